From an optimization exercise on the open Yosys and OpenROAD flow, aimed at small area, a short achievable clock period and few clock cycles per item; shortcuts taken in it are not production practice.
RTL that was checked went through simulation tests only; none was proved equivalent to the original.
The runs stand in the order in which they began. Some may have run side by side, so a run need not build on the results above it, and the first need not be the original design.
Not every run is shown, and edits may drop behaviour that the tests do not exercise.
Only the layout flow was run in run 2; the RTL was not checked for function there.
No activity file was given, so power comes from the tool's default toggle rates.

[flow/config.mk]
export PLATFORM = sky130hd
export DESIGN_NAME = net_16_8_8_4_16_1_5
export DESIGN_NICKNAME = net_16_8_8_4_16_1_5
export VERILOG_FILES = /design/flow/design.v
export SDC_FILE = /design/flow/constraint.sdc
export NUM_CORES = 4
export LEC_CHECK = 0
export CAP_MARGIN = 20
export CORE_MARGIN = 2
export CORE_UTILIZATION = 40
export SLEW_MARGIN = 20
[flow/constraint.sdc]
create_clock -name core_clock -period 11.0 [get_ports {clk}]
set_input_delay 2.2000 -clock core_clock [delete_from_list [all_inputs] [get_ports {clk}]]
set_output_delay 2.2000 -clock core_clock [all_outputs]
set_load 0.01 [all_outputs]
[flow/design.v]
module memory(clk, data_in, data_out, addr, wr_en);
    parameter                   T=16, SIZE=64;
    localparam                  LOGSIZE=$clog2(SIZE);
    input [T-1:0]               data_in;
    output logic [T-1:0]        data_out;
    input [LOGSIZE-1:0]         addr;
    input                       clk, wr_en;
    logic [SIZE-1:0][T-1:0]     mem;
    always_ff @(posedge clk) begin
        data_out <= mem[addr];
        if (wr_en)
            mem[addr] <= data_in;
    end
endmodule
module f_ff(clk, reset, clear, enable_f, acc, f);
    parameter                           T = 14;                          
    input                               clk, reset, clear, enable_f;     
    input signed [T-1:0]                acc;                             
    output logic signed [T-1:0]         f;                               
    always_ff @ (posedge clk) begin                                      
        if (reset == 1 || clear == 1)                                    
            f <= 0;                                                      
        else if (enable_f == 1)                                          
            f <= acc;                                                    
    end
endmodule
module control(clk, reset, input_valid, output_ready,
               addr_x, wr_en_x, addr_w, clear_acc, en_acc,
               input_ready, output_valid, state);
    parameter                   T = 14, M = 8, N = 8, P = 1;                                     
    localparam                  SIZE_x=$clog2(N), SIZE_w=$clog2(M*N);                            
    parameter [1:0]             STATE_INIT = 0,                                                  
                                STATE_STORE_X = 1, 
                                STATE_COMPUTE = 2, 
                                STATE_STALL = 3;
    output logic [1:0]          state; 
    logic [1:0]                 next_state;                                                      
    logic [SIZE_x:0]            iterations_x;                                                    
    logic [SIZE_w:0]            iterations_w;                                                    
    logic                       en_acc_delay, clear_acc_delay;                                   
    input                       clk, reset, input_valid, output_ready;                           
    output logic [SIZE_x-1:0]   addr_x;                                                          
    output logic [SIZE_w-1:0]   addr_w;                                                          
    output logic                wr_en_x, clear_acc, en_acc, input_ready, output_valid;           
    always_ff @ (posedge clk) begin
        if (reset)                                   
            state <= STATE_INIT;                     
        else begin                                   
            state <= next_state;                     
        end
    end
    always_ff @ (posedge clk) begin
        if (reset) begin                             
            iterations_x <= 0;                       
            iterations_w <= 0;                       
        end 
        else if (state == STATE_COMPUTE) begin       
            if (iterations_x == N-1) begin           
                iterations_x <= 0;                   
                iterations_w <= iterations_w + 1;  
            end
            else begin                               
                iterations_x <= iterations_x + 1;    
                iterations_w <= iterations_w + 1;    
            end
        end
        else if (state == STATE_STALL) begin         
            iterations_x <= iterations_x;            
            iterations_w <= iterations_w;            
        end
        else if (state != next_state) begin          
            iterations_x <= 0;                       
            iterations_w <= 0;                       
        end
        else if (state == STATE_STORE_X && input_valid && input_ready)    
            iterations_x <= iterations_x + 1;        
    end
    always_ff @ (posedge clk) begin
        if (reset) begin                             
            en_acc <= 0;                             
            clear_acc <= 1;                          
        end
        else begin                                   
            en_acc <= en_acc_delay;                  
            clear_acc <= clear_acc_delay;            
        end
    end
    always_ff @ (posedge clk) begin
        if (reset)                                   
            output_valid <= 0;                       
        if (state == STATE_STALL && next_state == STATE_STALL)   
            output_valid <= 1;                       
        else                                         
            output_valid <= 0;                       
    end
    always_comb begin
        case(state)
            STATE_INIT: begin
                addr_x = 0;                          
                wr_en_x = 0;                         
                addr_w = 0;                          
                clear_acc_delay = 1;                 
                en_acc_delay = 0;                    
                input_ready = 0;                     
                if (input_valid)                     
                    next_state = STATE_STORE_X;      
                else
                    next_state = STATE_INIT;         
            end
            STATE_STORE_X: begin                    
                addr_x = iterations_x;               
                wr_en_x = 1;                         
                addr_w = 0;                          
                clear_acc_delay = 0;                 
                en_acc_delay = 0;                    
                input_ready = 1;                     
                if (input_valid && iterations_x == N-1)          
                    next_state = STATE_COMPUTE;                  
                else                                             
                    next_state = STATE_STORE_X;                  
            end
            STATE_COMPUTE: begin
                addr_x = iterations_x;               
                wr_en_x = 0;                         
                addr_w = iterations_w;               
                clear_acc_delay = 0;                 
                en_acc_delay = 1;                    
                input_ready = 0;                     
                if ((iterations_w + 1) % N == 0)     
                    next_state = STATE_STALL;        
                else                                 
                    next_state = STATE_COMPUTE;      
            end
            STATE_STALL: begin
                addr_x = iterations_x;               
                wr_en_x = 0;                         
                addr_w = iterations_w;               
                en_acc_delay = 0;                    
                if (output_valid && output_ready)    
                    clear_acc_delay = 1;             
                else                                 
                    clear_acc_delay = 0;             
                input_ready = 0;                     
                if (output_valid && output_ready) begin              
                    if (iterations_w == M*N/P)                         
                        next_state = STATE_INIT;                     
                    else                                             
                        next_state = STATE_COMPUTE;                  
                end
                else                                                 
                    next_state = STATE_STALL;                        
            end
            default: begin
                addr_x = 0;                          
                wr_en_x = 0;                         
                addr_w = 0;                          
                clear_acc_delay = 1;                 
                en_acc_delay = 0;                    
                input_ready = 0;                     
                next_state = STATE_INIT;             
            end
        endcase
    end
endmodule
module l1_fc_8_16_16_1_2_W_rom_l1_fc_8_16_16_1_20(clk, addr, z);
   input clk;
   input [6:0] addr;
   output logic signed [15:0] z;
   always_ff @(posedge clk) begin
      case(addr)
        0: z <= 16'd7;
        1: z <= -16'd4;
        2: z <= 16'd7;
        3: z <= -16'd1;
        4: z <= 16'd6;
        5: z <= 16'd3;
        6: z <= -16'd5;
        7: z <= 16'd3;
        8: z <= -16'd2;
        9: z <= -16'd5;
        10: z <= 16'd6;
        11: z <= -16'd3;
        12: z <= -16'd8;
        13: z <= -16'd4;
        14: z <= -16'd2;
        15: z <= 16'd5;
        16: z <= -16'd2;
        17: z <= -16'd8;
        18: z <= 16'd0;
        19: z <= -16'd8;
        20: z <= 16'd1;
        21: z <= -16'd4;
        22: z <= 16'd4;
        23: z <= 16'd4;
        24: z <= -16'd4;
        25: z <= -16'd6;
        26: z <= 16'd3;
        27: z <= -16'd7;
        28: z <= 16'd7;
        29: z <= -16'd5;
        30: z <= -16'd7;
        31: z <= -16'd8;
        32: z <= 16'd5;
        33: z <= 16'd0;
        34: z <= -16'd8;
        35: z <= 16'd7;
        36: z <= 16'd0;
        37: z <= 16'd6;
        38: z <= -16'd6;
        39: z <= 16'd2;
        40: z <= 16'd5;
        41: z <= -16'd6;
        42: z <= -16'd3;
        43: z <= -16'd4;
        44: z <= 16'd3;
        45: z <= 16'd3;
        46: z <= 16'd7;
        47: z <= 16'd1;
        48: z <= 16'd0;
        49: z <= -16'd2;
        50: z <= -16'd8;
        51: z <= -16'd6;
        52: z <= -16'd8;
        53: z <= 16'd4;
        54: z <= -16'd4;
        55: z <= 16'd0;
        56: z <= -16'd2;
        57: z <= 16'd4;
        58: z <= -16'd7;
        59: z <= 16'd2;
        60: z <= 16'd1;
        61: z <= -16'd6;
        62: z <= 16'd5;
        63: z <= -16'd5;
        default: z <= '0;
      endcase
   end
endmodule
module l1_fc_8_16_16_1_2_W_rom_l1_fc_8_16_16_1_21(clk, addr, z);
   input clk;
   input [6:0] addr;
   output logic signed [15:0] z;
   always_ff @(posedge clk) begin
      case(addr)
        0: z <= 16'd1;
        1: z <= 16'd4;
        2: z <= 16'd7;
        3: z <= 16'd2;
        4: z <= 16'd3;
        5: z <= 16'd4;
        6: z <= -16'd2;
        7: z <= 16'd1;
        8: z <= 16'd3;
        9: z <= -16'd4;
        10: z <= -16'd7;
        11: z <= -16'd3;
        12: z <= -16'd8;
        13: z <= 16'd6;
        14: z <= -16'd8;
        15: z <= 16'd7;
        16: z <= -16'd3;
        17: z <= 16'd0;
        18: z <= 16'd6;
        19: z <= -16'd8;
        20: z <= -16'd1;
        21: z <= -16'd4;
        22: z <= -16'd3;
        23: z <= -16'd7;
        24: z <= -16'd3;
        25: z <= 16'd5;
        26: z <= 16'd1;
        27: z <= -16'd3;
        28: z <= 16'd6;
        29: z <= 16'd2;
        30: z <= 16'd5;
        31: z <= 16'd4;
        32: z <= -16'd7;
        33: z <= 16'd3;
        34: z <= -16'd4;
        35: z <= -16'd4;
        36: z <= 16'd3;
        37: z <= -16'd3;
        38: z <= 16'd3;
        39: z <= 16'd4;
        40: z <= -16'd3;
        41: z <= 16'd2;
        42: z <= -16'd7;
        43: z <= -16'd4;
        44: z <= -16'd3;
        45: z <= -16'd8;
        46: z <= -16'd1;
        47: z <= 16'd1;
        48: z <= -16'd1;
        49: z <= 16'd3;
        50: z <= -16'd7;
        51: z <= 16'd4;
        52: z <= -16'd7;
        53: z <= 16'd5;
        54: z <= -16'd8;
        55: z <= 16'd1;
        56: z <= -16'd6;
        57: z <= -16'd8;
        58: z <= 16'd3;
        59: z <= 16'd2;
        60: z <= 16'd2;
        61: z <= -16'd5;
        62: z <= 16'd5;
        63: z <= 16'd4;
        default: z <= '0;
      endcase
   end
endmodule
module multiplier(a, b, ab);
    parameter                                 T=16;
    input logic signed [T-1:0]                a, b;
    logic signed [2*T-1:0]                    intermediate;
    output logic signed [T-1:0]               ab;
    always_comb begin
        intermediate = a * b;
        if (intermediate > 17'sd32767)
            ab = 16'sd32767;
        else if (intermediate < -17'sd32768)
            ab = -16'sd32768;
        else
            ab = intermediate[15:0];
    end
endmodule
module adder(ab, f, acc);
    parameter                                 T=16;
    input signed [T-1:0]                      ab, f;
    logic signed [T:0]                        intermediate;
    output logic signed [T-1:0]               acc;
    always_comb begin
        intermediate = f + ab;
        if (intermediate > 17'sd32767)
            acc = 16'sd32767;
        else if (intermediate < -17'sd32768)
            acc = -16'sd32768;
        else
            acc = intermediate[15:0];
    end
endmodule
module OutputMUX_l1_fc_8_16_16_1_2(clk, reset, output_data_inside, output_valid_inside, output_data, output_valid, output_ready, output_ready_inside);
    parameter                                 T=16, P=2;
    localparam                                SIZE_turn=$clog2(P);
    input                                     clk, reset;
    input [P-1:0]                             output_valid_inside;
    input signed [P-1:0][T-1:0]               output_data_inside;
    output logic signed [T-1:0]               output_data;
    output logic                              output_valid;
    input                                     output_ready;
    output logic [P-1:0]                      output_ready_inside;
    logic [SIZE_turn-1:0]                     turn;
    always_comb begin
        if (turn == 0) begin
            output_data = output_data_inside[0];
            output_valid = output_valid_inside[0]; 
            output_ready_inside = (output_ready << 0);
        end
        else if (turn == 1) begin
            output_data = output_data_inside[1];
            output_valid = output_valid_inside[1];
            output_ready_inside = (output_ready << 1);
        end
        else begin
            output_data = '0;
            output_valid = 0;
            output_ready_inside = '0;
        end
    end
    always_ff @ (posedge clk) begin
        if (reset)
            turn <= 0;
        else if (output_ready && output_valid) begin
            if (turn == P-1)
                turn <= 0;
            else
                turn <= turn + 1;
        end
    end
endmodule
module DataPath_l1_fc_8_16_16_1_20(clk, reset, input_data, addr_x, wr_en_x, addr_w, clear_acc, en_acc, output_data);
    parameter                      T=16, M=8, N=16;
    localparam                     SIZE_x=$clog2(N), SIZE_w=$clog2(M*N);
    input                          clk, reset;
    input[T-1:0]                   input_data;
    input                          wr_en_x, clear_acc, en_acc;
    input logic [SIZE_x-1:0]       addr_x;
    input logic [SIZE_w-1:0]       addr_w;
    output logic [T-1:0]           output_data;
    logic [T-1:0]                  mem_x_out, mem_w_out;
    logic [T-1:0]                  multiplier_out, acc;
    memory #(T,N) mem_x(.clk(clk), .data_in(input_data), .data_out(mem_x_out), .addr(addr_x), .wr_en(wr_en_x));
    l1_fc_8_16_16_1_2_W_rom_l1_fc_8_16_16_1_20 mem_w(.clk(clk), .addr(addr_w), .z(mem_w_out));
    multiplier multiplier0(.a(mem_x_out), .b(mem_w_out), .ab(multiplier_out));
    adder adder0(.ab(multiplier_out), .f(output_data), .acc(acc));
    f_ff #(T) f_ff0(.clk(clk), .reset(reset), .clear(clear_acc), .enable_f(en_acc), .acc(acc), .f(output_data));
endmodule
module DataPath_l1_fc_8_16_16_1_21(clk, reset, input_data, addr_x, wr_en_x, addr_w, clear_acc, en_acc, output_data);
    parameter                      T=16, M=8, N=16;
    localparam                     SIZE_x=$clog2(N), SIZE_w=$clog2(M*N);
    input                          clk, reset;
    input[T-1:0]                   input_data;
    input                          wr_en_x, clear_acc, en_acc;
    input logic [SIZE_x-1:0]       addr_x;
    input logic [SIZE_w-1:0]       addr_w;
    output logic [T-1:0]           output_data;
    logic [T-1:0]                  mem_x_out, mem_w_out;
    logic [T-1:0]                  multiplier_out, acc;
    memory #(T,N) mem_x(.clk(clk), .data_in(input_data), .data_out(mem_x_out), .addr(addr_x), .wr_en(wr_en_x));
    l1_fc_8_16_16_1_2_W_rom_l1_fc_8_16_16_1_21 mem_w(.clk(clk), .addr(addr_w), .z(mem_w_out));
    multiplier multiplier0(.a(mem_x_out), .b(mem_w_out), .ab(multiplier_out));
    adder adder0(.ab(multiplier_out), .f(output_data), .acc(acc));
    f_ff #(T) f_ff0(.clk(clk), .reset(reset), .clear(clear_acc), .enable_f(en_acc), .acc(acc), .f(output_data));
endmodule
module ReLU(incoming, outgoing);
    parameter                                 T=16;
    input signed [T-1:0]                      incoming;
    output logic signed [T-1:0]               outgoing;
    always_comb begin
        if (incoming < 0)
            outgoing = 0;
        else
            outgoing = incoming;
    end
endmodule
module l1_fc_8_16_16_1_2(clk, reset, input_valid, input_ready, input_data, output_valid, output_ready, output_data);
   parameter                     T=16, M=8, N=16, P=2;
   localparam                    SIZE_x=$clog2(N), SIZE_w=$clog2(M*N);
   input                         clk, reset, input_valid, output_ready;
   input signed [T-1:0]          input_data;
   output logic signed [T-1:0]   output_data;
   output logic                  output_valid, input_ready;
   logic                         wr_en_x0, clear_acc0, en_acc0;
   logic[SIZE_x-1:0]             addr_x0;
   logic[SIZE_w-1:0]             addr_w0;
   logic                         wr_en_x1, clear_acc1, en_acc1;
   logic[SIZE_x-1:0]             addr_x1;
   logic[SIZE_w-1:0]             addr_w1;
   parameter[1:0]                STATE_INIT=0, STATE_STORE_X=1, STATE_COMPUTE=2, STATE_STALL=3;
   logic[1:0]                    state;
   logic [P-1:0]                 input_ready_inside, output_valid_inside, output_ready_inside;
   logic [P-1:0][T-1:0]          output_data_inside;
   assign input_ready = input_ready_inside[0] & input_ready_inside[1];
   control #(T,M,N,P) control0(.clk(clk), .reset(reset), .input_valid(input_valid && (state != STATE_COMPUTE && state != STATE_STALL)), .output_ready(output_ready_inside[0]), .addr_x(addr_x0), .wr_en_x(wr_en_x0), .addr_w(addr_w0), .clear_acc(clear_acc0), .en_acc(en_acc0), .input_ready(input_ready_inside[0]), .output_valid(output_valid_inside[0]));
   control #(T,M,N,P) control1(.clk(clk), .reset(reset), .input_valid(input_valid && (state != STATE_COMPUTE && state != STATE_STALL)), .output_ready(output_ready_inside[1]), .addr_x(addr_x1), .wr_en_x(wr_en_x1), .addr_w(addr_w1), .clear_acc(clear_acc1), .en_acc(en_acc1), .input_ready(input_ready_inside[1]), .output_valid(output_valid_inside[1]), .state(state));
   logic signed [T-1:0] datapathout0;
   DataPath_l1_fc_8_16_16_1_20 datapathinstance0(.clk(clk), .reset(reset), .input_data(input_data), .addr_x(addr_x0), .wr_en_x(wr_en_x0), .addr_w(addr_w0), .clear_acc(clear_acc0), .en_acc(en_acc0), .output_data(datapathout0));
   ReLU ReLU0(.incoming(datapathout0), .outgoing(output_data_inside[0]));
   logic signed [T-1:0] datapathout1;
   DataPath_l1_fc_8_16_16_1_21 datapathinstance1(.clk(clk), .reset(reset), .input_data(input_data), .addr_x(addr_x1), .wr_en_x(wr_en_x1), .addr_w(addr_w1), .clear_acc(clear_acc1), .en_acc(en_acc1), .output_data(datapathout1));
   ReLU ReLU1(.incoming(datapathout1), .outgoing(output_data_inside[1]));
   OutputMUX_l1_fc_8_16_16_1_2 outputmux(.clk(clk), .reset(reset), .output_data_inside(output_data_inside), .output_valid_inside(output_valid_inside), .output_data(output_data), .output_valid(output_valid), .output_ready(output_ready), .output_ready_inside(output_ready_inside));
endmodule
module l2_fc_8_8_16_1_2_W_rom_l2_fc_8_8_16_1_20(clk, addr, z);
   input clk;
   input [5:0] addr;
   output logic signed [15:0] z;
   always_ff @(posedge clk) begin
      case(addr)
        0: z <= 16'd0;
        1: z <= 16'd5;
        2: z <= 16'd1;
        3: z <= -16'd6;
        4: z <= -16'd7;
        5: z <= 16'd7;
        6: z <= 16'd4;
        7: z <= 16'd4;
        8: z <= -16'd6;
        9: z <= 16'd4;
        10: z <= -16'd6;
        11: z <= -16'd1;
        12: z <= 16'd5;
        13: z <= -16'd6;
        14: z <= -16'd7;
        15: z <= 16'd4;
        16: z <= -16'd4;
        17: z <= 16'd0;
        18: z <= 16'd4;
        19: z <= -16'd2;
        20: z <= -16'd8;
        21: z <= -16'd2;
        22: z <= 16'd3;
        23: z <= 16'd3;
        24: z <= 16'd1;
        25: z <= 16'd0;
        26: z <= -16'd5;
        27: z <= -16'd2;
        28: z <= 16'd6;
        29: z <= -16'd3;
        30: z <= -16'd7;
        31: z <= 16'd7;
        default: z <= '0;
      endcase
   end
endmodule
module l2_fc_8_8_16_1_2_W_rom_l2_fc_8_8_16_1_21(clk, addr, z);
   input clk;
   input [5:0] addr;
   output logic signed [15:0] z;
   always_ff @(posedge clk) begin
      case(addr)
        0: z <= -16'd8;
        1: z <= 16'd7;
        2: z <= 16'd1;
        3: z <= 16'd6;
        4: z <= 16'd5;
        5: z <= 16'd2;
        6: z <= 16'd5;
        7: z <= -16'd2;
        8: z <= 16'd3;
        9: z <= 16'd2;
        10: z <= 16'd6;
        11: z <= 16'd1;
        12: z <= 16'd3;
        13: z <= -16'd8;
        14: z <= -16'd6;
        15: z <= -16'd4;
        16: z <= -16'd7;
        17: z <= -16'd1;
        18: z <= 16'd6;
        19: z <= -16'd6;
        20: z <= -16'd3;
        21: z <= 16'd4;
        22: z <= 16'd2;
        23: z <= -16'd8;
        24: z <= 16'd2;
        25: z <= 16'd4;
        26: z <= 16'd5;
        27: z <= 16'd3;
        28: z <= 16'd5;
        29: z <= 16'd6;
        30: z <= -16'd5;
        31: z <= 16'd6;
        default: z <= '0;
      endcase
   end
endmodule
module OutputMUX_l2_fc_8_8_16_1_2(clk, reset, output_data_inside, output_valid_inside, output_data, output_valid, output_ready, output_ready_inside);
    parameter                                 T=16, P=2;
    localparam                                SIZE_turn=$clog2(P);
    input                                     clk, reset;
    input [P-1:0]                             output_valid_inside;
    input signed [P-1:0][T-1:0]               output_data_inside;
    output logic signed [T-1:0]               output_data;
    output logic                              output_valid;
    input                                     output_ready;
    output logic [P-1:0]                      output_ready_inside;
    logic [SIZE_turn-1:0]                     turn;
    always_comb begin
        if (turn == 0) begin
            output_data = output_data_inside[0];
            output_valid = output_valid_inside[0]; 
            output_ready_inside = (output_ready << 0);
        end
        else if (turn == 1) begin
            output_data = output_data_inside[1];
            output_valid = output_valid_inside[1];
            output_ready_inside = (output_ready << 1);
        end
        else begin
            output_data = '0;
            output_valid = 0;
            output_ready_inside = '0;
        end
    end
    always_ff @ (posedge clk) begin
        if (reset)
            turn <= 0;
        else if (output_ready && output_valid) begin
            if (turn == P-1)
                turn <= 0;
            else
                turn <= turn + 1;
        end
    end
endmodule
module DataPath_l2_fc_8_8_16_1_20(clk, reset, input_data, addr_x, wr_en_x, addr_w, clear_acc, en_acc, output_data);
    parameter                      T=16, M=8, N=8;
    localparam                     SIZE_x=$clog2(N), SIZE_w=$clog2(M*N);
    input                          clk, reset;
    input[T-1:0]                   input_data;
    input                          wr_en_x, clear_acc, en_acc;
    input logic [SIZE_x-1:0]       addr_x;
    input logic [SIZE_w-1:0]       addr_w;
    output logic [T-1:0]           output_data;
    logic [T-1:0]                  mem_x_out, mem_w_out;
    logic [T-1:0]                  multiplier_out, acc;
    memory #(T,N) mem_x(.clk(clk), .data_in(input_data), .data_out(mem_x_out), .addr(addr_x), .wr_en(wr_en_x));
    l2_fc_8_8_16_1_2_W_rom_l2_fc_8_8_16_1_20 mem_w(.clk(clk), .addr(addr_w), .z(mem_w_out));
    multiplier multiplier0(.a(mem_x_out), .b(mem_w_out), .ab(multiplier_out));
    adder adder0(.ab(multiplier_out), .f(output_data), .acc(acc));
    f_ff #(T) f_ff0(.clk(clk), .reset(reset), .clear(clear_acc), .enable_f(en_acc), .acc(acc), .f(output_data));
endmodule
module DataPath_l2_fc_8_8_16_1_21(clk, reset, input_data, addr_x, wr_en_x, addr_w, clear_acc, en_acc, output_data);
    parameter                      T=16, M=8, N=8;
    localparam                     SIZE_x=$clog2(N), SIZE_w=$clog2(M*N);
    input                          clk, reset;
    input[T-1:0]                   input_data;
    input                          wr_en_x, clear_acc, en_acc;
    input logic [SIZE_x-1:0]       addr_x;
    input logic [SIZE_w-1:0]       addr_w;
    output logic [T-1:0]           output_data;
    logic [T-1:0]                  mem_x_out, mem_w_out;
    logic [T-1:0]                  multiplier_out, acc;
    memory #(T,N) mem_x(.clk(clk), .data_in(input_data), .data_out(mem_x_out), .addr(addr_x), .wr_en(wr_en_x));
    l2_fc_8_8_16_1_2_W_rom_l2_fc_8_8_16_1_21 mem_w(.clk(clk), .addr(addr_w), .z(mem_w_out));
    multiplier multiplier0(.a(mem_x_out), .b(mem_w_out), .ab(multiplier_out));
    adder adder0(.ab(multiplier_out), .f(output_data), .acc(acc));
    f_ff #(T) f_ff0(.clk(clk), .reset(reset), .clear(clear_acc), .enable_f(en_acc), .acc(acc), .f(output_data));
endmodule
module l2_fc_8_8_16_1_2(clk, reset, input_valid, input_ready, input_data, output_valid, output_ready, output_data);
   parameter                     T=16, M=8, N=8, P=2;
   localparam                    SIZE_x=$clog2(N), SIZE_w=$clog2(M*N);
   input                         clk, reset, input_valid, output_ready;
   input signed [T-1:0]          input_data;
   output logic signed [T-1:0]   output_data;
   output logic                  output_valid, input_ready;
   logic                         wr_en_x0, clear_acc0, en_acc0;
   logic[SIZE_x-1:0]             addr_x0;
   logic[SIZE_w-1:0]             addr_w0;
   logic                         wr_en_x1, clear_acc1, en_acc1;
   logic[SIZE_x-1:0]             addr_x1;
   logic[SIZE_w-1:0]             addr_w1;
   parameter[1:0]                STATE_INIT=0, STATE_STORE_X=1, STATE_COMPUTE=2, STATE_STALL=3;
   logic[1:0]                    state;
   logic [P-1:0]                 input_ready_inside, output_valid_inside, output_ready_inside;
   logic [P-1:0][T-1:0]          output_data_inside;
   assign input_ready = input_ready_inside[0] & input_ready_inside[1];
   control #(T,M,N,P) control0(.clk(clk), .reset(reset), .input_valid(input_valid && (state != STATE_COMPUTE && state != STATE_STALL)), .output_ready(output_ready_inside[0]), .addr_x(addr_x0), .wr_en_x(wr_en_x0), .addr_w(addr_w0), .clear_acc(clear_acc0), .en_acc(en_acc0), .input_ready(input_ready_inside[0]), .output_valid(output_valid_inside[0]));
   control #(T,M,N,P) control1(.clk(clk), .reset(reset), .input_valid(input_valid && (state != STATE_COMPUTE && state != STATE_STALL)), .output_ready(output_ready_inside[1]), .addr_x(addr_x1), .wr_en_x(wr_en_x1), .addr_w(addr_w1), .clear_acc(clear_acc1), .en_acc(en_acc1), .input_ready(input_ready_inside[1]), .output_valid(output_valid_inside[1]), .state(state));
   logic signed [T-1:0] datapathout0;
   DataPath_l2_fc_8_8_16_1_20 datapathinstance0(.clk(clk), .reset(reset), .input_data(input_data), .addr_x(addr_x0), .wr_en_x(wr_en_x0), .addr_w(addr_w0), .clear_acc(clear_acc0), .en_acc(en_acc0), .output_data(datapathout0));
   ReLU ReLU0(.incoming(datapathout0), .outgoing(output_data_inside[0]));
   logic signed [T-1:0] datapathout1;
   DataPath_l2_fc_8_8_16_1_21 datapathinstance1(.clk(clk), .reset(reset), .input_data(input_data), .addr_x(addr_x1), .wr_en_x(wr_en_x1), .addr_w(addr_w1), .clear_acc(clear_acc1), .en_acc(en_acc1), .output_data(datapathout1));
   ReLU ReLU1(.incoming(datapathout1), .outgoing(output_data_inside[1]));
   OutputMUX_l2_fc_8_8_16_1_2 outputmux(.clk(clk), .reset(reset), .output_data_inside(output_data_inside), .output_valid_inside(output_valid_inside), .output_data(output_data), .output_valid(output_valid), .output_ready(output_ready), .output_ready_inside(output_ready_inside));
endmodule
module l3_fc_4_8_16_1_1_W_rom_l3_fc_4_8_16_1_10(clk, addr, z);
   input clk;
   input [4:0] addr;
   output logic signed [15:0] z;
   always_ff @(posedge clk) begin
      case(addr)
        0: z <= -16'd7;
        1: z <= 16'd5;
        2: z <= 16'd4;
        3: z <= -16'd1;
        4: z <= -16'd2;
        5: z <= 16'd4;
        6: z <= -16'd4;
        7: z <= -16'd1;
        8: z <= 16'd6;
        9: z <= 16'd1;
        10: z <= 16'd3;
        11: z <= -16'd8;
        12: z <= 16'd7;
        13: z <= -16'd4;
        14: z <= -16'd8;
        15: z <= -16'd5;
        16: z <= 16'd5;
        17: z <= 16'd4;
        18: z <= 16'd5;
        19: z <= -16'd3;
        20: z <= 16'd0;
        21: z <= 16'd2;
        22: z <= 16'd2;
        23: z <= 16'd2;
        24: z <= 16'd7;
        25: z <= 16'd3;
        26: z <= 16'd2;
        27: z <= 16'd4;
        28: z <= 16'd4;
        29: z <= 16'd5;
        30: z <= -16'd1;
        31: z <= -16'd1;
        default: z <= '0;
      endcase
   end
endmodule
module DataPath_l3_fc_4_8_16_1_10(clk, reset, input_data, addr_x, wr_en_x, addr_w, clear_acc, en_acc, output_data);
    parameter                      T=16, M=4, N=8;
    localparam                     SIZE_x=$clog2(N), SIZE_w=$clog2(M*N);
    input                          clk, reset;
    input[T-1:0]                   input_data;
    input                          wr_en_x, clear_acc, en_acc;
    input logic [SIZE_x-1:0]       addr_x;
    input logic [SIZE_w-1:0]       addr_w;
    output logic [T-1:0]           output_data;
    logic [T-1:0]                  mem_x_out, mem_w_out;
    logic [T-1:0]                  multiplier_out, acc;
    memory #(T,N) mem_x(.clk(clk), .data_in(input_data), .data_out(mem_x_out), .addr(addr_x), .wr_en(wr_en_x));
    l3_fc_4_8_16_1_1_W_rom_l3_fc_4_8_16_1_10 mem_w(.clk(clk), .addr(addr_w), .z(mem_w_out));
    multiplier multiplier0(.a(mem_x_out), .b(mem_w_out), .ab(multiplier_out));
    adder adder0(.ab(multiplier_out), .f(output_data), .acc(acc));
    f_ff #(T) f_ff0(.clk(clk), .reset(reset), .clear(clear_acc), .enable_f(en_acc), .acc(acc), .f(output_data));
endmodule
module l3_fc_4_8_16_1_1(clk, reset, input_valid, input_ready, input_data, output_valid, output_ready, output_data);
   parameter                     T=16, M=4, N=8, P=1;
   localparam                    SIZE_x=$clog2(N), SIZE_w=$clog2(M*N);
   input                         clk, reset, input_valid, output_ready;
   input signed [T-1:0]          input_data;
   output logic signed [T-1:0]   output_data;
   output logic                  output_valid, input_ready;
   logic                         wr_en_x0, clear_acc0, en_acc0;
   logic[SIZE_x-1:0]             addr_x0;
   logic[SIZE_w-1:0]             addr_w0;
   control #(T,M,N,P) control0(.clk(clk), .reset(reset), .input_valid(input_valid), .output_ready(output_ready), .addr_x(addr_x0), .wr_en_x(wr_en_x0), .addr_w(addr_w0), .clear_acc(clear_acc0), .en_acc(en_acc0), .input_ready(input_ready), .output_valid(output_valid));
   logic signed [T-1:0] datapathout0;
   DataPath_l3_fc_4_8_16_1_10 datapathinstance0(.clk(clk), .reset(reset), .input_data(input_data), .addr_x(addr_x0), .wr_en_x(wr_en_x0), .addr_w(addr_w0), .clear_acc(clear_acc0), .en_acc(en_acc0), .output_data(datapathout0));
   ReLU ReLU0(.incoming(datapathout0), .outgoing(output_data));
endmodule
module net_16_8_8_4_16_1_5(clk, reset, input_valid, input_ready, input_data, output_valid, output_ready, output_data);
   parameter                     T=16, N=16, M1=8, M2=8, M3=4;
   input                         clk, reset, input_valid, output_ready;
   input signed [T-1:0]          input_data;
   output logic signed [T-1:0]   output_data;
   output logic                  output_valid, input_ready;
   logic[T-1:0]                  dataL12, dataL23;
   logic                         validL12, validL23, readyL12, readyL23;
   l1_fc_8_16_16_1_2 l1_fc_8_16_16_1_20(.clk(clk), .reset(reset), .input_valid(input_valid), .input_ready(input_ready), .input_data(input_data), .output_valid(validL12), .output_ready(readyL12), .output_data(dataL12));
   l2_fc_8_8_16_1_2 l2_fc_8_8_16_1_20(.clk(clk), .reset(reset), .input_valid(validL12), .input_ready(readyL12), .input_data(dataL12), .output_valid(validL23), .output_ready(readyL23), .output_data(dataL23));
   l3_fc_4_8_16_1_1 l3_fc_4_8_16_1_10(.clk(clk), .reset(reset), .input_valid(validL23), .input_ready(readyL23), .input_data(dataL23), .output_valid(output_valid), .output_ready(output_ready), .output_data(output_data));
endmodule
[flow/run.sh]
#!/bin/bash
# synth_recipe.tcl (not shown) runs the flow's synth.tcl, then flattens the netlist and writes it again
# the make line also repeats each setting of config.mk as NAME=value (left out here)
make -C /OpenROAD-flow-scripts/flow DESIGN_CONFIG=/design/flow/config.mk WORK_HOME=/design/flow/orfs CLKGATE_MAP_FILE= SYNTH_SCRIPT=/design/flow/synth_recipe.tcl finish
==> results of run 1 <==
## worst max-delay path, delay by kind of cell (launching register included)
| family | cells | cell delay, ns |
|---|---|---|
| fa+ha+maj | 9 | 4.20 |
| flops | 1 | 0.41 |
| compound gates | 13 | 3.51 |
| buf+inv | 7 | 0.84 |
| xor+xnor | 2 | 0.28 |
| simple gates | 4 | 1.07 |
## report_power, final
part           internal, mW  switching (mW)  leakage [nW]  total, mW
combinational          1.86            2.65          34.8       4.51
clock                  2.63            1.85          2.12       4.48
sequential             4.84           0.106          10.1       4.95
total                  9.33            4.61          47.0       13.9
## timing repair
item	CTS	global route
gates resized for setup	0	39
setup buffers	0	12
endpoints found under the setup margin	0	78
## worst paths after layout
check	from	end	slack [ns]	cells past startpoint
setup / recovery	l1_fc_8_16_16_1_20.datapathinstance1.mem_w.z[14]	l1_fc_8_16_16_1_20.datapathinstance1.f_ff0.f[0]	0.53	35
hold / removal	l2_fc_8_8_16_1_20.control0.iterations_x[3]	l2_fc_8_8_16_1_20.control0.iterations_x[3]	0.49	1
setup reg to reg	l1_fc_8_16_16_1_20.datapathinstance1.mem_w.z[14]	l1_fc_8_16_16_1_20.datapathinstance1.f_ff0.f[0]	0.53	35
hold reg to reg	l2_fc_8_8_16_1_20.control0.iterations_x[3]	l2_fc_8_8_16_1_20.control0.iterations_x[3]	0.49	1
## flip-flops by register name (all words and copies together), names as in the netlist, 5 cells and up
signal,count
l1_fc_8_16_16_1_20.control0.iterations_x,5
l1_fc_8_16_16_1_20.datapathinstance0.mem_x.data_out,16
l1_fc_8_16_16_1_20.control1.iterations_w,8
l2_fc_8_8_16_1_20.datapathinstance1.mem_x.data_out,16
l3_fc_4_8_16_1_10.datapathinstance0.f_ff0.f,16
l2_fc_8_8_16_1_20.datapathinstance0.f_ff0.f,16
l1_fc_8_16_16_1_20.datapathinstance0.mem_x.mem,256
l3_fc_4_8_16_1_10.datapathinstance0.mem_x.mem,128
l2_fc_8_8_16_1_20.control0.iterations_w,7
l1_fc_8_16_16_1_20.datapathinstance1.mem_x.data_out,16
l1_fc_8_16_16_1_20.datapathinstance1.f_ff0.f,16
l2_fc_8_8_16_1_20.datapathinstance1.mem_x.mem,128
l3_fc_4_8_16_1_10.control0.iterations_w,6
l2_fc_8_8_16_1_20.datapathinstance1.f_ff0.f,16
l1_fc_8_16_16_1_20.control0.iterations_w,8
l2_fc_8_8_16_1_20.datapathinstance0.mem_x.data_out,16
l2_fc_8_8_16_1_20.control1.iterations_w,7
l3_fc_4_8_16_1_10.datapathinstance0.mem_x.data_out,16
l2_fc_8_8_16_1_20.datapathinstance0.mem_x.mem,128
l1_fc_8_16_16_1_20.datapathinstance0.f_ff0.f,16
l1_fc_8_16_16_1_20.datapathinstance1.mem_x.mem,256
l1_fc_8_16_16_1_20.control1.iterations_x,5
## layer usage
| layer | vias to the layer above | share of wire |
|---|---|---|
| li1 | 34670 | - |
| met1 | 37430 | 0.44 |
| met2 | 2252 | 0.48 |
| met3 | 414 | 0.054 |
| met4 | 2 | 0.030 |
| met5 | - | 0.000048 |
## cell type report
cell class,count,area (um^2),area share
Timing Repair Buffer,205,1624,0.01473
Inverter,1524,5724,0.05193
Multi-Input combinational cell,6908,62130,0.5636
Clock buffer,182,3825,0.03470
Clock inverter,57,485.5,0.004404
Tap cell,3366,4212,0.03821
Sequential cell,1161,32230,0.2924
Antenna cell,2,5.005,0.00004540
## kinds of logic after synthesis
| kind of cell | after synthesis | synth area share |
|---|---|---|
| and+or+nand+nor | 2275 | 0.1050 |
| DFF | 1161 | 0.3165 |
| muxes | 351 | 0.04301 |
| AOI/OAI and AO/OA | 2392 | 0.1659 |
| other | 1 | 0.00003684 |
| xor gates and xnor gates | 282 | 0.02434 |
| adders and majority gates | 1607 | 0.2684 |
| buffers and inverters | 2073 | 0.07685 |
## through the flow
step                instance area (um^2)  hold WS [ns]
floorplan                         101800        0.4002
global placement                  105500        0.4501
detailed placement                105600        0.4496
CTS                               109900        0.4910
global route                      110200        0.5110
finish                            110200        0.4904
## cells in the mapped netlist (27+ instances only)
cell type     n
nand2_1     914
xor2_1       90
a21o_1      141
a31oi_1      51
ha_1        608
mux2i_1     119
o31ai_1      41
clkbuf_1    493
xnor2_1     191
nand3_1     131
a211oi_1    129
nor2b_1      72
nor3_1      130
edfxtp_1    896
and2_1      214
or2_2        27
mux2_2      181
o21ai_0     522
nand2b_1    121
o21a_1       27
inv_1      1518
fa_1        970
a21oi_1     411
a221oi_1     44
a221o_1      28
a22oi_1      64
nor3b_1      31
a22o_1      587
a311oi_1     31
dfxtp_1     265
nand4_1      40
buf_1        42
nor2_1      445
maj3_1       29
and3_1       37
mux4_2       51
o211ai_1     48
==> run notes, run 1 <==
- Mean Syn Cell Area: between 10 and 15 um^2
- CTS Sinks: between 1000 and 1500
- Relative slew margins: 0.1318
- Yosys warns: 16
- Via count: between 70000 and 80000
- Post-route antenna net violation count: 0
- Met2 usage: 0.3481
- Largest area contributor in the netlist: edfxtp_1
- Largest net degree at the start of global routing: around 200
- Tmin final: between 10 and 15 ns
- Ys flop type: edfxtp_1
- Place WS: about 0.11 ns
- Crit-path most repeated cell: fa_1
- Setup CP Type: register to register
- Setup crit end kind: register
- Hpwl dp: 195700 um
- Synth unique cells: 107
- Slew @ Worst Pin: around 1.3 ns
- Post-Syn Nets: between 10000 and 15000
- Final core occ: 0.4349
- Core area: between 200000 and 300000 um^2
- Peak VDD IR: roughly 0.17 mV
- Root buf cell: clkbuf_16
- Status: timing/DRC/antenna clean
- TNS Setup: 0 ns
- Hold-fix buffers, CTS: 0
- H-tree levels: 4
- Die H: a little over 500 um
- Largest fanout on the critical path: 15
- Full die area: roughly 260000 um^2
- Vias in the first global route: approximately 76000
- Num rows: between 150 and 200
- Share of cells above drive strength 1: 0.07652
- Crit path setup slack, layout: about 0.53 ns
- Worst clock skew: between 0.06 and 0.07 ns
- Cts bufs inserted: around 140
- DRC errors left: 0
- Commonest non-fill, non-tap cell in the layout: inv_1
- Cells after Synth: between 10000 and 15000
- Fin crit share: 0.9519
- Post-synth EDFFs: 896
- Final setup viols: 0
- GRT Util Overall: 0.2059
- Clk buf depth: 4
- Leakage Power: 47.02 nW
- Met1 global-route usage: 0.2774
- Most frequent cells in the layout: inv_1, fa_1, nand2_1
- Mapped cell area: just over 100000 um^2
- Power, Total: about 14 mW
- Placed Cells: between 10000 and 15000
- PortBufs: 36
- Starting Density: 0.4016
- Placer's final routability congestion estimate: about 0.9
- Async S/R FF share, synth: 0
- Area growth, synth to finish: 8.297%
- Worst setup SP type: register
- TritonRoute pass-1 iters: 6
- Met3 Track Usage GR: 0.02442
- Wirelength per Cell: between 20 and 25 um
- Vias per cell: 5.578
- PwrDens: around 130 nW/um^2
- CP Data Arrival Time: roughly 11 ns
- Synth top area share: 0.2643
- Die X: approximately 500 um
- Hold crit path type: register to register
- Synth area leaders: edfxtp_1, fa_1, ha_1
- Post-Route WL: approximately 270000 um
- Final slew viol count: 0
- Total congestion overflow: 0
- CP max stage cell: fa_1
- First-pass GRT wire length: between 400000 and 500000 um
- Synth Register Bits: roughly 1200
- Max capacitance violation total: 0
- Clock Latency Late Sink: just under 0.8 ns
- FMAX: roughly 0.096 GHz
- Nets@finish: about 12000
- Crit path required time: ~12 ns
- Initial antenna violation count: 4
- CTS tree: built
- Boundary pin count: 38
- Initial DRC Count: 6281
- Sequential fraction of the synthesis area: 0.3165
- Final hold vios: 0
- Gr busiest metal: met2
- Peak per-stage delay on the critical path: roughly 0.54 ns
- Filler Cell Count: 24000
- Layout Cells excl Fill: between 10000 and 15000
- Clock transition at path regs: 0.06 ns
Testbench counts, summed over its fixed seeds: cycles 51,280, items 512.
==> inputs of run 2 (changes only) <==
==> flow/design.v (replaced) <==
module net_16_8_8_4_16_1_5(clk, reset, input_valid, input_ready, input_data,
                           output_valid, output_ready, output_data);
  input                        clk, reset, input_valid, output_ready;
  input  signed [15:0]         input_data;
  output logic signed [15:0]   output_data;
  output logic                 output_valid, input_ready;
  function automatic logic signed [15:0] mulsat(input logic [7:0] s, input logic signed [16:0] u,
                                                input logic signed [16:0] nu);
    logic signed [17:0] a1, a2, n1, n2, q0, q1;
    logic signed [19:0] pr;
    a1 = u;
    a2 = a1 <<< 1;
    n1 = nu;
    n2 = n1 <<< 1;
    q0 = ({18{s[0]}} & a1) | ({18{s[1]}} & a2) | ({18{s[2]}} & n1) | ({18{s[3]}} & n2);
    q1 = ({18{s[4]}} & a1) | ({18{s[5]}} & a2) | ({18{s[6]}} & n1) | ({18{s[7]}} & n2);
    pr = q1;
    pr = q0 + (pr <<< 2);
    if (pr[19] & ~&pr[18:15])      mulsat = 16'sh8000;
    else if (~pr[19] & |pr[18:15]) mulsat = 16'sh7fff;
    else                           mulsat = pr[15:0];
  endfunction
  function automatic logic signed [15:0] addsat(input logic signed [15:0] a, input logic signed [15:0] b);
    logic signed [16:0] s;
    s = a + b;
    if (s[16] != s[15]) addsat = s[16] ? 16'sh8000 : 16'sh7fff;
    else                addsat = s[15:0];
  endfunction
  function automatic logic [14:0] relu(input logic signed [15:0] a);
    relu = a[15] ? 15'd0 : a[14:0];
  endfunction
  genvar g;
  logic [3:0]          icnt;         
  logic                pend;         
  logic                accept;
  logic signed [16:0]  x_r, nx_r;    
  logic                xv;
  logic                xf, xl;       
  logic                pv, pf, pl;   
  logic [7:0]          dec1 [0:7];   
  logic                l1_full;      
  logic [14:0]         h1 [0:7];
  logic                h1_full;      
  logic                handoff, consume, h1_full_n, ready_n;
  logic [3:0]          icnt_n;
  logic                pend_n;
  logic signed [16:0]  in17;
  logic                busy, v2, v3, adv;
  logic [3:0]          step;
  logic [3:0]          sv;
  logic [14:0]         slot [0:3];
  assign accept    = input_valid & input_ready;
  assign consume   = adv & (step == 4'd15) & v2;
  assign handoff   = l1_full & (~h1_full | consume);
  assign h1_full_n = handoff | (h1_full & ~consume);
  assign icnt_n    = icnt + {3'd0, accept};
  assign pend_n    = (pend & ~handoff) | (accept & (icnt == 4'd15));
  assign ready_n   = (icnt_n != 4'd0) | ~pend_n | ~h1_full_n | (busy & v2 & (step == 4'd12));
  assign in17      = input_data;
  always_ff @(posedge clk) begin
    x_r  <= in17;
    nx_r <= -in17;
    if (reset) begin
      xf <= 1'b0;
      xl <= 1'b0;
      pf <= 1'b0;
      pl <= 1'b0;
      xv <= 1'b0;
      pv <= 1'b0;
      icnt <= 4'd0;
      pend <= 1'b0;
      l1_full <= 1'b0;
      input_ready <= 1'b0;
    end else begin
      xf <= accept & (icnt == 4'd0);
      xl <= accept & (icnt == 4'd15);
      pf <= xf;
      pl <= xl;
      xv <= accept;
      pv <= xv;
      icnt <= icnt_n;
      pend <= pend_n;
      l1_full <= (l1_full & ~handoff) | pl;
      input_ready <= ready_n;
    end
  end
  assign dec1[0][0] = (icnt == 4'd11) | (icnt == 4'd15);
  assign dec1[0][1] = 1'b0;
  assign dec1[0][2] = (icnt == 4'd0) | (icnt == 4'd2) | (icnt == 4'd3) | (icnt == 4'd5) | (icnt == 4'd6) | (icnt == 4'd7) | (icnt == 4'd9);
  assign dec1[0][3] = (icnt == 4'd4) | (icnt == 4'd8) | (icnt == 4'd10) | (icnt == 4'd14);
  assign dec1[0][4] = (icnt == 4'd5) | (icnt == 4'd7) | (icnt == 4'd15);
  assign dec1[0][5] = (icnt == 4'd0) | (icnt == 4'd2) | (icnt == 4'd4) | (icnt == 4'd10);
  assign dec1[0][6] = (icnt == 4'd1) | (icnt == 4'd6) | (icnt == 4'd9) | (icnt == 4'd11) | (icnt == 4'd13);
  assign dec1[0][7] = (icnt == 4'd12);
  assign dec1[1][0] = (icnt == 4'd0) | (icnt == 4'd7) | (icnt == 4'd10) | (icnt == 4'd11);
  assign dec1[1][1] = 1'b0;
  assign dec1[1][2] = (icnt == 4'd2) | (icnt == 4'd4) | (icnt == 4'd8) | (icnt == 4'd15);
  assign dec1[1][3] = (icnt == 4'd3) | (icnt == 4'd6) | (icnt == 4'd13);
  assign dec1[1][4] = (icnt == 4'd1) | (icnt == 4'd3) | (icnt == 4'd4) | (icnt == 4'd5) | (icnt == 4'd8);
  assign dec1[1][5] = (icnt == 4'd2) | (icnt == 4'd13) | (icnt == 4'd15);
  assign dec1[1][6] = (icnt == 4'd9) | (icnt == 4'd11);
  assign dec1[1][7] = (icnt == 4'd10) | (icnt == 4'd12) | (icnt == 4'd14);
  assign dec1[2][0] = (icnt == 4'd4) | (icnt == 4'd11) | (icnt == 4'd14);
  assign dec1[2][1] = 1'b0;
  assign dec1[2][2] = (icnt == 4'd10) | (icnt == 4'd12) | (icnt == 4'd13);
  assign dec1[2][3] = (icnt == 4'd0) | (icnt == 4'd9);
  assign dec1[2][4] = (icnt == 4'd6) | (icnt == 4'd7) | (icnt == 4'd10);
  assign dec1[2][5] = (icnt == 4'd12);
  assign dec1[2][6] = (icnt == 4'd5) | (icnt == 4'd8) | (icnt == 4'd9) | (icnt == 4'd13);
  assign dec1[2][7] = (icnt == 4'd1) | (icnt == 4'd3) | (icnt == 4'd11) | (icnt == 4'd14) | (icnt == 4'd15);
  assign dec1[3][0] = (icnt == 4'd0) | (icnt == 4'd6) | (icnt == 4'd7) | (icnt == 4'd8) | (icnt == 4'd9) | (icnt == 4'd10) | (icnt == 4'd11) | (icnt == 4'd14);
  assign dec1[3][1] = 1'b0;
  assign dec1[3][2] = (icnt == 4'd4);
  assign dec1[3][3] = (icnt == 4'd2) | (icnt == 4'd12) | (icnt == 4'd13);
  assign dec1[3][4] = (icnt == 4'd9) | (icnt == 4'd13) | (icnt == 4'd14) | (icnt == 4'd15);
  assign dec1[3][5] = (icnt == 4'd2) | (icnt == 4'd12);
  assign dec1[3][6] = (icnt == 4'd0) | (icnt == 4'd5) | (icnt == 4'd6) | (icnt == 4'd8) | (icnt == 4'd11);
  assign dec1[3][7] = (icnt == 4'd3) | (icnt == 4'd7);
  assign dec1[4][0] = (icnt == 4'd0) | (icnt == 4'd8) | (icnt == 4'd10) | (icnt == 4'd15);
  assign dec1[4][1] = 1'b0;
  assign dec1[4][2] = (icnt == 4'd3) | (icnt == 4'd12) | (icnt == 4'd13) | (icnt == 4'd14);
  assign dec1[4][3] = (icnt == 4'd5) | (icnt == 4'd6) | (icnt == 4'd7) | (icnt == 4'd9);
  assign dec1[4][4] = (icnt == 4'd0) | (icnt == 4'd7) | (icnt == 4'd8) | (icnt == 4'd12) | (icnt == 4'd13);
  assign dec1[4][5] = (icnt == 4'd3) | (icnt == 4'd5) | (icnt == 4'd14);
  assign dec1[4][6] = (icnt == 4'd6) | (icnt == 4'd9) | (icnt == 4'd10) | (icnt == 4'd11);
  assign dec1[4][7] = (icnt == 4'd2);
  assign dec1[5][0] = (icnt == 4'd0) | (icnt == 4'd5) | (icnt == 4'd8) | (icnt == 4'd10) | (icnt == 4'd12) | (icnt == 4'd15);
  assign dec1[5][1] = 1'b0;
  assign dec1[5][2] = (icnt == 4'd1) | (icnt == 4'd4) | (icnt == 4'd6) | (icnt == 4'd14);
  assign dec1[5][3] = (icnt == 4'd9);
  assign dec1[5][4] = (icnt == 4'd1) | (icnt == 4'd4) | (icnt == 4'd6) | (icnt == 4'd7) | (icnt == 4'd9);
  assign dec1[5][5] = 1'b0;
  assign dec1[5][6] = (icnt == 4'd2) | (icnt == 4'd3) | (icnt == 4'd5) | (icnt == 4'd8) | (icnt == 4'd11) | (icnt == 4'd12);
  assign dec1[5][7] = (icnt == 4'd0) | (icnt == 4'd10) | (icnt == 4'd13);
  assign dec1[6][0] = (icnt == 4'd10) | (icnt == 4'd12) | (icnt == 4'd14);
  assign dec1[6][1] = 1'b0;
  assign dec1[6][2] = (icnt == 4'd15);
  assign dec1[6][3] = (icnt == 4'd1) | (icnt == 4'd3) | (icnt == 4'd8) | (icnt == 4'd11) | (icnt == 4'd13);
  assign dec1[6][4] = (icnt == 4'd5) | (icnt == 4'd9) | (icnt == 4'd11) | (icnt == 4'd14);
  assign dec1[6][5] = 1'b0;
  assign dec1[6][6] = (icnt == 4'd3) | (icnt == 4'd6) | (icnt == 4'd13) | (icnt == 4'd15);
  assign dec1[6][7] = (icnt == 4'd2) | (icnt == 4'd4) | (icnt == 4'd10);
  assign dec1[7][0] = (icnt == 4'd2) | (icnt == 4'd4) | (icnt == 4'd5) | (icnt == 4'd7) | (icnt == 4'd14);
  assign dec1[7][1] = 1'b0;
  assign dec1[7][2] = (icnt == 4'd0) | (icnt == 4'd1) | (icnt == 4'd10) | (icnt == 4'd13);
  assign dec1[7][3] = (icnt == 4'd8) | (icnt == 4'd11) | (icnt == 4'd12);
  assign dec1[7][4] = (icnt == 4'd1) | (icnt == 4'd3) | (icnt == 4'd5) | (icnt == 4'd10) | (icnt == 4'd11) | (icnt == 4'd12) | (icnt == 4'd14) | (icnt == 4'd15);
  assign dec1[7][5] = 1'b0;
  assign dec1[7][6] = (icnt == 4'd8) | (icnt == 4'd13);
  assign dec1[7][7] = (icnt == 4'd2) | (icnt == 4'd4) | (icnt == 4'd6) | (icnt == 4'd9);
  generate for (g = 0; g < 8; g++) begin : l1
    logic [7:0]         sel;          
    logic signed [15:0] p, acc;
    always_ff @(posedge clk) begin
      sel <= accept ? dec1[g] : 8'd0;        
      p   <= mulsat(sel, x_r, nx_r);
      acc <= addsat(pf ? 16'sd0 : acc, p);
      if (handoff) h1[g] <= relu(acc);
    end
  end endgenerate
  assign adv = busy & ~((step == 4'd8) & v3 & sv[0]);
  always_ff @(posedge clk) begin
    if (reset) begin
      busy <= 1'b0;
      step <= 4'd0;
      v2 <= 1'b0;
      v3 <= 1'b0;
      h1_full <= 1'b0;
    end else begin
      h1_full <= h1_full_n;
      if (adv) begin
        step <= step + 4'd1;
        if (step == 4'd15) begin
          v2 <= h1_full_n;
          v3 <= v2;
          busy <= h1_full_n | v2;
        end
      end else if (~busy & handoff) begin
        busy <= 1'b1;
        step <= 4'd0;
        v2 <= 1'b1;
        v3 <= 1'b0;
      end
    end
  end
  logic [2:0]          c2;
  logic [7:0]          dec2 [0:3];
  logic [14:0]         u2;
  logic signed [16:0]  u2_r, nu2_r;
  logic                f2_d, f2_dd;
  logic [14:0]         h2 [0:3];
  assign c2 = step[2:0];
  assign u2 = h1[c2];
  always_ff @(posedge clk) begin
    u2_r  <= {2'b0, u2};
    nu2_r <= -{2'b0, u2};
    if (reset) begin
      f2_d <= 1'b0;
      f2_dd <= 1'b0;
    end else begin
      f2_d <= adv & (c2 == 3'd0);
      f2_dd <= f2_d;
    end
  end
  assign dec2[0][0] = (step == 4'd1) | (step == 4'd2) | (step == 4'd4);
  assign dec2[0][1] = 1'b0;
  assign dec2[0][2] = (step == 4'd5) | (step == 4'd14) | (step == 4'd15);
  assign dec2[0][3] = (step == 4'd3) | (step == 4'd11) | (step == 4'd13);
  assign dec2[0][4] = (step == 4'd1) | (step == 4'd6) | (step == 4'd7) | (step == 4'd10) | (step == 4'd14) | (step == 4'd15);
  assign dec2[0][5] = (step == 4'd5);
  assign dec2[0][6] = (step == 4'd3) | (step == 4'd8);
  assign dec2[0][7] = (step == 4'd4) | (step == 4'd12);
  assign dec2[1][0] = (step == 4'd2) | (step == 4'd4) | (step == 4'd6) | (step == 4'd8) | (step == 4'd12);
  assign dec2[1][1] = 1'b0;
  assign dec2[1][2] = (step == 4'd1) | (step == 4'd9);
  assign dec2[1][3] = (step == 4'd3) | (step == 4'd5) | (step == 4'd7) | (step == 4'd10) | (step == 4'd11) | (step == 4'd14);
  assign dec2[1][4] = (step == 4'd4) | (step == 4'd5) | (step == 4'd6) | (step == 4'd13) | (step == 4'd14);
  assign dec2[1][5] = (step == 4'd1) | (step == 4'd3) | (step == 4'd10);
  assign dec2[1][6] = (step == 4'd11) | (step == 4'd12);
  assign dec2[1][7] = (step == 4'd0) | (step == 4'd8) | (step == 4'd15);
  assign dec2[2][0] = (step == 4'd4) | (step == 4'd6) | (step == 4'd8) | (step == 4'd13) | (step == 4'd14);
  assign dec2[2][1] = 1'b0;
  assign dec2[2][2] = (step == 4'd3) | (step == 4'd10) | (step == 4'd15);
  assign dec2[2][3] = (step == 4'd0) | (step == 4'd2) | (step == 4'd5) | (step == 4'd11) | (step == 4'd12);
  assign dec2[2][4] = (step == 4'd1) | (step == 4'd4) | (step == 4'd7);
  assign dec2[2][5] = (step == 4'd12) | (step == 4'd15);
  assign dec2[2][6] = (step == 4'd0) | (step == 4'd2) | (step == 4'd5) | (step == 4'd10) | (step == 4'd13);
  assign dec2[2][7] = (step == 4'd6) | (step == 4'd14);
  assign dec2[3][0] = (step == 4'd3) | (step == 4'd10) | (step == 4'd12);
  assign dec2[3][1] = 1'b0;
  assign dec2[3][2] = (step == 4'd0) | (step == 4'd4) | (step == 4'd11) | (step == 4'd14);
  assign dec2[3][3] = (step == 4'd1) | (step == 4'd2) | (step == 4'd6) | (step == 4'd8) | (step == 4'd13) | (step == 4'd15);
  assign dec2[3][4] = (step == 4'd0) | (step == 4'd1) | (step == 4'd4) | (step == 4'd8) | (step == 4'd9) | (step == 4'd10) | (step == 4'd11) | (step == 4'd12);
  assign dec2[3][5] = (step == 4'd2) | (step == 4'd13) | (step == 4'd15);
  assign dec2[3][6] = (step == 4'd6) | (step == 4'd7) | (step == 4'd14);
  assign dec2[3][7] = (step == 4'd5);
  generate for (g = 0; g < 4; g++) begin : l2
    logic [7:0]         sel;
    logic signed [15:0] p, acc;
    always_ff @(posedge clk) begin
      sel <= (adv & v2) ? dec2[g] : 8'd0;
      p   <= mulsat(sel, u2_r, nu2_r);
      acc <= addsat(f2_dd ? 16'sd0 : acc, p);
      if (adv & ((step == 4'd10) | (step == 4'd2))) h2[g] <= relu(acc);
    end
  end endgenerate
  logic [3:0]          k3;
  logic [2:0]          c3;
  logic                pair, val3, f3_d, f3_dd, a3_d, a3_dd;
  logic [7:0]          dec3 [0:1];
  logic [14:0]         u3;
  logic signed [16:0]  u3_r, nu3_r;
  logic [14:0]         y [0:3];
  assign k3   = step + 4'd5;           
  assign c3   = k3[3:1];
  assign pair = k3[0];
  assign val3 = (step >= 4'd11) ? v2 : v3;
  assign u3   = h2[c3[1:0]];
  always_ff @(posedge clk) begin
    u3_r   <= {2'b0, u3};
    nu3_r  <= -{2'b0, u3};
    if (reset) begin
      f3_d <= 1'b0;
      f3_dd <= 1'b0;
      a3_d <= 1'b0;
      a3_dd <= 1'b0;
    end else begin
      f3_d <= adv & (c3 == 3'd0);
      f3_dd <= f3_d;
      a3_d <= adv;
      a3_dd <= a3_d;
    end
  end
  assign dec3[0][0] = (step == 4'd0) | (step == 4'd2) | (step == 4'd11) | (step == 4'd12) | (step == 4'd13);
  assign dec3[0][1] = 1'b0;
  assign dec3[0][2] = (step == 4'd1) | (step == 4'd9);
  assign dec3[0][3] = (step == 4'd3) | (step == 4'd6) | (step == 4'd8) | (step == 4'd10);
  assign dec3[0][4] = (step == 4'd0) | (step == 4'd5) | (step == 4'd6) | (step == 4'd8) | (step == 4'd10) | (step == 4'd12) | (step == 4'd13) | (step == 4'd14) | (step == 4'd15);
  assign dec3[0][5] = 1'b0;
  assign dec3[0][6] = (step == 4'd2) | (step == 4'd7);
  assign dec3[0][7] = (step == 4'd11);
  assign dec3[1][0] = (step == 4'd6) | (step == 4'd13);
  assign dec3[1][1] = 1'b0;
  assign dec3[1][2] = (step == 4'd3) | (step == 4'd8) | (step == 4'd9) | (step == 4'd10) | (step == 4'd12) | (step == 4'd14) | (step == 4'd15);
  assign dec3[1][3] = (step == 4'd0) | (step == 4'd11);
  assign dec3[1][4] = (step == 4'd0) | (step == 4'd2) | (step == 4'd4) | (step == 4'd6) | (step == 4'd14) | (step == 4'd15);
  assign dec3[1][5] = (step == 4'd3) | (step == 4'd11) | (step == 4'd12);
  assign dec3[1][6] = (step == 4'd5) | (step == 4'd9);
  assign dec3[1][7] = (step == 4'd1) | (step == 4'd7);
  generate for (g = 0; g < 2; g++) begin : l3
    logic [7:0]         sel;
    logic signed [15:0] p, top, oth;
    always_ff @(posedge clk) begin
      sel <= (adv & val3) ? dec3[g] : 8'd0;
      p <= mulsat(sel, u3_r, nu3_r);
      if (a3_dd) begin
        top <= oth;
        oth <= addsat(f3_dd ? 16'sd0 : top, p);
      end
    end
    assign y[g]     = relu(top);
    assign y[g + 2] = relu(oth);
  end endgenerate
  logic load, shift;
  assign load  = adv & (step == 4'd13) & v3;
  assign shift = sv[0] & output_ready;
  always_ff @(posedge clk) begin
    if (reset) sv <= 4'd0;
    else if (load) sv <= 4'b1111;
    else if (shift) sv <= {1'b0, sv[3:1]};
    if (load) begin
      slot[0] <= y[0];
      slot[1] <= y[1];
      slot[2] <= y[2];
      slot[3] <= y[3];
    end else if (shift) begin
      slot[0] <= slot[1];
      slot[1] <= slot[2];
      slot[2] <= slot[3];
    end
  end
  assign output_valid = sv[0];
  assign output_data  = {1'b0, slot[0]};
endmodule
==> flow/flow/run.sh (new file) <==
#!/bin/bash
set -euo pipefail
bash standard.sh synth > synth.log 2>&1
bash standard.sh SETUP_SLACK_MARGIN=7.5 finish > layout.log 2>&1
==> flow/standard.sh (new file) <==
#!/bin/bash
# synth_recipe.tcl (not shown) runs the flow's synth.tcl, then flattens the netlist and writes it again
# the make line also repeats each setting of config.mk as NAME=value (left out here)
make -C /OpenROAD-flow-scripts/flow DESIGN_CONFIG=/design/flow/config.mk WORK_HOME=/design/flow/orfs CLKGATE_MAP_FILE= SYNTH_SCRIPT=/design/flow/synth_recipe.tcl "${@:-finish}"
--- a/flow/config.mk
+++ b/flow/config.mk
@@ -6,4 +6,5 @@
 export NUM_CORES = 4
 export LEC_CHECK = 0
+export ABC_CLOCK_PERIOD_IN_PS = 4000
 export CAP_MARGIN = 20
 export CORE_MARGIN = 2
removed: flow/run.sh
==> run 2 against run 1 <==
Net effect:
- clock-buffer cell count fell by 59
- first-iteration DRC count up 17%
- synthesized cell count shrank 30%
- area after synthesis decreased by 39%
- largest cell class unchanged
- clock power is 19% lower
- power is 6.0% lower
- register-to-register slack improved by 6.8 ns
- combinational power grew 8.4%
- worst hold slack worse by 0.069 ns
==> run notes, run 2 <==
- Status: timing/DRC/antenna clean
- Final slew viol count: 0
- Final hold vios: 0
- Most frequent cells in the layout: nand2_1, a21oi_1, dfxtp_1
- Max capacitance violation total: 0
- Hold Path Origin: l3[1].oth[10]
- Ant. Diodes: 0
- Fin crit share: 0.3334
- Clk buf depth: 3
- Die X: between 300 and 400 um
- Largest regs: l1.acc: 128 flops, l1.p: 128 flops, h1: 120 flops
- H-tree levels: 3
- RSZ-0062 raised after global routing: true
- Switching Share: 0.3558
- Share of cells above drive strength 1: 0.1621
- Relative slew margins: 0.3746
- Slew @ Worst Pin: approximately 0.94 ns
- Mean Syn Cell Area: 8.687 um^2
- PortBufs: 36
- Setup CP Type: register to register
- Post-synth EDFFs: 304
- Internal power: roughly 8.4 mW
- Mapped cell area: 61740 um^2
- Core area: 153700 um^2
- Wirelength per Cell: around 22 um
- Hold-fix buffers, CTS: 0
- Worst hold stages: 0
- Final setup viols: 0
- Hpwl dp: 133200 um
- TritonRoute pass-1 iters: 16
- Post-Syn Nets: roughly 7600
- Largest area contributor in the netlist: dfxtp_1
- Worst clock skew: roughly 0.032 ns
- Logic gate share of total power: 0.373
- Via count: roughly 55000
- Vias in the first global route: 50190
- Hold crit path type: register to register
- Worst setup SP type: register
- Worst Reg-to-Reg Cells: 16
- Worst Hold End: l3[1].top[10]
- Initial DRC Count: between 7000 and 8000
- Synth top area share: 0.2043
- Largest net degree at the start of global routing: roughly 90
- CP Data Arrival Time: between 4 and 5 ns
- Full die area: 157500 um^2
- Psw: 4.661 mW
- Synth Register Bits: about 930
- Crit path setup slack, layout: 7.333 ns
- Commonest non-fill, non-tap cell in the layout: nand2_1
- RR Startpoint: x_r[3]
- Leakage Power: 31.15 nW
- Vias per cell: between 5 and 6
- Starting Density: 0.4017
- Placer's final routability congestion estimate: 0.9310
- CTS Sinks: between 900 and 1000
- Clk pwr share: 0.277
- GRT Util Overall: 0.2345
- CP Cell Sequence: buf_12 > buf_12 > a222oi_1 > buf_4 > inv_2 > ha_4 > a211oi_4 > o21ai_2 > a31oi_2 > o21ai_2 > a311o_1 > xor2_1 > or3_4 > o21ai_4 > clkbuf_16 > o21ai_2
- First-pass GRT wire length: around 290000 um
- Tmin final: 3.667 ns
- CP max stage cell: or3_4
- Place WS: around 6.1 ns
- Die H: about 400 um
- Ys flop type: dfxtp_1
- Peak VDD IR: 0.1338 mV
- Crit path required time: 11.60 ns
- Reg2reg setup slack: ~7.3 ns
- Boundary pin count: 38
- Synth unique cells: a little over 100
- Total congestion overflow: 0
- Synth area leaders: dfxtp_1, edfxtp_1, ha_1
- Root buf cell: clkbuf_16
- Sequential share of power: 0.350
- Area growth, synth to finish: 18.24%
- Cells after Synth: between 7000 and 8000
- Crit-path most repeated cell: o21ai_2
- Peak per-stage delay on the critical path: roughly 0.42 ns
- Most common library cells after synthesis: dfxtp_1, a21oi_1, nand2_1
- Async S/R FF share, synth: 0
- Setup crit end kind: register
- FMAX: between 0.2 and 0.3 GHz
- Nets@finish: between 7000 and 8000
- Largest fanout on the critical path: 7
- Post-Route WL: roughly 200000 um
- CTS tree: built
- Yosys warns: 8
- Most common cell in the netlist: dfxtp_1
- Clock transition at path regs: around 0.060 ns
- PwrDens: 179.5 nW/um^2
- Sequential fraction of the synthesis area: 0.3521
- Num rows: ~140
- Initial antenna violation count: 0
- Cts bufs inserted: roughly 100
- R2r endpoint: l1[5].p[11]
- Post-route antenna net violation count: 0
- TNS Setup: 0 ns
- DRC errors left: 0
- Clock Latency Late Sink: between 0.7 and 0.8 ns
[run 2: cell count changes in the layout (fill, tap and decap cells not counted), sizes merged, moves of 121 or more]
cell	change
inv	-1106
fa	-942
edfxtp	-592
a22o	-564
nor2b	+431
dfxtp	+365
nand2	-322
a222oi	+263
a22oi	+259
and2	-193
a21oi	+191
mux2	-172
ha	-135
buf	+121
[run 2: per-layer routing]
metal / global-route usage / vias up / wire length, um
met3: 0.03120 / 511 / 14150
li1: - / 25970 / -
met5: 0 / - / 0
met4: 0.1163 / 0 / 11750
met1: 0.3190 / 25730 / 84960
met2: 0.3645 / 2323 / 88460
[run 2: metrics by stage]
| stage | power [mW] | cells | hold slack (ns) | utilization | instance area [um^2] |
|---|---|---|---|---|---|
| floorplan | 7.836 | 7107 | 0.4130 | - | 61830 |
| global placement | 8.834 | 8773 | 0.4215 | 0.4119 | 63300 |
| detailed placement | 8.907 | 8773 | 0.4253 | 0.4119 | 63300 |
| CTS | 12.78 | 9076 | 0.4244 | 0.4512 | 69350 |
| global route | 13.85 | 9238 | 0.4363 | 0.4750 | 73000 |
| finish | 13.10 | 9238 | 0.4211 | 0.4750 | 73000 |
[run 2: worst max-delay path by stage]
stage                       startpoint             to  depth (start not counted)
after floorplan                step[1]       h1[0][0]                         10
after global placement              pf  l1[4].acc[11]                         13
after detailed placement            pf  l1[4].acc[11]                         13
after CTS                       x_r[3]     l1[4].p[7]                         15
after global routing      l3[0].sel[6]    l3[0].p[12]                         15
final                           x_r[3]    l1[5].p[11]                         16
[run 2: layout make-up]
type	count	area (um^2)
Sequential cell	934	22030
Multi-Input combinational cell	5319	39870
Timing Repair inverter	1	5.005
Tap cell	2044	2557
Clock inverter	68	754.5
Fill cell	14270	80690
Clock buffer	123	2818
Timing Repair Buffer	339	3412
Inverter	410	1550
[run 2: power groups by stage]
stage | Sequential [mW] | Clock, mW | Combinational (mW)
6_report | 4.59 | 3.63 | 4.89
2_1_floorplan | 4.41 | 0 | 3.43
3_3_place_gp | 4.66 | 0 | 4.17
5_1_grt | 4.63 | 3.81 | 5.41
3_5_place_dp | 4.65 | 0 | 4.25
4_1_cts | 4.58 | 3.68 | 4.52
[run 2: critical path, delay by kind of cell, from the launching register on]
family,cells,cell delay (ns)
and+or+nand+nor,1,0.42
adders and majority gates,1,0.22
xor gates and xnor gates,1,0.19
AOI/OAI and AO/OA,8,1.68
buffers and inverters,5,0.70
DFF,1,0.36
[run 2: repair_timing]
action / CTS / global route
pin swaps: 81 / 222
gates resized for setup: 482 / 521
endpoints found under the setup margin: 611 / 548
gates cloned: 14 / 23
setup buffers: 98 / 139
[run 2: kinds of logic after synthesis]
kind of cell | synth area share
adders and majority gates | 0.1109
and+or+nand+nor | 0.1637
xor gates and xnor gates | 0.05733
other | 0.00006074
buffers and inverters | 0.05393
muxes | 0.009221
AOI/OAI and AO/OA | 0.2527
DFF | 0.3521
==> inputs of run 3 (changes only) <==
--- a/flow/design.v
+++ b/flow/design.v
@@ -46,5 +46,5 @@
   logic                pend_n;
   logic signed [16:0]  in17;
-  logic                busy, v2, v3, adv;
+  logic                busy, v2, v3, adv, stall, pz;
   logic [3:0]          step;
   logic [3:0]          sv;
@@ -71,5 +71,5 @@
       pend <= 1'b0;
       l1_full <= 1'b0;
-      input_ready <= 1'b0;
+      input_ready <= 1'b1;         
     end else begin
       xf <= accept & (icnt == 4'd0);
@@ -159,5 +159,6 @@
     end
   end endgenerate
-  assign adv = busy & ~((step == 4'd8) & v3 & sv[0]);
+  assign stall = (step == 4'd8) & v3 & sv[0];
+  assign adv   = busy & ~stall & ~pz;
   always_ff @(posedge clk) begin
     if (reset) begin
@@ -167,6 +168,8 @@
       v3 <= 1'b0;
       h1_full <= 1'b0;
+      pz <= 1'b0;
     end else begin
       h1_full <= h1_full_n;
+      pz <= pz ^ (busy & ~adv);
       if (adv) begin
         step <= step + 4'd1;
@@ -247,5 +250,5 @@
   logic [3:0]          k3;
   logic [2:0]          c3;
-  logic                pair, val3, f3_d, f3_dd, a3_d, a3_dd;
+  logic                pair, val3, f3_d, f3_dd;
   logic [7:0]          dec3 [0:1];
   logic [14:0]         u3;
@@ -263,11 +266,7 @@
       f3_d <= 1'b0;
       f3_dd <= 1'b0;
-      a3_d <= 1'b0;
-      a3_dd <= 1'b0;
     end else begin
       f3_d <= adv & (c3 == 3'd0);
       f3_dd <= f3_d;
-      a3_d <= adv;
-      a3_dd <= a3_d;
     end
   end
@@ -294,8 +293,6 @@
       sel <= (adv & val3) ? dec3[g] : 8'd0;
       p <= mulsat(sel, u3_r, nu3_r);
-      if (a3_dd) begin
-        top <= oth;
-        oth <= addsat(f3_dd ? 16'sd0 : top, p);
-      end
+      top <= oth;
+      oth <= addsat(f3_dd ? 16'sd0 : top, p);
     end
     assign y[g]     = relu(top);
==> flow/flow/run.sh (replaced) <==
#!/bin/bash
set -euo pipefail
bash standard.sh synth > synth.log 2>&1
bash standard.sh SETUP_SLACK_MARGIN=7.2 finish > layout.log 2>&1
--- a/flow/config.mk
+++ b/flow/config.mk
@@ -9,4 +9,5 @@
 export CAP_MARGIN = 20
 export CORE_MARGIN = 2
-export CORE_UTILIZATION = 40
+export CORE_UTILIZATION = 30
+export PLACE_DENSITY = 0.45
 export SLEW_MARGIN = 20
==> run 3 against run 2 <==
Net effect:
- still clean
- power is 12% higher
- worst setup slack worse by 0.12 ns
- wire length is 1.6% higher
- clock power hardly changed
- flip-flop and latch count is 1 lower
- global-route usage is 4.5 points lower
- final cell count is 3.7% higher
- combinational power is 27% higher
- sequential share of layout area is 0.65 points higher
- die area is 31% higher
- synthesized cell count is 1.7% lower
- critical endpoint is now l1[2].p[14]
- highest routed layer unchanged
==> run notes, run 3 <==
- Status: timing/DRC/antenna clean
- CP Data Arrival Time: between 4 and 5 ns
- Vias in the first global route: slightly below 50000
- Most common library cells after synthesis: dfxtp_1, a21oi_1, nand2_1
- Largest fanout on the critical path: 32
- First-pass GRT wire length: approximately 310000 um
- Post-route antenna net violation count: 0
- Placer's final routability congestion estimate: approximately 0.89
- Async S/R FF share, synth: 0
- Commonest non-fill, non-tap cell in the layout: dfxtp_1
- H-tree levels: 3
- TNS Setup: 0 ns
- Clk pwr share: 0.247
- Setup CP Type: register to register
- GRT Util Overall: 0.1892
- Num rows: about 170
- Nets@finish: ~7300
- Wirelength per Cell: approximately 21 um
- Switching Share: 0.3817
- CTS Sinks: ~930
- Synth top area share: 0.2278
- CTS tree: built
- Initial DRC Count: 5643
- Crit path required time: around 12 ns
- Synth area leaders: dfxtp_1, edfxtp_1, ha_1
- Layout Cells excl Fill: 9579
- Crit path from: nx_r[0]
- Final hold vios: 0
- Synth unique cells: 98
- Worst clock skew: around 0.048 ns
- Buf/Inv on CP: 3
- R2r endpoint: l1[2].p[14]
- Boundary pin count: 38
- PortBufs: 36
- Largest area contributor in the netlist: dfxtp_1
- Tmin final: 3.791 ns
- Post-Syn Nets: about 7500
- Hold Path Origin: l3[1].oth[13]
- Full die area: around 210000 um^2
- Internal power: approximately 9.1 mW
- Fin crit share: 0.3446
- Die X: around 450 um
- Ys flop type: dfxtp_1
- Hold crit path type: register to register
- Max capacitance violation total: 0
- RSZ-0062 raised after global routing: true
- Vias per cell: roughly 5.4
- Final slew viol count: 0
- Share of cells above drive strength 1: 0.09736
- Cells after Synth: 6988
- Root buf cell: clkbuf_16
- Worst setup SP type: register
- Peak VDD IR: 0.1152 mV
- Hold-fix buffers, CTS: 0
- Initial antenna violation count: 5
- Starting Density: 0.3017
- Most common cell in the netlist: dfxtp_1
- Psw: 5.610 mW
- Mean Syn Cell Area: around 8.7 um^2
- Yosys warns: 8
- Peak per-stage delay on the critical path: between 0.4 and 0.5 ns
- FMAX: ~0.26 GHz
- DRC errors left: 0
- Largest net degree at the start of global routing: 97
- PwrDens: 213.0 nW/um^2
- Die H: 454.6 um
- Clock transition at path regs: roughly 0.060 ns
- Worst Reg-to-Reg Cells: 14
- Crit-path most repeated cell: o31ai_2
- Leakage Power: 29.87 nW
- Relative slew margins: 0.2894
- Most frequent cells in the layout: dfxtp_1, a21oi_1, nand2_1
- Placed Cells: approximately 9300
- Final setup viols: 0
- Setup crit end kind: register
- Worst hold stages: 0
- Synth Register Bits: 933
- Setup crit end: l1[2].p[14]
- RR Startpoint: nx_r[0]
- Clk buf depth: 3
- Slew @ Worst Pin: between 1 and 1.5 ns
- Sequential share of power: 0.331
- Area growth, synth to finish: 13.31%
- Filler Cell Count: about 21000
- Cts bufs inserted: approximately 100
- CP Cell Sequence: buf_6 > o21a_1 > ha_1 > inv_1 > fa_1 > nor2b_1 > o2111ai_1 > nand4b_1 > o31ai_2 > o31ai_2 > o211ai_1 > o31a_2 > buf_12 > o31a_1
- Logic gate share of total power: 0.422
- Largest regs: l1.acc: 128 flops, l1.p: 128 flops, h1: 120 flops
- Hpwl dp: 144500 um
- Mapped cell area: roughly 60000 um^2
- Post-synth EDFFs: between 200 and 250
- TritonRoute pass-1 iters: 13
- Stages on the worst setup path: 14
- Reg2reg setup slack: slightly above 7 ns
- CP max stage cell: fa_1
- Clock Latency Late Sink: roughly 0.76 ns
- Top Family by Delay on Critical Path: compound AO/OA/AOI/OAI gates
- Total congestion overflow: 0
- Sequential fraction of the synthesis area: 0.3461
- Via count: just over 50000
- Core area: around 200000 um^2
- Post-Route WL: just over 200000 um
run 3: cell count changes after synthesis, moves of 22 or more:
cell | previous run | this run
nand2b_1 | 159 | 91
nand2_1 | 588 | 525
inv_1 | 407 | 433
o21ai_0 | 443 | 316
a22oi_1 | 323 | 301
nand4_1 | 28 | 53
a21oi_1 | 600 | 578
a21o_1 | 139 | 203
o31ai_1 | 45 | 18
xor2_1 | 176 | 203
dfxtp_1 | 630 | 693
nor3_1 | 101 | 123
edfxtp_1 | 304 | 240
run 3: cell families (layout without fill, tap and decap cells):
| kind of cell | Yosys count | in the layout | share of synthesized area |
|---|---|---|---|
| compound gates | 2241 | 2245 | 0.2560 |
| simple gates | 1900 | 1901 | 0.1556 |
| flops | 933 | 933 | 0.3461 |
| buf+inv | 897 | 806 | 0.05626 |
| fa+ha+maj | 523 | 523 | 0.1100 |
| xor+xnor | 447 | 447 | 0.06489 |
| mux | 46 | 46 | 0.01119 |
| other cells | 1 | 6 | 0.00006156 |
run 3: final cells by class:
class | count | area, um^2 | share of cell area
sequential | 933 | 21280 | 0.3083
antenna | 5 | 12.51 | 0.0001813
clock inverter | 57 | 663.1 | 0.009608
clock buffer | 138 | 2913 | 0.04220
timing repair inverter | 2 | 12.51 | 0.0001813
inverter | 437 | 1658 | 0.02402
timing repair buffer | 172 | 1712 | 0.02480
tap | 2672 | 3343 | 0.04844
multi-input combinational | 5163 | 37430 | 0.5423
run 3: per-stage QoR:
stage	utilization	power [mW]	setup WS [ns]	cell area, um^2	hold WS [ns]
after floorplan	-	9.350	7.226	60920	0.3235
after global placement	0.3134	10.88	6.095	63280	0.3251
after detailed placement	0.3134	10.88	6.024	63280	0.3314
after CTS	0.3353	14.68	7.101	67700	0.3176
after global routing	0.3418	15.75	7.020	69010	0.3228
final	0.3418	14.70	7.209	69020	0.3128
run 3: worst min-delay path by stage:
| stage | to | slack [ns] |
|---|---|---|
| 2_1_floorplan | l3[1].top[0] | 0.32 |
| 3_5_place_dp | l3[1].top[14] | 0.33 |
| 5_1_grt | l3[1].top[13] | 0.32 |
| 6_report | l3[1].top[13] | 0.31 |
| 4_1_cts | l3[1].top[13] | 0.32 |
| 3_3_place_gp | l3[1].top[3] | 0.33 |
run 3: repair_timing:
action	4_1_cts	5_1_grt
buffers inserted	33	46
gates resized for setup	159	208
pin swaps	21	47
cloned	5	3
endpoints found under the setup margin	488	417
run 3: worst register-to-register path, delay by kind of cell (launching register included):
kind	cells	cell delay [ns]
AO/OA/AOI/OAI	7	1.76
adder cells (fa/ha/maj)	2	0.67
buffers and inverters	3	0.56
flip-flops	1	0.32
AND/OR/NAND/NOR	2	0.37
run 3: power groups by stage:
stage,clock network [mW],logic [mW],registers [mW]
4_1_cts,3.73,6.08,4.87
2_1_floorplan,0,4.75,4.60
6_report,3.63,6.21,4.87
3_3_place_gp,0,5.94,4.94
3_5_place_dp,0,5.94,4.93
5_1_grt,3.87,6.94,4.94
run 3: routing by layer:
metal	GRT usage	share of wire	up-vias
met4	0.06364	0.035	0
met1	0.2626	0.47	24590
li1	-	-	25230
met5	0	0	-
met2	0.3030	0.45	1573
met3	0.02170	0.049	303
Testbench counts for the RTL of run 3, summed over its fixed seeds: cycles 8,488, items 512.
==> inputs of run 4 (changes only) <==
==> flow/run.sh (new file) <==
#!/bin/bash
# synth_recipe.tcl (not shown) runs the flow's synth.tcl, then flattens the netlist and writes it again
# the make line also repeats each setting of config.mk as NAME=value (left out here)
make -C /OpenROAD-flow-scripts/flow DESIGN_CONFIG=/design/flow/config.mk WORK_HOME=/design/flow/orfs CLKGATE_MAP_FILE= SYNTH_SCRIPT=/design/flow/synth_recipe.tcl finish
--- a/flow/config.mk
+++ b/flow/config.mk
@@ -11,3 +11,4 @@
 export CORE_UTILIZATION = 30
 export PLACE_DENSITY = 0.45
+export SETUP_SLACK_MARGIN = 5
 export SLEW_MARGIN = 20
removed: flow/flow/run.sh
removed: flow/standard.sh
==> run 4 against run 3 <==
Net effect:
- cell area fell by 3.0%
- core utilization fell by 1.0 points
- fmax fell by 22%
- clock skew rose by 0.015 ns
- synthesized cell count did not move
- global-route usage fell by 0.15 points
- power fell by 0.71%
- worst setup slack got worse by 1.1 ns
- critical path type unchanged
==> run notes, run 4 <==
- First-pass GRT wire length: approximately 300000 um
- Clk buf depth: 3
- TritonRoute pass-1 iters: 15
- Num rows: about 170
- Setup repair bufs after CTS: 0
- Initial antenna violation count: 4
- Post-route antenna net violation count: 0
- Post-Synth Adder-Cell Area: 0.1100
- Max capacitance violation total: 0
- Relative slew margins: 0.2582
- Final hold vios: 0
- Mapped cell area: approximately 60000 um^2
- Final slew viol count: 0
- RR Startpoint: step[2]
- CP Data Arrival Time: roughly 5.2 ns
- Post-synthesis compound-gate area fraction: 0.2560
- Post_cts resized: 0
- Top Family by Delay on Critical Path: buffers and inverters
- FMAX: around 0.2 GHz
- Worst setup SP type: register
- Metal1 wirelength: 93300 um
- Vias in the first global route: approximately 50000
- Synth Register Bits: roughly 930
- Clock Latency Late Sink: 0.75 ns
- Buf/Inv on CP: 3
- CP Cell Sequence: buf_4 > nor2b_1 > nand4_1 > nor2b_1 > nand2_1 > o21ai_1 > nand2_1 > inv_4 > buf_4
- Starting Density: 0.3017
- Fin crit share: 0.4414
- Ys flop type: dfxtp_1
- Slew @ Worst Pin: between 1 and 1.5 ns
- WL met2: 89490 um
- RSZ-0062 raised after global routing: false
- Async S/R FF share, synth: 0
- Main combinational cell family by area after synthesis: compound AO/OA/AOI/OAI gates
- Simple-gate share of the synthesized area: 0.1556
- Post-Route WL: between 200000 and 250000 um
- Area growth, synth to finish: 9.950%
- Clock transition at path regs: ~0.060 ns
- CTS tree: built
- Via count: between 50000 and 60000
- Sequential fraction of the synthesis area: 0.3461
- Hold crit path type: register to register
- Hold Path Origin: l3[1].oth[14]
- TNS Setup: 0 ns
- Cells after Synth: roughly 7000
- Yosys warns: 8
- Hpwl dp: 144800 um
- Leakage Power: between 20 and 30 nW
- Share of cells above drive strength 1: 0.05150
- H-tree levels: 3
- Post-synth EDFFs: 240
- Top sig layer: met4
- PwrDens: ~220 nW/um^2
- Crit path from: step[2]
- Die X: roughly 450 um
- Tmin final: 4.856 ns
- Core area: around 200000 um^2
- Setup CP Type: register to register
- Initial DRC Count: 5993
- Placer's final routability congestion estimate: around 0.9
- Wirelength per Cell: between 20 and 25 um
- Mux contribution to synthesized area: 0.01119
- PortBufs: 36
- Largest regs: l1.acc: 128 flops, l1.p: 128 flops, h1: 120 flops
- Synth area leaders: dfxtp_1, edfxtp_1, ha_1
- Peak per-stage delay on the critical path: around 0.81 ns
- Vias per cell: 5.400
- Most common cell in the netlist: dfxtp_1
- Crit path setup slack, layout: 6.144 ns
- Peak VDD IR: ~0.13 mV
- Mean Syn Cell Area: between 8 and 9 um^2
- DR WL met3: ~11000 um
- Final setup viols: 0
- Hold slack: ~0.34 ns
- Largest net degree at the start of global routing: just under 100
- GRT Util Overall: 0.1876
- Root buf cell: clkbuf_16
- Most frequent cells in the layout: dfxtp_1, a21oi_1, nand2_1
- Status: timing/DRC/antenna clean
- Largest area contributor in the netlist: dfxtp_1
- Setup crit end kind: register
- Cts bufs inserted: between 100 and 150
- Commonest non-fill, non-tap cell in the layout: dfxtp_1
- Boundary pin count: 38
- Crit path required time: between 10 and 15 ns
- Total congestion overflow: 0
- Full die area: 206700 um^2
- CP max stage cell: buf_4
- Worst clock skew: roughly 0.063 ns
- CTS Sinks: about 930
- Post-Syn Nets: between 7000 and 8000
- DRC errors left: 0
- Die H: 454.6 um
- Synth unique cells: 98
- Place WS: between 6 and 7 ns
- Largest fanout on the critical path: 75
- Hold-fix buffers, CTS: 0
- Nets@finish: about 7200
- Synth top area share: 0.2278
- Most common library cells after synthesis: dfxtp_1, a21oi_1, nand2_1
- Post-Synth XOR/XNOR Area: 0.06489
==> run 4: cell types whose count changed in the layout (fill, tap and decap cells not counted), moves of 9 or more <==
| cell | previous run | this run |
|---|---|---|
| dfxtp_1 | 578 | 685 |
| dfxtp_2 | 93 | 7 |
| buf_4 | 98 | 53 |
| dfxtp_4 | 22 | 1 |
| buf_12 | 20 | 0 |
| clkdlybuf4s50_1 | 18 | 35 |
| dlygate4sd2_1 | 16 | 0 |
| xnor2_1 | 224 | 239 |
| buf_6 | 14 | 0 |
| nor2_1 | 359 | 373 |
| xnor2_2 | 19 | 5 |
| nor2_2 | 14 | 2 |
| a21oi_1 | 568 | 578 |
| a21oi_2 | 19 | 10 |
==> run 4: path summary, 6_finish.rpt <==
path	slack [ns]	cells after the start	endpoint
worst min register to register	0.34	0	l3[1].top[14]
worst max-delay path	6.14	9	h1[7][11]
worst max register to register	6.14	9	h1[7][11]
worst min-delay path	0.34	0	l3[1].top[14]
==> run 4: through the flow <==
step / total power, mW / instances / utilization / cell area [um^2]
floorplan: 9.350 / 6988 / - / 60910
global placement: 10.92 / 9288 / 0.3132 / 63240
detailed placement: 10.89 / 9288 / 0.3133 / 63250
CTS: 14.71 / 9487 / 0.3316 / 66950
global route: 15.62 / 9489 / 0.3317 / 66970
finish: 14.59 / 9492 / 0.3317 / 66970
==> run 4: area by class of cell <==
class                      instances  area [um^2]
tap                             2672         3343
multi-input combinational       5158        36430
antenna                            4        10.01
fill                           20950       134900
clock buffer                     142         3044
clock inverter                    57        653.1
inverter                         437         1643
timing repair buffer              89        753.2
sequential                       933        21090
==> run 4: report_power, final <==
part | switching [mW] | leakage [nW] | internal, mW
clock network | 1.56 | 1.82 | 2.15
logic | 3.48 | 19.4 | 2.54
registers | 0.507 | 7.92 | 4.35
total | 5.54 | 29.1 | 9.05
==> run 4: cell families after synthesis <==
kind of cell	count (synthesis)
compound gates	2241
simple gates	1900
flops	933
buf+inv	897
fa+ha+maj	523
xor+xnor	447
mux	46
other cells	1
==> run 4: per-layer routing <==
layer	up-vias	global-route usage
met3	310	0.02599
met2	1505	0.2985
met1	24420	0.2590
met4	0	0.06431
li1	25030	-
met5	-	0
==> inputs of run 5 (changes only) <==
==> flow/flow/run.sh (new file) <==
#!/bin/bash
set -euo pipefail
bash standard.sh synth > synth.log 2>&1
bash standard.sh SETUP_SLACK_MARGIN=7.5 finish > layout.log 2>&1
==> flow/standard.sh (new file) <==
#!/bin/bash
# synth_recipe.tcl (not shown) runs the flow's synth.tcl, then flattens the netlist and writes it again
# the make line also repeats each setting of config.mk as NAME=value (left out here)
make -C /OpenROAD-flow-scripts/flow DESIGN_CONFIG=/design/flow/config.mk WORK_HOME=/design/flow/orfs CLKGATE_MAP_FILE= SYNTH_SCRIPT=/design/flow/synth_recipe.tcl "${@:-finish}"
--- a/flow/config.mk
+++ b/flow/config.mk
@@ -11,4 +11,3 @@
 export CORE_UTILIZATION = 30
 export PLACE_DENSITY = 0.45
-export SETUP_SLACK_MARGIN = 5
 export SLEW_MARGIN = 20
removed: flow/run.sh
==> run 5 against run 4 <==
Net effect:
- clock-buffer cell count fell by 14
- sequential power barely moved
- combinational power rose by 9.0%
- register-to-register slack improved by 1.2 ns
- flip-flop and latch count did not move
- worst setup slack improved by 1.2 ns
- critical endpoint is now l1[7].p[14]
- highest routed layer is now met5
- clock power fell by 2%
- core utilization rose by 2.9 points
- worst hold slack improved by 0.0057 ns
- cell area rose by 8.8%
==> run notes, run 5 <==
- Status: timing/DRC/antenna clean
- Via count: between 50000 and 60000
- TNS Setup: 0 ns
- RSZ-0062 raised after global routing: true
- Post-synth EDFFs: 240
- CTS Sinks: approximately 930
- Tmin final: roughly 3.7 ns
- Filler Cell Count: 20630
- Most common cell in the netlist: dfxtp_1
- Largest regs: l1.acc: 128 flops, l1.p: 128 flops, h1: 120 flops
- Hold-fix buffers, CTS: 0
- Cells after Synth: roughly 7000
- Die H: between 400 and 500 um
- Most frequent cells in the layout: dfxtp_1, nand2_1, nor2b_1
- Ys flop type: dfxtp_1
- GRT Util Overall: 0.1933
- Hold Path Origin: l3[1].oth[10]
- Initial antenna violation count: 9
- Post-route antenna net violation count: 0
- CP Data Arrival Time: 4.27 ns
- Core area: between 200000 and 250000 um^2
- Nets@finish: approximately 7500
- Placer's final routability congestion estimate: just under 0.9
- Post-Route WL: about 210000 um
- First-pass GRT wire length: 311200 um
- H-tree levels: 3
- Largest area contributor in the netlist: dfxtp_1
- Mapped cell area: 60910 um^2
- Synth unique cells: 98
- Crit path required time: 11.58 ns
- Boundary pin count: 38
- Num rows: 165
- Synth area leaders: dfxtp_1, edfxtp_1, ha_1
- Slew @ Worst Pin: roughly 0.93 ns
- Clk buf depth: 3
- Area growth, synth to finish: 19.61%
- Crit path from: x_r[1]
- Starting Density: 0.3017
- Relative slew margins: 0.3782
- Sequential fraction of the synthesis area: 0.3461
- Leakage Power: 31.23 nW
- DRC errors left: 0
- Root buf cell: clkbuf_16
- Hpwl dp: ~140000 um
- Initial DRC Count: between 6000 and 7000
- Commonest non-fill, non-tap cell in the layout: dfxtp_1
- Final hold vios: 0
- Fin crit share: 0.3348
- Setup crit end kind: register
- Total congestion overflow: 0
- Full die area: between 200000 and 250000 um^2
- RR Startpoint: x_r[1]
- Largest net degree at the start of global routing: between 90 and 100
- Peak VDD IR: roughly 0.13 mV
- Vias in the first global route: approximately 50000
- CTS tree: built
- Hold crit path type: register to register
- Max capacitance violation total: 0
- PortBufs: 36
- Final setup viols: 0
- Die X: 454.6 um
- Clock transition at path regs: 0.06 ns
- FMAX: 0.2715 GHz
- Hold slack: ~0.34 ns
- Clock Latency Late Sink: about 0.75 ns
- Post-Syn Nets: approximately 7500
- Worst setup SP type: register
- Largest fanout on the critical path: 11
- Cts bufs inserted: about 100
- Synth top area share: 0.2278
- Final slew viol count: 0
- Setup CP Type: register to register
- Mean Syn Cell Area: a little under 9 um^2
- Vias per cell: between 5 and 6
- PwrDens: slightly above 200 nW/um^2
- Share of cells above drive strength 1: 0.1615
- Wirelength per Cell: 21.73 um
- Most common library cells after synthesis: dfxtp_1, a21oi_1, nand2_1
- Synth Register Bits: approximately 930
- Async S/R FF share, synth: 0
- Yosys warns: 8
- TritonRoute pass-1 iters: 13
- Worst clock skew: approximately 0.065 ns
run 5: cell counts after synthesis:
Identical to the previous run, type by type.
run 5: per-layer routing:
metal | track usage | wire length (um)
met5 | 0 | 12
met4 | 0.06343 | 6826
met3 | 0.02683 | 12440
met2 | 0.3137 | 97600
met1 | 0.2629 | 94640
run 5: report_power, final:
| group | internal (mW) | total, mW | switching, mW | leakage [nW] |
|---|---|---|---|---|
| Clock | 2.08 | 3.63 | 1.55 | 1.74 |
| Sequential | 4.34 | 4.84 | 0.501 | 7.98 |
| Combinational | 2.87 | 6.56 | 3.69 | 21.5 |
| Total | 9.29 | 15.0 | 5.74 | 31.2 |
run 5: cells by family after synthesis:
| group | after synthesis | share of synthesized area |
|---|---|---|
| AO/OA/AOI/OAI | 2241 | 0.2560 |
| AND/OR/NAND/NOR | 1900 | 0.1556 |
| flip-flops | 933 | 0.3461 |
| buffers and inverters | 897 | 0.05626 |
| adder cells (fa/ha/maj) | 523 | 0.1100 |
| XOR/XNOR | 447 | 0.06489 |
| multiplexers | 46 | 0.01119 |
| other | 1 | 0.00006156 |
run 5: cell type report:
class | instances | area, um^2 | share of cell area
diodes | 2 | 5.005 | 0.00006869
clock buffers | 128 | 2805 | 0.03850
repair buffers | 327 | 3428 | 0.04705
flip-flops and latches | 933 | 21400 | 0.2938
inverters | 437 | 1657 | 0.02274
multi-input cells | 5170 | 39480 | 0.5419
well taps | 2672 | 3343 | 0.04589
clock inverters | 65 | 734.5 | 0.01008
run 5: final timing paths:
path,cells after the start,slack (ns),to
worst min register to register,0,0.34,l3[1].top[10]
worst max-delay path,14,7.32,l1[7].p[14]
worst max register to register,14,7.32,l1[7].p[14]
worst min-delay path,0,0.34,l3[1].top[10]
run 5: metrics by stage:
step	cells	util	area (um^2)	worst slack, ns	total power, mW
detailed placement	9295	0.3139	63390	6.277	10.87
global route	9733	0.3608	72860	7.193	16.09
CTS	9608	0.3453	69720	7.361	14.82
floorplan	6988	-	61050	7.480	9.354
finish	9734	0.3609	72860	7.317	15.03
global placement	9294	0.3139	63370	6.183	10.87
run 5: timing repair:
| item | in CTS | in global routing |
|---|---|---|
| gates resized for setup | 484 | 411 |
| gates cloned | 15 | 16 |
| pin swaps | 93 | 213 |
| buffers inserted | 105 | 107 |
| endpoints found under the hold margin | 0 | 0 |
| endpoints found under the setup margin | 598 | 440 |
run 5: worst max-delay path, cell delays in order (launching register included):
cell	delay, ns
dfxtp_4	0.37
buf_12	0.17
a222oi_1	0.35
buf_4	0.18
inv_1	0.06
ha_4	0.25
a211oi_4	0.24
nor2_2	0.10
o41ai_4	0.27
o21ai_2	0.10
a221o_1	0.39
a311oi_2	0.38
xnor2_2	0.21
a41o_4	0.33
o21a_1	0.12
==> inputs of run 6 (changes only) <==
==> flow/flow/run.sh (replaced) <==
#!/bin/bash
set -euo pipefail
bash standard.sh synth > synth.log 2>&1
bash standard.sh SETUP_SLACK_MARGIN=7.3 finish > layout.log 2>&1
--- a/flow/config.mk
+++ b/flow/config.mk
@@ -9,5 +9,5 @@
 export CAP_MARGIN = 20
 export CORE_MARGIN = 2
-export CORE_UTILIZATION = 30
-export PLACE_DENSITY = 0.45
+export CORE_UTILIZATION = 25
+export PLACE_DENSITY = 0.4
 export SLEW_MARGIN = 20
==> run 6 against run 5 <==
Net effect:
- still clean
- sequential share of layout area increased by 0.42 points
- clock-buffer cell count increased by 32
- worst setup slack lost 0.079 ns
- die area rose by 20%
- non-clock buffer count decreased by 85
- area after synthesis unchanged
- wire length increased by 2.8%
- power rose by 0.49%
- register-to-register slack worse by 0.08 ns
- synthesized cell count unchanged
- critical endpoint is now l1[5].p[6]
- highest routed layer is now met4
==> run notes, run 6 <==
- Status: timing/DRC/antenna clean
- Setup crit end kind: register
- R2r endpoint: l1[5].p[6]
- Core area: approximately 240000 um^2
- FMAX: between 0.2 and 0.3 GHz
- Wirelength per Cell: approximately 21 um
- Largest fanout on the critical path: 7
- Boundary pin count: 38
- Relative slew margins: 0.3061
- Hold-fix buffers, CTS: 0
- Final instance area: 71690 um^2
- Fin crit share: 0.3420
- RR Startpoint: x_r[3]
- Slew @ Worst Pin: 1.037 ns
- Clock transition at path regs: approximately 0.06 ns
- CP max stage cell: a222oi_1
- Power, Total: between 15 and 20 mW
- Peak per-stage delay on the critical path: between 0.3 and 0.4 ns
- Storage cell area: between 20000 and 25000 um^2
- Synth unique cells: a little under 100
- PortBufs: 36
- Placed Cells: 9819
- RSZ-0062 raised after global routing: true
- Post-Synth XOR/XNOR Area: 0.06489
- Post-Syn Nets: between 7000 and 8000
- Clk buf depth: 3
- Tmin final: around 3.8 ns
- Layout Cells excl Fill: between 10000 and 15000
- Num rows: 181
- CP Data Arrival Time: around 4.4 ns
- Hold slack: around 0.34 ns
- Worst Hold End: l3[1].top[3]
- Sequential fraction of the synthesis area: 0.3461
- Placed Area: 63940 um^2
- Main combinational cell family by area after synthesis: compound AO/OA/AOI/OAI gates
- First-pass GRT wire length: roughly 320000 um
- Post-synth EDFFs: between 200 and 250
- Area growth, synth to finish: 17.69%
- Placer's final routability congestion estimate: around 0.84
- Post-Route WL: 217500 um
- CTS Sinks: 933
- Largest area contributor in the netlist: dfxtp_1
- Post-route antenna net violation count: 0
- Area of the multi-input gates: 38220 um^2
- Final hold vios: 0
- Synth area leaders: dfxtp_1, edfxtp_1, ha_1
- Mux contribution to synthesized area: 0.01119
- Post-synthesis compound-gate area fraction: 0.2560
- Nets@finish: 7412
- Root buf cell: clkbuf_16
- Final slew viol count: 0
- Worst clock skew: 0.04698 ns
- Cells after Synth: around 7000
- GRT Util Overall: 0.1631
- Ys flop type: dfxtp_1
- Worst hold stages: 0
- Leakage Power: 30.60 nW
- Worst Reg-to-Reg Cells: 15
- Mean Syn Cell Area: 8.717 um^2
- TNS Setup: 0 ns
- Most common library cells after synthesis: dfxtp_1, a21oi_1, nand2_1
- Total congestion overflow: 0
- Hold crit path type: register to register
- Filler Cell Count: approximately 26000
- Peak VDD IR: about 0.12 mV
- Starting Density: 0.2509
- Async S/R FF share, synth: 0
- Mapped cell area: just over 60000 um^2
- Synth Register Bits: between 900 and 1000
- Simple-gate share of the synthesized area: 0.1556
- Max capacitance violation total: 0
- Vias per cell: roughly 5.2
- Cts bufs inserted: between 100 and 150
- Final setup viols: 0
- Vias in the first global route: 50050
- Largest regs: l1.acc: 128 flops, l1.p: 128 flops, h1: 120 flops
- PwrDens: around 210 nW/um^2
- Initial DRC Count: approximately 5200
- Die H: approximately 500 um
- Crit-path most repeated cell: buf_12
- Hpwl dp: 149300 um
- Setup CP Type: register to register
- TritonRoute pass-1 iters: 14
- Clock Latency Late Sink: 0.76 ns
- Share of cells above drive strength 1: 0.1232
- Synth top area share: 0.2278
- Crit path from: x_r[3]
- Largest net degree at the start of global routing: 96
- DRC errors left: 0
- Yosys warns: 8
- Worst setup SP type: register
- Most frequent cells in the layout: dfxtp_1, a21oi_1, nand2_1
- Full die area: around 250000 um^2
- Hold Path Origin: l3[1].oth[3]
- Via count: approximately 53000
- Reg2reg setup slack: 7.24 ns
- Crit path required time: 11.64 ns
- Commonest non-fill, non-tap cell in the layout: dfxtp_1
- Post-Synth Adder-Cell Area: 0.1100
- H-tree levels: 3
- CP Cell Sequence: buf_12 > buf_12 > a222oi_1 > inv_1 > ha_4 > a211oi_4 > o2111ai_2 > a41o_1 > a31o_2 > and3_4 > o41ai_4 > xor2_2 > inv_2 > o21a_4 > a21oi_4
- Die X: 497.6 um
- Initial antenna violation count: 8
- CTS tree: built
- Most common cell in the netlist: dfxtp_1
-- run 6: power breakdown --
group          switching, mW  total, mW  internal [mW]
Combinational           3.72       6.48           2.77
Clock                   1.57       3.75           2.18
Sequential             0.527       4.87           4.35
Total                   5.81       15.1           9.29
-- run 6: cell families (layout without fill, tap and decap cells) --
family	count (synthesis)	in the layout
AOI/OAI and AO/OA	2241	2247
xor gates and xnor gates	447	447
adders and majority gates	523	523
buffers and inverters	897	891
DFF	933	933
muxes	46	46
other	1	3
and+or+nand+nor	1900	1901
-- run 6: how the worst max path moves through the flow --
stage | end | depth (start not counted)
floorplan | nx_r[13] | 7
global placement | h1[7][9] | 9
detailed placement | h1[7][12] | 9
CTS | output_data[13] | 1
global route | l1[5].p[6] | 15
finish | l1[5].p[6] | 15
-- run 6: cell type report --
class,instances,share of cell area
clock inverter,50,0.007714
tap,3202,0.05589
inverter,437,0.02300
timing repair inverter,2,0.0001745
clock buffer,160,0.04473
timing repair buffer,242,0.03733
sequential,933,0.2979
multi-input combinational,5165,0.5331
antenna,2,0.00006981
-- run 6: layer usage --
| layer | up-vias | wire length, um | track usage |
|---|---|---|---|
| met5 | - | 0 | 0 |
| met4 | 0 | 6060 | 0.04492 |
| met3 | 264 | 11620 | 0.02173 |
| met2 | 1458 | 98580 | 0.2615 |
| met1 | 25440 | 101200 | 0.2281 |
| li1 | 25380 | - | - |
-- run 6: stage by stage --
step                worst slack [ns]    util
global placement               5.810  0.2633
CTS                            7.280  0.2839
global route                   7.127  0.2953
finish                         7.238  0.2953
floorplan                      7.307       -
detailed placement             5.760  0.2634
-- run 6: critical path, delay by kind of cell, from the launching register on --
family          cells  cell delay, ns
compound gates      8            1.99
xor+xnor            1            0.31
fa+ha+maj           1            0.27
buf+inv             4            0.54
flops               1            0.35
simple gates        1            0.19
-- run 6: timing repair --
item | CTS | global route
setup buffers | 36 | 98
resized for setup | 252 | 347
endpoints found under the setup margin | 597 | 463
endpoints found under the hold margin | 0 | 0
pin swaps | 39 | 140
gates cloned | 4 | 24
==> inputs of run 7 (changes only) <==
==> flow/flow/run.sh (replaced) <==
#!/bin/bash
set -euo pipefail
bash standard.sh synth > synth.log 2>&1
bash standard.sh SETUP_SLACK_MARGIN=7.1 finish > layout.log 2>&1
--- a/flow/config.mk
+++ b/flow/config.mk
@@ -9,5 +9,5 @@
 export CAP_MARGIN = 20
 export CORE_MARGIN = 2
-export CORE_UTILIZATION = 25
-export PLACE_DENSITY = 0.4
+export CORE_UTILIZATION = 30
+export PLACE_DENSITY = 0.45
 export SLEW_MARGIN = 20
==> run 7 against run 6 <==
Net effect:
- power down 3.3%
- final cell count fell by 6.2%
- sequential share of layout area increased by 1.3 points
- flip-flop and latch count is the same
- combinational power down 4.3%
- global-route usage is 2.6 points higher
- critical path depth shrank 14
- sequential power about the same
- worst setup slack worse by 0.053 ns
- first-iteration DRC count grew 6.1%
==> run notes, run 7 <==
- Status: timing/DRC/antenna clean
- Share of cells above drive strength 1: 0.08293
- Num rows: around 170
- Largest regs: l1.acc: 128 flops, l1.p: 128 flops, h1: 120 flops
- Core area: around 200000 um^2
- Async S/R FF share, synth: 0
- Setup CP Type: register to output pin
- GRT Util Overall: 0.1896
- Final slew viol count: 0
- Cells after Synth: approximately 7000
- CTS tree: built
- Synth Register Bits: roughly 930
- Sequential fraction of the synthesis area: 0.3461
- Vias per cell: about 5.4
- Boundary pin count: 38
- Worst clock skew: about 0.056 ns
- Final core occ: 0.3386
- Total congestion overflow: 0
- Largest area contributor in the netlist: dfxtp_1
- Largest net degree at the start of global routing: 97
- CP max stage cell: clkdlybuf4s50_1
- TritonRoute pass-1 iters: 17
- Yosys warns: 8
- Final hold vios: 0
- Mapped cell area: between 60000 and 70000 um^2
- Final setup viols: 0
- CTS Sinks: 933
- Full die area: 206700 um^2
- Die H: approximately 450 um
- Via count: ~52000
- Crit path required time: just under 9 ns
- FMAX: 0.2621 GHz
- Wirelength per Cell: about 21 um
- Tmin final: roughly 3.8 ns
- Mean Syn Cell Area: between 8 and 9 um^2
- Area growth, synth to finish: 12.22%
- Post-route antenna net violation count: 0
- Synth top area share: 0.2278
- Clock transition at path regs: about 0.06 ns
- DRC errors left: 0
- RSZ-0062 raised after global routing: true
- Most frequent cells in the layout: dfxtp_1, a21oi_1, nand2_1
- Synth area leaders: dfxtp_1, edfxtp_1, ha_1
- TNS Setup: 0 ns
- Post-Syn Nets: ~7500
- Placer's final routability congestion estimate: between 0.8 and 0.9
- Fin crit share: 0.3468
- Hold-fix buffers, CTS: 0
- H-tree levels: 3
- Starting Density: 0.3017
- Hpwl dp: 143000 um
- Vias in the first global route: 50120
- Root buf cell: clkbuf_16
- Slew @ Worst Pin: ~1.1 ns
- Hold crit path type: register to register
- Power, Total: roughly 15 mW
- Synth unique cells: approximately 100
- Peak VDD IR: ~0.15 mV
- CP Cell Sequence: clkdlybuf4s50_1
- Most common library cells after synthesis: dfxtp_1, a21oi_1, nand2_1
- Max capacitance violation total: 0
- Buf/Inv on CP: 1
- PortBufs: 36
- Post-Route WL: 203000 um
- Commonest non-fill, non-tap cell in the layout: dfxtp_1
- Post-synth EDFFs: 240
- Leakage Power: 29.61 nW
- Nets@finish: approximately 7300
- Ys flop type: dfxtp_1
- Setup crit end kind: output pin
- First-pass GRT wire length: 306800 um
- Initial antenna violation count: 5
- Top Family by Delay on Critical Path: buffers and inverters
- Worst setup SP type: register
- Cts bufs inserted: about 110
- Initial DRC Count: between 5000 and 6000
- PwrDens: approximately 210 nW/um^2
- Clk buf depth: 3
- Most common cell in the netlist: dfxtp_1
- Clock Latency Late Sink: about 0.76 ns
- Relative slew margins: 0.2949
- Die X: 454.6 um
- Peak per-stage delay on the critical path: 0.54 ns
- CP Data Arrival Time: about 1.6 ns
- Largest fanout on the critical path: 1
[run 7: cell counts after synthesis]
Identical to the previous run, type by type.
[run 7: final cells by class]
class | instances | area (um^2)
diodes | 1 | 2.502
multi-input cells | 5163 | 37070
fillers | 20920 | 133500
flip-flops and latches | 933 | 21280
repair inverters | 2 | 12.51
inverters | 437 | 1652
clock buffers | 146 | 3010
repair buffers | 149 | 1470
clock inverters | 55 | 518.0
well taps | 2672 | 3343
[run 7: worst paths after layout]
kind	start	slack (ns)	to	cells after the start
worst max register to register	x_r[1]	7.22	l1[7].p[0]	14
worst max-delay path	slot[0][0]	7.19	output_data[0]	1
worst min-delay path	l3[1].oth[14]	0.34	l3[1].top[14]	0
worst min register to register	l3[1].oth[14]	0.34	l3[1].top[14]	0
[run 7: power by group]
part	switching [mW]	total, mW	internal, mW
Sequential	0.503	4.85	4.35
Clock	1.54	3.55	2.01
Combinational	3.57	6.20	2.64
[run 7: metal layers]
| layer | up-vias | part of all wire | track usage |
|---|---|---|---|
| met1 | 24850 | 0.46 | 0.2602 |
| met4 | 0 | 0.032 | 0.06048 |
| met3 | 286 | 0.053 | 0.02590 |
| li1 | 25180 | - | - |
| met2 | 1610 | 0.45 | 0.3059 |
| met5 | - | 0 | 0 |
[run 7: cell families (layout without fill, tap and decap cells)]
| group | Yosys count | count (layout) | share of synthesized area |
|---|---|---|---|
| buf+inv | 897 | 789 | 0.05626 |
| xor+xnor | 447 | 447 | 0.06489 |
| fa+ha+maj | 523 | 523 | 0.1100 |
| compound gates | 2241 | 2245 | 0.2560 |
| simple gates | 1900 | 1901 | 0.1556 |
| mux | 46 | 46 | 0.01119 |
| other cells | 1 | 2 | 0.00006156 |
| flops | 933 | 933 | 0.3461 |
[run 7: timing repair]
item,CTS,global route
buffers inserted,16,41
endpoints found under the setup margin,495,399
pin swaps,11,39
resized for setup,102,179
endpoints found under the hold margin,0,0
cloned,2,6
[run 7: stage by stage]
step	instance area (um^2)	hold WS [ns]	std cells	setup slack, ns
floorplan	60920	0.3235	6988	7.156
global placement	63260	0.3272	9290	5.885
detailed placement	63280	0.3334	9291	5.753
CTS	67280	0.3478	9510	7.102
global route	68360	0.3572	9558	7.050
finish	68360	0.3432	9558	7.185

separate check: timing with driven ports:
The results above use ideal ports. As a check the final layouts listed here were re-extracted and re-timed, cells and wires unchanged. Step 1: set_driving_cell puts a clkbuf_16 on clk and a buf_2 on each other input, an assumption about the parent block. Step 2 also shifts input and output timing later by t, the mid clock arrival at the registers, as if the neighbouring blocks saw the same clock. Three values: ideal ports, drivers, drivers and shift; two values: the first two.
run	t, ns	setup slack, ns	worst slew at a driven data input, ns
run 1	0.868	0.529 / 0.529 / 0.529	0.05
run 2	0.798	7.333 / 7.333 / 6.815	0.03
run 3	0.820	7.209 / 7.199 / 6.515	0.05
run 4	0.807	6.144 / 6.144 / 6.144	0.04
run 5	0.807	7.317 / 7.317 / 6.787	0.04
run 6	0.828	7.238 / 7.238 / 6.590	0.04
run 7	0.818	7.185 / 7.101 / 6.481	0.03
After both steps every run listed still meets setup and hold. For run 7, which loses most, drivers alone change the setup slack by -0.084 ns; drivers and shift together by -0.704 ns.
